What follows belongs to an exercise in optimizing a design on an open flow for small area; a production flow would make more cautious choices.
Function was checked by simulation only, so behaviour that the tests miss may differ from the original.
Order is by start time. A run may have started before the one above it ended, and the first run may already hold edits.
Not every run is shown, and edits may drop behaviour that the tests do not exercise.

===== flow/config.mk =====
export PLATFORM = sky130hd
export DESIGN_NAME = ArbTop
export DESIGN_NICKNAME = ArbTop
export VERILOG_FILES = /design/flow/design.v
export SDC_FILE = /design/flow/constraint.sdc
export NUM_CORES = 4
export LEC_CHECK = 0
export CAP_MARGIN = 20
export CORE_MARGIN = 2
export CORE_UTILIZATION = 40
export SLEW_MARGIN = 20

===== flow/constraint.sdc =====
create_clock -name core_clock -period 6.0 [get_ports {CLK}]
set_input_delay 1.2000 -clock core_clock [delete_from_list [all_inputs] [get_ports {CLK}]]
set_output_delay 1.2000 -clock core_clock [all_outputs]
set_load 0.01 [all_outputs]

===== flow/design.v =====
module RstGen(
    input           clk,
    input           asrst_n,
    output wire     srst_n
);
reg  asrst_n_d1, asrst_n_d2;
always @(posedge clk or negedge asrst_n) begin
    if (!asrst_n) begin
        asrst_n_d1 <= 1'b0;
        asrst_n_d2 <= 1'b0;
    end
    else begin
        asrst_n_d1 <= asrst_n;
        asrst_n_d2 <= asrst_n_d1;
    end
end
assign srst_n = asrst_n_d2;
endmodule
module RoundRobinArbiter(
    input wire clk,
    input wire asrst,            
    input wire en,
    input wire [2:0] req_vld,
    output reg [2:0] o_grant
);
reg [2:0] last_grant;            
always @(*) begin
    if (en)
        case (last_grant)
            'b001: begin
                if      (req_vld[1]) o_grant = 3'b010;
                else if (req_vld[2]) o_grant = 3'b100;
                else if (req_vld[0]) o_grant = 3'b001;
                else                 o_grant = 3'b000;
            end
            'b010: begin
                if      (req_vld[2]) o_grant = 3'b100;
                else if (req_vld[0]) o_grant = 3'b001;
                else if (req_vld[1]) o_grant = 3'b010;
                else                 o_grant = 3'b000;
            end
            'b100: begin
                if      (req_vld[0]) o_grant = 3'b001;
                else if (req_vld[1]) o_grant = 3'b010;
                else if (req_vld[2]) o_grant = 3'b100;
                else                 o_grant = 3'b000;
            end
            default: o_grant <= 3'b000;
        endcase
    else
        o_grant <= 3'b000;
end
always @(posedge clk or posedge asrst) begin
    if (asrst) last_grant <= 'b100;
    else if (en && (| req_vld)) begin
        last_grant <= o_grant;
    end
end
endmodule
module SyncFIFO #(
    parameter DEPTH = 192,
    parameter WIDTH = 8
)(
    input                           clk,
    input                           asrst,   
    input                           wren,    
    input           [WIDTH-1:0]     wrdata,  
    output   wire                   full,    
    input                           rden,    
    output   reg    [WIDTH-1:0]     rddata,  
    output   wire                   empty    
);
localparam ADDR_WIDTH = $clog2(DEPTH);       
reg  [WIDTH-1:0] mem [0:DEPTH-1];            
reg  [ADDR_WIDTH-1:0] wrptr;                 
reg  [ADDR_WIDTH-1:0] rdptr;
reg  [ADDR_WIDTH:0] cnt;                     
always @(posedge clk or posedge asrst) begin
    if (asrst) begin
        rdptr  <= 'd0;
        rddata <= 'd0;
    end 
    else if (rden && !empty) begin
        rddata <= mem[rdptr];
        if (rdptr < DEPTH - 1) 
            rdptr <= rdptr + 'd1;
        else rdptr <= 'd0;
    end
end
always @(posedge clk or posedge asrst) begin
    if (asrst) begin
        wrptr <= 'd0;
    end 
    else if (wren && !full) begin
        mem[wrptr] <= wrdata;
        if (wrptr < DEPTH - 1) 
            wrptr <= wrptr + 'd1;
        else wrptr <= 'd0;
    end
end
always @(posedge clk or posedge asrst) begin
    if (asrst) 
        cnt <= 'd0;
    else if ((wren && !full) && !(rden && !empty))
        cnt <= cnt + 'd1;
    else if (!(wren && !full) && (rden && !empty))
        cnt <= cnt - 'd1;
end
assign full = (cnt == DEPTH);
assign empty = (cnt == 0);
endmodule
module SyncFIFO_Bypass #(
    parameter   DEPTH = 8,
    parameter   WIDTH = 64
)(
    input                       CLK,
    input                       Reset,       
    input                       i_WrEn,      
    input       [WIDTH-1:0]     i_WrData,    
    output wire                 o_Valid,     
    output wire [WIDTH-1:0]     o_Data,
    input                       i_Grant,
    output wire                 o_Grant
);
wire                    fifo_wren, fifo_rden;
wire                    fifo_empty;
wire  [WIDTH-1:0]       fifo_wrdata, fifo_rddata;
reg   [WIDTH-1:0]       i_WrData_reg;        
reg                     i_Grant_reg;         
reg                     fifo_empty_reg;      
always @(posedge CLK) begin
    i_WrData_reg <= i_WrData;
    i_Grant_reg  <= i_Grant;
    fifo_empty_reg <= fifo_empty;
end
assign o_Valid = i_Grant_reg;
assign fifo_wren = (i_WrEn && i_Grant && fifo_empty) ? 0 : i_WrEn;
assign fifo_wrdata = i_WrData;
assign fifo_rden = i_Grant;
assign o_Grant = fifo_empty ? i_WrEn : 1;
assign o_Data  = (i_Grant_reg && fifo_empty_reg) ? i_WrData_reg : fifo_rddata;
SyncFIFO #(
    .DEPTH      ( DEPTH         ),
    .WIDTH      ( WIDTH         )
)u_SyncFIFO(
    .clk        ( CLK           ),
    .asrst      ( Reset         ),
    .wren       ( fifo_wren     ),
    .wrdata     ( fifo_wrdata   ),
    .full       (               ),
    .rden       ( fifo_rden     ),
    .rddata     ( fifo_rddata   ),
    .empty      ( fifo_empty    )
);
endmodule
module PassC #(
    parameter WIDTH = 8
)(
    input                       CLK,
    input                       Reset,       
    input                       i_WrEn,      
    input       [WIDTH-1:0]     i_WrData,    
    output reg                  o_Valid,     
    output reg  [WIDTH-1:0]     o_Data,
    input                       i_Grant,
    output wire                 o_Grant
);
assign o_Grant = i_WrEn;
always @(posedge CLK or posedge Reset) begin
    if (Reset)
        o_Valid <= 'd0;
    else
        o_Valid <= i_Grant;
end
always @(posedge CLK or posedge Reset) begin
    if (Reset)
        o_Data  <= 'd0;
    else if (i_Grant)
        o_Data  <= i_WrData;
end
endmodule
module ArbTop #(
    parameter   FIFO_DEPTH = 8,
    parameter   WIDTH = 64
)(
    input                       CLK,
    input                       ASynReset_N,
    input                       i_DataValid_A, i_DataValid_B, i_DataValid_C,
    input       [WIDTH-1:0]     i_DataIn_A,    i_DataIn_B,    i_DataIn_C,
    input                       i_DataGrant_D,
    output wire                 o_DataValid_D,
    output wire [WIDTH-1:0]     o_DataOut_D,
    output wire                 o_DataGrant_A, o_DataGrant_B, o_DataGrant_C
);
wire                SynReset_N;
wire  [2:0]         arb_req, arb_grant;
wire                PassA_DataVld, PassB_DataVld, PassC_DataVld;
wire  [WIDTH-1:0]   PassA_Data,    PassB_Data,    PassC_Data;
assign {o_DataGrant_C, o_DataGrant_B, o_DataGrant_A} = arb_grant;
assign o_DataValid_D = (PassA_DataVld || PassB_DataVld || PassC_DataVld);
assign o_DataOut_D = PassA_DataVld ? PassA_Data :
                     PassB_DataVld ? PassB_Data :
                     PassC_DataVld ? PassC_Data :
                     0;
RstGen u_RstGen(
    .clk        ( CLK           ),
    .asrst_n    ( ASynReset_N   ),
    .srst_n     ( SynReset_N    )
);
RoundRobinArbiter u_RoundRobinArbiter(
    .clk        ( CLK           ),
    .asrst      ( ~SynReset_N   ),
    .en         ( i_DataGrant_D ),
    .req_vld    ( arb_req       ),
    .o_grant    ( arb_grant     )
);
SyncFIFO_Bypass #(
    .DEPTH      ( FIFO_DEPTH    ),
    .WIDTH      ( WIDTH         )
) u_PassA (
    .CLK        ( CLK           ),
    .Reset      ( ~SynReset_N   ),
    .i_Grant    ( arb_grant[0]  ),
    .i_WrEn     ( i_DataValid_A ),
    .i_WrData   ( i_DataIn_A    ),
    .o_Grant    ( arb_req[0]    ),
    .o_Valid    ( PassA_DataVld ),
    .o_Data     ( PassA_Data    )
);
SyncFIFO_Bypass #(
    .DEPTH      ( FIFO_DEPTH    ),
    .WIDTH      ( WIDTH         )
) u_PassB (
    .CLK        ( CLK           ),
    .Reset      ( ~SynReset_N   ),
    .i_Grant    ( arb_grant[1]  ),
    .i_WrEn     ( i_DataValid_B ),
    .i_WrData   ( i_DataIn_B    ),
    .o_Grant    ( arb_req[1]    ),
    .o_Valid    ( PassB_DataVld ),
    .o_Data     ( PassB_Data    )
);
PassC #(
    .WIDTH      ( WIDTH         )
)u_PassC (
    .CLK        ( CLK           ),
    .Reset      ( ~SynReset_N   ),
    .i_Grant    ( arb_grant[2]  ),
    .i_WrEn     ( i_DataValid_C ),
    .i_WrData   ( i_DataIn_C    ),
    .o_Grant    ( arb_req[2]    ),
    .o_Valid    ( PassC_DataVld ),
    .o_Data     ( PassC_Data    )
);
endmodule

===== flow/run.sh =====
#!/bin/bash
# synth_recipe.tcl (not shown) runs the flow's synth.tcl, then flattens the netlist and writes it again
# the make line also repeats each setting of config.mk as NAME=value (left out here)
make -C /OpenROAD-flow-scripts/flow DESIGN_CONFIG=/design/flow/config.mk WORK_HOME=/design/flow/orfs CLKGATE_MAP_FILE= SYNTH_SCRIPT=/design/flow/synth_recipe.tcl finish

==> results of run 1 <==
area by class of cell:
class,instances,area share (%)
flip-flops and latches,1374,63.14
inverters,40,0.2439
clock buffers,206,6.609
repair buffers,335,5.514
clock inverters,59,1.061
multi-input cells,1381,19.86
diodes,9,0.03658
well taps,1742,3.540
how the worst max path moves through the flow:
stage | slack, ns | end | start
after floorplan | 0.69 | u_PassA.u_SyncFIFO.mem[3][0] | u_RstGen.asrst_n_d2
after global placement | 1.21 | o_DataGrant_A | i_DataValid_B
after detailed placement | 1.21 | o_DataGrant_A | i_DataValid_B
after CTS | 1.05 | o_DataOut_D[61] | u_PassB.fifo_empty_reg
after global routing | 0.96 | o_DataGrant_B | u_PassA.u_SyncFIFO.cnt[3]
final | 1.10 | o_DataGrant_B | u_PassA.u_SyncFIFO.cnt[3]
logic make-up (layout without fill, tap and decap cells):
family,after synthesis,after routing,synth area share (%)
DFF,1374,1374,74.92
AOI/OAI and AO/OA,680,680,10.48
muxes,451,451,9.814
buffers and inverters,242,640,2.010
and+or+nand+nor,210,210,1.851
adders and majority gates,30,30,0.7529
xor gates and xnor gates,10,10,0.1689
other,0,9,0
cell usage after synthesis, types with 19 or more instances:
| master | count | area share, % |
|---|---|---|
| a221o_1 | 57 | 1.1 |
| mux2_4 | 26 | 0.75 |
| a222oi_1 | 86 | 1.7 |
| mux2i_1 | 70 | 1.4 |
| mux2_2 | 346 | 7.5 |
| edfxtp_1 | 1024 | 59 |
| dfxtp_1 | 132 | 5.1 |
| o211ai_1 | 22 | 0.32 |
| ha_1 | 28 | 0.68 |
| inv_1 | 40 | 0.29 |
| nor2_1 | 74 | 0.54 |
| a221oi_1 | 89 | 1.5 |
| a211o_1 | 19 | 0.32 |
| a21oi_1 | 114 | 1.1 |
| dfrtp_1 | 217 | 10 |
| a22o_1 | 104 | 1.8 |
| clkbuf_1 | 159 | 1.2 |
| a22oi_1 | 103 | 1.5 |
| a31oi_1 | 41 | 0.49 |
| nand2_1 | 72 | 0.52 |
critical path, cell delays in order (launching register included):
cell and delay (ns):
dfrtp_1 0.69, or4_1 0.79, a2111oi_4 0.39, nor2_1 0.12
nor3_1 0.37, clkdlybuf4s50_1 0.62
metal layers:
metal / GRT usage, % / up-vias
li1: - / 12650
met1: 29.86 / 14870
met2: 33.00 / 1061
met3: 4.437 / 203
met4: 6.247 / 12
met5: 0 / -
through the flow:
stage / std cells / util (%) / instance area (um2) / setup WS (ns)
finish: 5146 / 47.67 / 61570 / 1.102
global route: 5145 / 47.67 / 61560 / 0.9629
CTS: 5137 / 47.65 / 61540 / 1.050
detailed placement: 4872 / 43.99 / 56820 / 1.206
global placement: 4871 / 43.98 / 56810 / 1.209
floorplan: 2997 / - / 51970 / 0.6895
placed cells by master, fill, tap and decap left out, types with 26 or more instances in the layout:
cell type	instances
a21oi_1	114
a221o_1	57
a221oi_1	89
a222oi_1	86
a22o_1	104
a22oi_1	103
a31oi_1	41
buf_4	52
clkbuf_1	41
clkbuf_16	146
clkdlybuf4s50_1	265
dfrtp_1	214
dfxtp_1	128
edfxtp_1	1024
inv_1	40
mux2_2	346
mux2_4	26
mux2i_1	70
nand2_1	72
nor2_1	73
==> run notes, run 1 <==
result of the run timing/DRC/antenna clean; register area share after synthesis 74.92%; DRC violations left 0; wire length after detailed routing 142,100 um; mean number of vias per cell 5.596; sum of negative setup slack 0 ns; dominant synthesized flop cell edfxtp_1; number of cell instances on the worst register-to-register path 11; antenna violations before repair 25; CTS tree yes; antenna-violating nets left 0; vias after detailed routing 28,796; first-pass GRT wire length 204,000 um; clk slew on worst S/H paths 0.06 ns; die area 0.1325 mm2; fraction of final layout cells with drive strength greater than 1 20.80%; port bufs 265; average wire length per cell after detail routing 27.62 um; FF-to-FF End u_PassB.u_SyncFIFO.cnt[3]; proportion of synthesized flip-flops having asynchronous set or reset 15.87%; number of instances in the synthesized netlist 2,997; beginning of the worst register-to-register path u_PassA.u_SyncFIFO.cnt[3]; Final Setup Violations 0; netlist area before placement 0.05185 mm2; max-slew violation count 0; Max FO, Critical Path 14; initial standard-cell utilization of the core 40.15%; core outline area 0.1292 mm2; iteration count of the initial detailed-routing pass 9; # fillers 10,962; Period Utilization, post-route 81.64%; number of violations reported at the end of detailed-routing iteration 0 3,176; warnings from Yosys 6; minimum hold slack 0.2518 ns; Worst-Margin Slew 1.135 ns; routed wl met3 10,060 um; sort of element at the start of the critical path register; overall fraction of global-route tracks in use 21.15%; number of enable flip-flop cells after synthesis 1,024; maximum number of pins on one net before global-route repair 118; number of top-level pins 266; vertical die dimension 364.0 um; post-synthesis sequential element count 1,374; distinct cell type count after synthesis 65; Synth-to-Final Area Change 18.73%; Slew Limit Headroom 24.31%; via count of the first global-routing pass 29,185; routed metal-1 wire length 62,920 um; clock tree buffer depth 3; Post-CTS Setup Bufs 0; worst endpoint data arrival time 3.70 ns; Fmax 204.2 MHz; critical path start-end classification reg2out; GR Overflow Total 0; final weighted congestion in routability-driven placement 0.8418; area of combinational cells with multiple inputs 0.01223 mm2; Data required, critical path 4.80 ns; met2 layer wire length in the routed design 65,970 um; Register Area 0.03887 mm2; worst-skew pair later-pin latency 0.75 ns; H-tree levels 4; row count 132; Final Hold Violating Endpoints 0; Post-DP HPWL 84,830 um; setup repair after global routing missed its margin false; CTS hold repair buffers 0; mean cell area of the mapped netlist 17.30 um2; DR top layer met5; horizontal die dimension 364.0 um; total clock sinks 1,374; final net count 3,502; number of max-cap violations 0; setup slack on the worst flop-to-flop path 2.04 ns; Clk Tree Root Cell clkbuf_16; kind of end point of the critical path output port; number of nets in the synthesized netlist 3,225; count of instances resized after the clock tree is built 0; TritonCTS buffer count 142; min Tclk post-route 4.898 ns; worst clock skew on the final layout 0.01971 ns; largest registers in the final layout u_PassA.u_SyncFIFO.mem: 512 flops, u_PassB.u_SyncFIFO.mem: 512 flops; path type of the worst min-delay path reg2async
Power of run 1 is not shown: the default activity estimate is doubtful for this run.
==> inputs of run 2 (changes only) <==
==> flow/design.v (replaced) <==
module RstGen(
    input           clk,
    input           asrst_n,
    output wire     srst_n
);
reg  asrst_n_d1, asrst_n_d2;
always @(posedge clk or negedge asrst_n) begin
    if (!asrst_n) begin
        asrst_n_d1 <= 1'b0;
        asrst_n_d2 <= 1'b0;
    end
    else begin
        asrst_n_d1 <= asrst_n;
        asrst_n_d2 <= asrst_n_d1;
    end
end
assign srst_n = asrst_n_d2;
endmodule
module RoundRobinArbiter(
    input  wire       clk,
    input  wire       asrst,         
    input  wire       en,
    input  wire [2:0] req_vld,
    output reg  [2:0] o_grant,
    output reg        o_valid        
);
reg [1:0] last;
always @(*) begin
    o_grant = 3'b000;
    if (en)
        case (last)
            2'd0:    o_grant = req_vld[1] ? 3'b010 : req_vld[2] ? 3'b100 : req_vld[0] ? 3'b001 : 3'b000;
            2'd1:    o_grant = req_vld[2] ? 3'b100 : req_vld[0] ? 3'b001 : req_vld[1] ? 3'b010 : 3'b000;
            default: o_grant = req_vld[0] ? 3'b001 : req_vld[1] ? 3'b010 : req_vld[2] ? 3'b100 : 3'b000;
        endcase
end
always @(posedge clk or posedge asrst) begin
    if (asrst) begin
        last    <= 2'd2;
        o_valid <= 1'b0;
    end else begin
        o_valid <= |o_grant;
        if (o_grant[0])      last <= 2'd0;
        else if (o_grant[1]) last <= 2'd1;
        else if (o_grant[2]) last <= 2'd2;
    end
end
endmodule
module SyncFIFO_Bypass #(
    parameter   DEPTH = 8,
    parameter   WIDTH = 64
)(
    input                       CLK,
    input                       Reset,       
    input                       i_WrEn,
    input       [WIDTH-1:0]     i_WrData,
    input                       i_Grant,
    output wire                 o_Grant,     
    output wire [WIDTH-1:0]     o_Data       
);
localparam AW = $clog2(DEPTH);
reg  [AW-1:0]   head;
reg  [AW:0]     cnt;
wire            empty = (cnt == 0);
wire            full  = (cnt == DEPTH);
wire            wr    = i_WrEn && !full;
wire [AW-1:0]   tail  = head + cnt[AW-1:0];
assign o_Grant = !empty || i_WrEn;
always @(posedge CLK or posedge Reset) begin
    if (Reset) begin
        head <= 'd0;
        cnt  <= 'd0;
    end else begin
        if (i_Grant)
            head <= head + 1'b1;
        if (wr && !i_Grant)
            cnt <= cnt + 1'b1;
        else if (!wr && i_Grant)
            cnt <= cnt - 1'b1;
    end
end
wire [WIDTH-1:0] slot_out [0:DEPTH-1];
genvar k;
generate
    for (k = 0; k < DEPTH; k = k + 1) begin : g_slot
        reg [WIDTH-1:0] data_q;
        reg             sel_q;
        always @(posedge CLK) begin
            if (wr && tail == k)
                data_q <= i_WrData;
            sel_q <= i_Grant && head == k;
        end
        assign slot_out[k] = data_q & {WIDTH{sel_q}};
    end
endgenerate
integer i;
reg [WIDTH-1:0] rd;
always @(*) begin
    rd = 'd0;
    for (i = 0; i < DEPTH; i = i + 1)
        rd = rd | slot_out[i];
end
assign o_Data = rd;
endmodule
module PassC #(
    parameter WIDTH = 8
)(
    input                       CLK,
    input                       i_WrEn,
    input       [WIDTH-1:0]     i_WrData,
    input                       i_Grant,
    output wire                 o_Grant,
    output wire [WIDTH-1:0]     o_Data
);
assign o_Grant = i_WrEn;
reg [WIDTH-1:0] data_q;
reg             sel_q;       
always @(posedge CLK) begin
    data_q <= i_WrData;
    sel_q  <= i_Grant;
end
assign o_Data = data_q & {WIDTH{sel_q}};
endmodule
module ArbTop #(
    parameter   FIFO_DEPTH = 8,
    parameter   WIDTH = 64
)(
    input                       CLK,
    input                       ASynReset_N,
    input                       i_DataValid_A, i_DataValid_B, i_DataValid_C,
    input       [WIDTH-1:0]     i_DataIn_A,    i_DataIn_B,    i_DataIn_C,
    input                       i_DataGrant_D,
    output wire                 o_DataValid_D,
    output wire [WIDTH-1:0]     o_DataOut_D,
    output wire                 o_DataGrant_A, o_DataGrant_B, o_DataGrant_C
);
wire                SynReset_N;
wire  [2:0]         arb_req, arb_grant;
wire  [WIDTH-1:0]   PassA_Data, PassB_Data, PassC_Data;
assign {o_DataGrant_C, o_DataGrant_B, o_DataGrant_A} = arb_grant;
RstGen u_RstGen(
    .clk        ( CLK           ),
    .asrst_n    ( ASynReset_N   ),
    .srst_n     ( SynReset_N    )
);
RoundRobinArbiter u_RoundRobinArbiter(
    .clk        ( CLK           ),
    .asrst      ( ~SynReset_N   ),
    .en         ( i_DataGrant_D ),
    .req_vld    ( arb_req       ),
    .o_grant    ( arb_grant     ),
    .o_valid    ( o_DataValid_D )
);
SyncFIFO_Bypass #(
    .DEPTH      ( FIFO_DEPTH    ),
    .WIDTH      ( WIDTH         )
) u_PassA (
    .CLK        ( CLK           ),
    .Reset      ( ~SynReset_N   ),
    .i_Grant    ( arb_grant[0]  ),
    .i_WrEn     ( i_DataValid_A ),
    .i_WrData   ( i_DataIn_A    ),
    .o_Grant    ( arb_req[0]    ),
    .o_Data     ( PassA_Data    )
);
SyncFIFO_Bypass #(
    .DEPTH      ( FIFO_DEPTH    ),
    .WIDTH      ( WIDTH         )
) u_PassB (
    .CLK        ( CLK           ),
    .Reset      ( ~SynReset_N   ),
    .i_Grant    ( arb_grant[1]  ),
    .i_WrEn     ( i_DataValid_B ),
    .i_WrData   ( i_DataIn_B    ),
    .o_Grant    ( arb_req[1]    ),
    .o_Data     ( PassB_Data    )
);
PassC #(
    .WIDTH      ( WIDTH         )
) u_PassC (
    .CLK        ( CLK           ),
    .i_Grant    ( arb_grant[2]  ),
    .i_WrEn     ( i_DataValid_C ),
    .i_WrData   ( i_DataIn_C    ),
    .o_Grant    ( arb_req[2]    ),
    .o_Data     ( PassC_Data    )
);
assign o_DataOut_D = PassA_Data | PassB_Data | PassC_Data;
endmodule
==> run 2 against run 1 <==
  * Still clean on timing, DRC and antenna
  * Clock skew rose by 0.028 ns
  * Maximum frequency rose by 4.5%
  * Register-to-register slack improved by 0.59 ns
  * Synthesized cell count fell by 30%
  * Sequential share of layout area rose by 5.7 points
  * Die area fell by 23%
  * Area after synthesis fell by 23%
  * First-iteration DRC count fell by 6.5%
  * Non-clock buffer count fell by 30
  * Design area fell by 22%
==> run notes, run 2 <==
result of the run timing/DRC/antenna clean; port bufs 265; kind of end point of the critical path output port; share of the synthesized area in the top cell type 77.46%; wire length after detailed routing 116,500 um; DRC violations left 0; netlist area before placement 0.03970 mm2; number of enable flip-flop cells after synthesis 1,024; largest registers in the final layout u_PassA.g_slot.data_q: 512 flops, u_PassB.g_slot.data_q: 512 flops, u_PassC.data_q: 64 flops; Layout Cell Area excl Fill 0.04783 mm2; first-pass GRT wire length 165,700 um; initial standard-cell utilization of the core 40.33%; number of violations reported at the end of detailed-routing iteration 0 2,969; Data required, critical path 4.80 ns; TritonCTS buffer count 112; worst-skew pair later-pin latency 0.70 ns; most common cell after layout, fill and taps aside edfxtp_1; proportion of synthesized flip-flops having asynchronous set or reset 1.690%; die area 0.1018 mm2; min Tclk post-route 4.686 ns; max-slew violation count 0; sum of negative setup slack 0 ns; clock tree buffer depth 3; total clock sinks 1,124; core outline area 0.09842 mm2; Final Hold Violating Endpoints 0; Period Utilization, post-route 78.10%; commonest cells after routing, fill and taps aside edfxtp_1, clkdlybuf4s50_1, a22oi_1; fraction of final layout cells with drive strength greater than 1 9.952%; overall fraction of global-route tracks in use 22.43%; Synth-to-Final Area Change 20.48%; horizontal die dimension 319.0 um; worst clock skew on the final layout 0.04725 ns; final net count 2,618; number of nets in the synthesized netlist 2,324; setup repair after global routing missed its margin false; final weighted congestion in routability-driven placement 0.7870; Worst-Margin Slew 1.230 ns; Post-CTS Setup Bufs 0; distinct cell type count after synthesis 50; number of instances in the synthesized netlist 2,102; via count of the first global-routing pass 23,197; clk slew on worst S/H paths 0.06 ns; Final Setup Violations 0; maximum number of pins on one net before global-route repair 65; cells traversed along the worst timing path buf_4 -> a22o_1 -> a221oi_1 -> and3_1 -> nand3_1 -> clkdlybuf4s50_1; ranking of synthesized cells by area edfxtp_1, a22oi_1, dfxtp_1; mean cell area of the mapped netlist 18.89 um2; row count 115; vias after detailed routing 22,882; CTS hold repair buffers 0; sort of element at the start of the critical path register; CTS tree yes; register area share after synthesis 82.75%; most common cell in the netlist edfxtp_1; antenna-violating nets left 0; minimum hold slack 0.2960 ns; mean number of vias per cell 6.049; H-tree levels 3; post-synthesis sequential element count 1,124; placed standard-cell area 0.04409 mm2; biggest cell delay along the critical path 0.80 ns; count of instances resized after the clock tree is built 0; cell with the largest stage delay on the worst path dfxtp_4; Max FO, Critical Path 33; antenna violations before repair 9; Fmax 213.4 MHz; number of top-level pins 266; number of max-cap violations 0; leading area contributor after synthesis edfxtp_1; critical path start-end classification reg2out; dominant synthesized flop cell edfxtp_1; GR Overflow Total 0; Clk Tree Root Cell clkbuf_16; Slew Limit Headroom 18.00%; warnings from Yosys 4; Post-DP HPWL 63,210 um; average wire length per cell after detail routing 30.80 um; iteration count of the initial detailed-routing pass 8; worst endpoint data arrival time 3.49 ns; commonest cells in the netlist edfxtp_1, a22oi_1, a221oi_1; vertical die dimension 319.0 um; path type of the worst min-delay path reg2async
-- run 2: per-stage QoR --
stage | util (%) | instances | worst slack (ns)
6_report | 48.60 | 3783 | 1.314
3_5_place_dp | 44.80 | 3569 | 1.498
3_3_place_gp | 44.78 | 3568 | 1.525
2_1_floorplan | - | 2102 | -2.114
5_1_grt | 48.59 | 3780 | 1.243
4_1_cts | 48.59 | 3779 | 1.320
-- run 2: cell type report --
type                            count  area (um2)
Inverter                           12       45.04
Timing Repair Buffer              305        3123
Clock inverter                     65       754.5
Multi-Input combinational cell    841        6405
Antenna cell                        4       10.01
Sequential cell                  1124       32910
Fill cell                        8137       50590
Tap cell                         1287        1610
Clock buffer                      145        2968
-- run 2: worst paths after layout --
| kind | depth (start not counted) | slack (ns) | start | to |
|---|---|---|---|---|
| min | 0 | 0.30 | u_RstGen.asrst_n_d2 | u_PassA.head[0] |
| max in group asynchronous | 1 | 5.18 | ASynReset_N | u_RstGen.asrst_n_d1 |
| min in group core_clock | 0 | 0.35 | u_RstGen.asrst_n_d1 | u_RstGen.asrst_n_d2 |
| max | 6 | 1.31 | u_PassA.g_slot[2].sel_q | o_DataOut_D[62] |
| min reg2reg | 0 | 0.30 | u_RstGen.asrst_n_d2 | u_PassA.head[0] |
| max reg2reg | 7 | 2.63 | u_PassB.cnt[0] | u_PassB.g_slot[2].data_q[39] |
-- run 2: per-layer routing --
metal	up-vias	share of wire [%]	GRT usage, %
li1	9457	-	-
met1	11931	41	31.11
met2	1323	47	36.05
met3	159	10	5.277
met4	12	1.8	5.168
met5	-	0.066	0
-- run 2: critical path, delay by kind of cell (launching register included) --
family | cells | cell delay (ns)
flip-flops | 1 | 0.80
AO/OA/AOI/OAI | 2 | 0.29
buffers and inverters | 2 | 1.26
AND/OR/NAND/NOR | 2 | 0.40
-- run 2: kinds of logic after synthesis --
| logic type | after synthesis | synth area share, % |
|---|---|---|
| AOI/OAI and AO/OA | 536 | 11.17 |
| and+or+nand+nor | 262 | 3.376 |
| xor gates and xnor gates | 11 | 0.2427 |
| muxes | 8 | 0.2143 |
| DFF | 1124 | 82.75 |
| buffers and inverters | 137 | 1.421 |
| adders and majority gates | 24 | 0.8321 |
Power of run 2 is not shown: the default activity estimate is doubtful for this run.
==> inputs of run 3 (changes only) <==
==> flow/flow/run.sh (new file) <==
#!/bin/bash
# Layout: the standard flow (standard.sh, unchanged synthesis), with
#  - the smallest buffer (buf_1) for the port buffers instead of the default choice,
#  - CTS with clkbuf_8 leaf clusters of at most 16 sinks and no dummy loads.
# make's full output goes to make.log in this folder; ORFS's own per-step logs stay under orfs/logs.
set -euo pipefail
bash standard.sh \
  "BUFFER_PORTS_ARGS=-buffer_cell sky130_fd_sc_hd__buf_1" \
  "CTS_ARGS=-sink_clustering_enable -repair_clock_nets -dont_use_dummy_load -buf_list sky130_fd_sc_hd__clkbuf_8 -sink_clustering_size 16 -sink_clustering_max_diameter 80" \
  finish > make.log 2>&1
==> flow/standard.sh (new file) <==
#!/bin/bash
# synth_recipe.tcl (not shown) runs the flow's synth.tcl, then flattens the netlist and writes it again
# the make line also repeats each setting of config.mk as NAME=value (left out here)
make -C /OpenROAD-flow-scripts/flow DESIGN_CONFIG=/design/flow/config.mk WORK_HOME=/design/flow/orfs CLKGATE_MAP_FILE= SYNTH_SCRIPT=/design/flow/synth_recipe.tcl "${@:-finish}"
removed: flow/run.sh
==> run 3 against run 2 <==
  * Still clean on timing, DRC and antenna
  * Via count down 3.3%
  * Register-to-register slack worse by 0.23 ns
  * Area after synthesis did not move
  * Sequential share of layout area rose by 6.9 points
==> run notes, run 3 <==
Worst-Margin Slew 1.227 ns; clk slew on worst S/H paths 0.10 ns; row count 115; die area 0.1018 mm2; most common cell after layout, fill and taps aside edfxtp_1; max-slew violation count 0; worst clock skew on the final layout 0.08963 ns; count of instances resized after the clock tree is built 0; number of max-cap violations 0; proportion of synthesized flip-flops having asynchronous set or reset 1.690%; fraction of final layout cells with drive strength greater than 1 6.882%; number of enable flip-flop cells after synthesis 1,024; worst endpoint data arrival time 3.01 ns; iteration count of the initial detailed-routing pass 8; most common cell in the netlist edfxtp_1; result of the run timing/DRC/antenna clean; wire length after detailed routing 112,200 um; Post-DP HPWL 60,830 um; min Tclk post-route 4.210 ns; antenna-violating nets left 0; distinct cell type count after synthesis 50; GR Overflow Total 0; mean number of vias per cell 6.064; Worst Setup SP u_PassA.g_slot[2].sel_q; initial standard-cell utilization of the core 40.33%; average wire length per cell after detail routing 30.77 um; maximum number of pins on one net before global-route repair 65; final core utilization 44.18%; final weighted congestion in routability-driven placement 0.8090; FF-to-FF End u_PassA.g_slot[1].data_q[35]; # fillers 8,447; port bufs 265; Final Setup Violations 0; Slew Limit Headroom 18.17%; ranking of synthesized cells by area edfxtp_1, a22oi_1, dfxtp_1; number of nets in the synthesized netlist 2,324; dominant synthesized flop cell edfxtp_1; setup slack on the worst flop-to-flop path 2.40 ns; setup repair after global routing missed its margin false; core outline area 0.09842 mm2; CTS hold repair buffers 0; critical path start-end classification reg2out; H-tree levels 3; commonest cells after routing, fill and taps aside edfxtp_1, buf_1, a22oi_1; kind of end point of the critical path output port; Max FO, Critical Path 35; register area share after synthesis 82.75%; path type of the worst min-delay path reg2async; DRC violations left 0; post-synthesis sequential element count 1,124; antenna violations before repair 20; total clock sinks 1,124; sort of element at the start of the critical path register; sum of negative setup slack 0 ns; mean cell area of the mapped netlist 18.89 um2; clock tree buffer depth 3; end point of the critical path o_DataOut_D[62]; Synth-to-Final Area Change 9.544%; leading area contributor after synthesis edfxtp_1; worst-skew pair later-pin latency 0.74 ns; beginning of the worst register-to-register path u_PassA.cnt[0]; largest registers in the final layout u_PassA.g_slot.data_q: 512 flops, u_PassB.g_slot.data_q: 512 flops, u_PassC.data_q: 64 flops; CTS tree yes; share of the synthesized area in the top cell type 77.46%; via count of the first global-routing pass 22,530; Final Hold Violating Endpoints 0; number of violations reported at the end of detailed-routing iteration 0 3,084; final net count 2,578; vias after detailed routing 22,121; number of cell instances on the worst register-to-register path 7; number of instances in the synthesized netlist 2,102; commonest cells in the netlist edfxtp_1, a22oi_1, a221oi_1; Period Utilization, post-route 70.17%; TritonCTS buffer count 83; overall fraction of global-route tracks in use 21.62%; warnings from Yosys 4; first-pass GRT wire length 159,100 um; number of top-level pins 266; Clk Tree Root Cell clkbuf_8; netlist area before placement 0.03970 mm2; horizontal die dimension 319.0 um; Post-CTS Setup Bufs 0; Fmax 237.5 MHz; vertical die dimension 319.0 um; Data required, critical path 4.80 ns
[run 3: cell count changes in the layout (fill, tap and decap cells not counted), moves of 3 or more]
| cell | before | now |
|---|---|---|
| clkinv_2 | 13 | 0 |
| inv_6 | 3 | 0 |
| clkbuf_16 | 113 | 0 |
| clkinv_1 | 22 | 0 |
| clkbuf_8 | 2 | 83 |
| buf_4 | 27 | 17 |
| buf_1 | 0 | 265 |
| diode_2 | 4 | 7 |
| clkbuf_1 | 30 | 0 |
| clkinvlp_4 | 6 | 0 |
| clkdlybuf4s50_1 | 265 | 0 |
| bufinv_16 | 13 | 0 |
[run 3: stage by stage]
stage / instance area, um2 / cells / setup WS (ns) / hold WS, ns
after floorplan: 39710 / 2102 / -2.114 / 0.2124
after global placement: 42320 / 3558 / 1.670 / 0.3364
after detailed placement: 42330 / 3558 / 1.705 / 0.3365
after CTS: 43470 / 3641 / 1.770 / 0.2865
after global routing: 43480 / 3647 / 1.696 / 0.3039
final: 43490 / 3648 / 1.790 / 0.2582
[run 3: layout make-up]
type                       count  area (um2)  area share [%]
tap                         1287        1610           3.703
sequential                  1124       32910           75.68
antenna                        7       17.52         0.04028
clock buffer                  83        1142           2.627
inverter                      12       45.04          0.1036
timing repair buffer         294        1354           3.113
multi-input combinational    841        6405           14.73
[run 3: kinds of logic after synthesis]
| group | share of synthesized area (%) |
|---|---|
| compound gates | 11.17 |
| xor+xnor | 0.2427 |
| fa+ha+maj | 0.8321 |
| buf+inv | 1.421 |
| flops | 82.75 |
| mux | 0.2143 |
| simple gates | 3.376 |
[run 3: worst min path at each step]
stage	from	to	cells after the start
floorplan	u_RstGen.asrst_n_d2	u_PassA.cnt[0]	0
CTS	ASynReset_N	u_RstGen.asrst_n_d1	1
finish	u_RstGen.asrst_n_d2	u_PassB.cnt[2]	0
global route	ASynReset_N	u_RstGen.asrst_n_d1	1
detailed placement	u_RstGen.asrst_n_d1	u_RstGen.asrst_n_d2	0
global placement	u_RstGen.asrst_n_d2	u_RoundRobinArbiter.o_valid	0
[run 3: routing by layer]
metal	track usage, %	part of all wire (%)
met1	29.07	40
met2	35.00	47
met3	5.588	10
met4	5.587	2.3
met5	0.9456	0.14
[run 3: critical path, stage by stage (launching register included)]
cell      delay (ns)
dfxtp_4         0.84
buf_4           0.59
a22o_1          0.23
a221oi_1        0.05
and3_1          0.20
nand3_1         0.20
buf_1           0.19
Power of run 3 is not shown: the default activity estimate is doubtful for this run.
==> inputs of run 4 (changes only) <==
--- a/flow/design.v
+++ b/flow/design.v
@@ -56,7 +56,8 @@
     input       [WIDTH-1:0]     i_WrData,
     input                       i_Grant,
     output wire                 o_Grant,     
-    output wire [WIDTH-1:0]     o_Data       
+    output wire [DEPTH*WIDTH-1:0] o_Slots,   
+    output wire [DEPTH-1:0]     o_Sel        
 );
 localparam AW = $clog2(DEPTH);
 reg  [AW-1:0]   head;
@@ -79,7 +80,6 @@
             cnt <= cnt - 1'b1;
     end
 end
-wire [WIDTH-1:0] slot_out [0:DEPTH-1];
 genvar k;
 generate
     for (k = 0; k < DEPTH; k = k + 1) begin : g_slot
@@ -90,17 +90,10 @@
                 data_q <= i_WrData;
             sel_q <= i_Grant && head == k;
         end
-        assign slot_out[k] = data_q & {WIDTH{sel_q}};
+        assign o_Slots[k*WIDTH +: WIDTH] = data_q;
+        assign o_Sel[k] = sel_q;
     end
 endgenerate
-integer i;
-reg [WIDTH-1:0] rd;
-always @(*) begin
-    rd = 'd0;
-    for (i = 0; i < DEPTH; i = i + 1)
-        rd = rd | slot_out[i];
-end
-assign o_Data = rd;
 endmodule
 module PassC #(
     parameter WIDTH = 8
@@ -110,7 +103,8 @@
     input       [WIDTH-1:0]     i_WrData,
     input                       i_Grant,
     output wire                 o_Grant,
-    output wire [WIDTH-1:0]     o_Data
+    output wire                 o_Sel,       
+    output wire [WIDTH-1:0]     o_Data       
 );
 assign o_Grant = i_WrEn;
 reg [WIDTH-1:0] data_q;
@@ -119,7 +113,8 @@
     data_q <= i_WrData;
     sel_q  <= i_Grant;
 end
-assign o_Data = data_q & {WIDTH{sel_q}};
+assign o_Sel  = sel_q;
+assign o_Data = data_q;
 endmodule
 module ArbTop #(
     parameter   FIFO_DEPTH = 8,
@@ -136,7 +131,10 @@
 );
 wire                SynReset_N;
 wire  [2:0]         arb_req, arb_grant;
-wire  [WIDTH-1:0]   PassA_Data, PassB_Data, PassC_Data;
+wire  [FIFO_DEPTH*WIDTH-1:0] PassA_Slots, PassB_Slots;
+wire  [FIFO_DEPTH-1:0]       PassA_Sel,   PassB_Sel;
+wire                         PassC_Sel;
+wire  [WIDTH-1:0]            PassC_Data;
 assign {o_DataGrant_C, o_DataGrant_B, o_DataGrant_A} = arb_grant;
 RstGen u_RstGen(
     .clk        ( CLK           ),
@@ -161,7 +159,8 @@
     .i_WrEn     ( i_DataValid_A ),
     .i_WrData   ( i_DataIn_A    ),
     .o_Grant    ( arb_req[0]    ),
-    .o_Data     ( PassA_Data    )
+    .o_Slots    ( PassA_Slots   ),
+    .o_Sel      ( PassA_Sel     )
 );
 SyncFIFO_Bypass #(
     .DEPTH      ( FIFO_DEPTH    ),
@@ -173,7 +172,8 @@
     .i_WrEn     ( i_DataValid_B ),
     .i_WrData   ( i_DataIn_B    ),
     .o_Grant    ( arb_req[1]    ),
-    .o_Data     ( PassB_Data    )
+    .o_Slots    ( PassB_Slots   ),
+    .o_Sel      ( PassB_Sel     )
 );
 PassC #(
     .WIDTH      ( WIDTH         )
@@ -183,7 +183,36 @@
     .i_WrEn     ( i_DataValid_C ),
     .i_WrData   ( i_DataIn_C    ),
     .o_Grant    ( arb_req[2]    ),
+    .o_Sel      ( PassC_Sel     ),
     .o_Data     ( PassC_Data    )
 );
-assign o_DataOut_D = PassA_Data | PassB_Data | PassC_Data;
-endmodule
+genvar i;
+generate
+    for (i = 0; i < WIDTH; i = i + 1) begin : g_out
+        wire [FIFO_DEPTH-1:0] a, b;
+        wire [5:0] x;
+        wire       y;
+        genvar k;
+        for (k = 0; k < FIFO_DEPTH; k = k + 1) begin : g_bit
+            assign a[k] = PassA_Slots[k*WIDTH + i];
+            assign b[k] = PassB_Slots[k*WIDTH + i];
+        end
+        AOI222 u_x0 (.a1(PassA_Sel[0]), .a2(a[0]), .b1(PassA_Sel[1]), .b2(a[1]), .c1(PassA_Sel[2]), .c2(a[2]), .y(x[0]));
+        AOI222 u_x1 (.a1(PassA_Sel[3]), .a2(a[3]), .b1(PassA_Sel[4]), .b2(a[4]), .c1(PassA_Sel[5]), .c2(a[5]), .y(x[1]));
+        AOI222 u_x2 (.a1(PassA_Sel[6]), .a2(a[6]), .b1(PassA_Sel[7]), .b2(a[7]), .c1(PassB_Sel[0]), .c2(b[0]), .y(x[2]));
+        AOI222 u_x3 (.a1(PassB_Sel[1]), .a2(b[1]), .b1(PassB_Sel[2]), .b2(b[2]), .c1(PassB_Sel[3]), .c2(b[3]), .y(x[3]));
+        AOI222 u_x4 (.a1(PassB_Sel[4]), .a2(b[4]), .b1(PassB_Sel[5]), .b2(b[5]), .c1(PassB_Sel[6]), .c2(b[6]), .y(x[4]));
+        AND4   u_y  (.a(x[0]), .b(x[1]), .c(x[2]), .d(x[3]), .y(y));
+        FIN    u_o  (.a(y), .b(x[4]), .p1(PassB_Sel[7]), .p2(b[7]), .q1(PassC_Sel), .q2(PassC_Data[i]), .y(o_DataOut_D[i]));
+    end
+endgenerate
+endmodule
+module AOI222(input a1, a2, b1, b2, c1, c2, output y);
+assign y = ~((a1 & a2) | (b1 & b2) | (c1 & c2));
+endmodule
+module FIN(input a, b, p1, p2, q1, q2, output y);
+assign y = ~(a & b) | (p1 & p2) | (q1 & q2);
+endmodule
+module AND4(input a, b, c, d, output y);
+assign y = a & b & c & d;
+endmodule
--- a/flow/config.mk
+++ b/flow/config.mk
@@ -9,3 +9,5 @@
 export CORE_MARGIN = 2
 export CORE_UTILIZATION = 40
 export SLEW_MARGIN = 20
+export SYNTH_HIERARCHICAL = 1
+export SYNTH_MINIMUM_KEEP_SIZE = 0
==> run 4 against run 3 <==
  * Still clean
  * Synthesized cell count fell by 14%
  * Hold slack got worse by 0.10 ns
  * Non-clock buffer count rose by 14
  * Global-route usage fell by 1.2 points
==> run notes, run 4 <==
Max FO, Critical Path 36; row count 114; number of top-level pins 266; number of nets in the synthesized netlist 2,040; sum of negative setup slack 0 ns; CTS tree yes; final weighted congestion in routability-driven placement 0.7530; number of violations reported at the end of detailed-routing iteration 0 3,308; Final Hold Violating Endpoints 0; total buffers and inverters traversed by the critical path 2; clk slew on worst S/H paths 0.09 ns; total clock sinks 1,124; max-slew violation count 0; initial standard-cell utilization of the core 40.19%; instance count on the critical path 5; setup repair after global routing missed its margin false; count of instances resized after the clock tree is built 0; Synth-to-Final Area Change 10.64%; worst-skew pair later-pin latency 0.72 ns; main combinational cell family by area after synthesis compound AO/OA/AOI/OAI gates; result of the run timing/DRC/antenna clean; multiplexer area fraction after synthesis 0.1875%; beginning of the worst register-to-register path u_PassA.cnt[0]; sort of element at the start of the critical path register; warnings from Yosys 10; mean cell area of the mapped netlist 21.29 um2; clock tree buffer depth 3; ranking of synthesized cells by area edfxtp_1, a222oi_1, dfxtp_1; number of cell instances on the worst register-to-register path 6; dominant synthesized flop cell edfxtp_1; # fillers 8,200; register area share after synthesis 84.88%; Register Area 0.03291 mm2; Data required, critical path 4.80 ns; share of the synthesized netlist area taken by xor and xnor gates 0.2522%; path type of the worst min-delay path reg2async; kind of end point of the critical path output port; share of the synthesized area in the top cell type 79.46%; iteration count of the initial detailed-routing pass 8; post-synthesis sequential element count 1,124; end point of the critical path o_DataOut_D[32]; vertical die dimension 315.0 um; wire length after detailed routing 103,100 um; first-pass GRT wire length 146,200 um; DRC violations left 0; area fraction in compound gates after synthesis 9.949%; commonest cells after routing, fill and taps aside edfxtp_1, a222oi_1, buf_1; critical path start-end classification reg2out; distinct cell type count after synthesis 40; Slew Limit Headroom 26.31%; worst clock skew on the final layout 0.03711 ns; vias after detailed routing 21,029; Period Utilization, post-route 70.47%; commonest cells in the netlist edfxtp_1, a222oi_1, dfxtp_1; biggest cell delay along the critical path 0.75 ns; core outline area 0.09628 mm2; Worst Setup SP u_PassB.g_slot[3].sel_q; largest registers in the final layout u_PassA.g_slot.data_q: 512 flops, u_PassB.g_slot.data_q: 512 flops, u_PassC.data_q: 64 flops; Clk Tree Root Cell clkbuf_8; Post-CTS Setup Bufs 0; worst endpoint data arrival time 3.03 ns; antenna-violating nets left 0; delay-heaviest family, CP buffers and inverters; maximum number of pins on one net before global-route repair 65; cells traversed along the worst timing path buf_4 -> a222oi_1 -> and4_1 -> nand3_1 -> buf_1; most common cell in the netlist edfxtp_1; FF-to-FF End u_PassA.g_slot[1].data_q[33]; most common cell after layout, fill and taps aside edfxtp_1; cell with the largest stage delay on the worst path dfxtp_4; port bufs 265; leading area contributor after synthesis edfxtp_1; min Tclk post-route 4.228 ns; overall fraction of global-route tracks in use 20.45%; number of enable flip-flop cells after synthesis 1,024; GR Overflow Total 0; proportion of synthesized flip-flops having asynchronous set or reset 1.690%; fraction of final layout cells with drive strength greater than 1 7.499%; area of combinational cells with multiple inputs 0.005766 mm2; Final Setup Violations 0; mean number of vias per cell 6.062; H-tree levels 3; die area 0.09925 mm2; netlist area before placement 0.03870 mm2; horizontal die dimension 315.0 um; via count of the first global-routing pass 21,452; Post-DP HPWL 57,580 um; final net count 2,411; synthesized-area fraction occupied by and/or/nand/nor cells 3.346%; TritonCTS buffer count 82; setup slack on the worst flop-to-flop path 2.67 ns; Fmax 236.5 MHz; number of instances in the synthesized netlist 1,818; post-synthesis share of cell area spent on full adders, half adders and majority gates 0.8536%; CTS hold repair buffers 0; average wire length per cell after detail routing 29.72 um; number of max-cap violations 0; Worst-Margin Slew 1.105 ns; antenna violations before repair 27
## run 4: cell count changes in the layout (fill, tap and decap cells not counted), sizes merged, moves of 6 or more
cell,previous run,this run
a222oi,64,320
a22oi,256,64
a221oi,128,0
and3,76,0
and4,0,64
nand2,79,15
a22o,64,1
nor2,15,32
buf,294,308
nor3,13,2
nand3b,0,6
xnor2,10,4
## run 4: tightest hold or removal path: stages, from the launching register on
cell	delay [ns]
dfrtp_1	0.33
inv_1	0.06
inv_1	0.12
## run 4: cell families (layout without fill, tap and decap cells)
family                     after synthesis  count (layout)
DFF                                   1124            1124
AOI/OAI and AO/OA                      408             408
and+or+nand+nor                        210             210
buffers and inverters                   37             406
adders and majority gates               24              24
xor gates and xnor gates                 8               8
muxes                                    7               7
other                                    0               6
## run 4: how the worst min path moves through the flow
stage | to | slack, ns | start
final | u_RoundRobinArbiter.last[0] | 0.16 | u_RstGen.asrst_n_d2
after floorplan | u_RoundRobinArbiter.last[0] | 0.11 | u_RstGen.asrst_n_d2
after global placement | u_RoundRobinArbiter.last[0] | 0.16 | u_RstGen.asrst_n_d2
after CTS | u_RoundRobinArbiter.last[0] | 0.16 | u_RstGen.asrst_n_d2
after detailed placement | u_RoundRobinArbiter.last[0] | 0.16 | u_RstGen.asrst_n_d2
after global routing | u_RoundRobinArbiter.last[0] | 0.20 | u_RstGen.asrst_n_d2
## run 4: routing by layer
metal  routed length, um  vias to the layer above  global-route usage, %
met5                 264                        -                      0
met4                2416                       44                  5.422
met3                8916                      198                  5.065
met2               50340                      944                  34.27
met1               41160                    10938                  26.63
li1                    -                     8905                      -
## run 4: stage by stage
stage | hold WS [ns] | setup WS, ns | instances | instance area, um2 | util [%]
2_1_floorplan | 0.1104 | 1.387 | 1818 | 38700 | -
3_3_place_gp | 0.1609 | 2.153 | 3380 | 41640 | 43.25
3_5_place_dp | 0.1603 | 2.068 | 3380 | 41640 | 43.25
4_1_cts | 0.1626 | 1.735 | 3462 | 42770 | 44.43
5_1_grt | 0.1985 | 1.648 | 3468 | 42810 | 44.47
6_report | 0.1551 | 1.772 | 3469 | 42810 | 44.47
## run 4: cell type report
| cell class | instances | area share (%) |
|---|---|---|
| Antenna cell | 6 | 0.03507 |
| Clock buffer | 82 | 2.636 |
| Inverter | 16 | 0.1403 |
| Multi-Input combinational cell | 657 | 13.47 |
| Sequential cell | 1124 | 76.87 |
| Tap cell | 1276 | 3.729 |
| Timing Repair Buffer | 308 | 3.124 |
## run 4: per-module statistics from Yosys, one instance, submodules excluded, a selection
module             flops+latches  cell area [um2]  cells
AOI222                         0            10.01      1
ArbTop                         0            3.754      1
RoundRobinArbiter              3            202.7     23
RstGen                         2            50.05      2
FIN                            0            12.51      2
AND4                           0            8.758      1
Power of run 4 is not shown: the default activity estimate is doubtful for this run.
==> inputs of run 5 (changes only) <==
--- a/flow/design.v
+++ b/flow/design.v
@@ -21,29 +21,19 @@
     input  wire       asrst,         
     input  wire       en,
     input  wire [2:0] req_vld,
-    output reg  [2:0] o_grant,
-    output reg        o_valid        
-);
-reg [1:0] last;
-always @(*) begin
-    o_grant = 3'b000;
-    if (en)
-        case (last)
-            2'd0:    o_grant = req_vld[1] ? 3'b010 : req_vld[2] ? 3'b100 : req_vld[0] ? 3'b001 : 3'b000;
-            2'd1:    o_grant = req_vld[2] ? 3'b100 : req_vld[0] ? 3'b001 : req_vld[1] ? 3'b010 : 3'b000;
-            default: o_grant = req_vld[0] ? 3'b001 : req_vld[1] ? 3'b010 : req_vld[2] ? 3'b100 : 3'b000;
-        endcase
-end
+    output wire [2:0] o_grant
+);
+reg  [2:0] last_grant;
+wire [2:0] r = req_vld;
+wire [2:0] l = last_grant;
+assign o_grant[0] = en && r[0] && (l[2] || (!r[2] && (l[1] || !r[1])));
+assign o_grant[1] = en && r[1] && (l[0] || (!r[0] && (l[2] || !r[2])));
+assign o_grant[2] = en && r[2] && (l[1] || (!r[1] && (l[0] || !r[0])));
 always @(posedge clk or posedge asrst) begin
-    if (asrst) begin
-        last    <= 2'd2;
-        o_valid <= 1'b0;
-    end else begin
-        o_valid <= |o_grant;
-        if (o_grant[0])      last <= 2'd0;
-        else if (o_grant[1]) last <= 2'd1;
-        else if (o_grant[2]) last <= 2'd2;
-    end
+    if (asrst)
+        last_grant <= 3'b100;
+    else if (|o_grant)
+        last_grant <= o_grant;
 end
 endmodule
 module SyncFIFO_Bypass #(
@@ -56,42 +46,45 @@
     input       [WIDTH-1:0]     i_WrData,
     input                       i_Grant,
     output wire                 o_Grant,     
+    output reg                  o_Valid,     
     output wire [DEPTH*WIDTH-1:0] o_Slots,   
     output wire [DEPTH-1:0]     o_Sel        
 );
 localparam AW = $clog2(DEPTH);
-reg  [AW-1:0]   head;
-reg  [AW:0]     cnt;
-wire            empty = (cnt == 0);
-wire            full  = (cnt == DEPTH);
+reg  [AW-1:0]   head, tail;
+reg             full;
+wire            same  = (head == tail);
+wire            empty = same && !full;
 wire            wr    = i_WrEn && !full;
-wire [AW-1:0]   tail  = head + cnt[AW-1:0];
+wire [AW-1:0]   tail1 = tail + 1'b1;
 assign o_Grant = !empty || i_WrEn;
 always @(posedge CLK or posedge Reset) begin
     if (Reset) begin
         head <= 'd0;
-        cnt  <= 'd0;
+        tail <= 'd0;
+        full <= 1'b0;
     end else begin
         if (i_Grant)
             head <= head + 1'b1;
-        if (wr && !i_Grant)
-            cnt <= cnt + 1'b1;
-        else if (!wr && i_Grant)
-            cnt <= cnt - 1'b1;
-    end
-end
+        if (wr)
+            tail <= tail1;
+        if (i_Grant)
+            full <= 1'b0;
+        else if (wr && tail1 == head)
+            full <= 1'b1;
+    end
+end
+always @(posedge CLK)
+    o_Valid <= i_Grant;
 genvar k;
 generate
     for (k = 0; k < DEPTH; k = k + 1) begin : g_slot
         reg [WIDTH-1:0] data_q;
-        reg             sel_q;
-        always @(posedge CLK) begin
+        always @(posedge CLK)
             if (wr && tail == k)
                 data_q <= i_WrData;
-            sel_q <= i_Grant && head == k;
-        end
         assign o_Slots[k*WIDTH +: WIDTH] = data_q;
-        assign o_Sel[k] = sel_q;
+        assign o_Sel[k] = o_Valid && head == ((k + 1) % DEPTH);
     end
 endgenerate
 endmodule
@@ -103,18 +96,14 @@
     input       [WIDTH-1:0]     i_WrData,
     input                       i_Grant,
     output wire                 o_Grant,
-    output wire                 o_Sel,       
-    output wire [WIDTH-1:0]     o_Data       
+    output reg                  o_Valid,
+    output reg  [WIDTH-1:0]     o_Data       
 );
 assign o_Grant = i_WrEn;
-reg [WIDTH-1:0] data_q;
-reg             sel_q;       
 always @(posedge CLK) begin
-    data_q <= i_WrData;
-    sel_q  <= i_Grant;
-end
-assign o_Sel  = sel_q;
-assign o_Data = data_q;
+    o_Data  <= i_WrData;
+    o_Valid <= i_Grant;
+end
 endmodule
 module ArbTop #(
     parameter   FIFO_DEPTH = 8,
@@ -133,7 +122,7 @@
 wire  [2:0]         arb_req, arb_grant;
 wire  [FIFO_DEPTH*WIDTH-1:0] PassA_Slots, PassB_Slots;
 wire  [FIFO_DEPTH-1:0]       PassA_Sel,   PassB_Sel;
-wire                         PassC_Sel;
+wire                         PassA_Vld,   PassB_Vld,   PassC_Sel;
 wire  [WIDTH-1:0]            PassC_Data;
 assign {o_DataGrant_C, o_DataGrant_B, o_DataGrant_A} = arb_grant;
 RstGen u_RstGen(
@@ -146,8 +135,7 @@
     .asrst      ( ~SynReset_N   ),
     .en         ( i_DataGrant_D ),
     .req_vld    ( arb_req       ),
-    .o_grant    ( arb_grant     ),
-    .o_valid    ( o_DataValid_D )
+    .o_grant    ( arb_grant     )
 );
 SyncFIFO_Bypass #(
     .DEPTH      ( FIFO_DEPTH    ),
@@ -159,6 +147,7 @@
     .i_WrEn     ( i_DataValid_A ),
     .i_WrData   ( i_DataIn_A    ),
     .o_Grant    ( arb_req[0]    ),
+    .o_Valid    ( PassA_Vld     ),
     .o_Slots    ( PassA_Slots   ),
     .o_Sel      ( PassA_Sel     )
 );
@@ -172,6 +161,7 @@
     .i_WrEn     ( i_DataValid_B ),
     .i_WrData   ( i_DataIn_B    ),
     .o_Grant    ( arb_req[1]    ),
+    .o_Valid    ( PassB_Vld     ),
     .o_Slots    ( PassB_Slots   ),
     .o_Sel      ( PassB_Sel     )
 );
@@ -183,9 +173,10 @@
     .i_WrEn     ( i_DataValid_C ),
     .i_WrData   ( i_DataIn_C    ),
     .o_Grant    ( arb_req[2]    ),
-    .o_Sel      ( PassC_Sel     ),
+    .o_Valid    ( PassC_Sel     ),
     .o_Data     ( PassC_Data    )
 );
+assign o_DataValid_D = PassA_Vld | PassB_Vld | PassC_Sel;
 genvar i;
 generate
     for (i = 0; i < WIDTH; i = i + 1) begin : g_out
==> run 5 against run 4 <==
  * First-iteration DRC count decreased by 3.4%
  * Wire length decreased by 2.6%
  * Via count decreased by 1.7%
  * Register-to-register slack improved by 0.54 ns
  * Setup slack got worse by 0.48 ns
  * Die area decreased by 1.2%
  * Critical endpoint is now o_DataOut_D[60]
  * Cell count decreased by 1.6%
==> run notes, run 5 <==
Worst-Margin Slew 1.112 ns; overall fraction of global-route tracks in use 20.09%; placed standard-cell area 0.04119 mm2; min Tclk post-route 4.713 ns; number of violations reported at the end of detailed-routing iteration 0 3,197; via count of the first global-routing pass 20,877; horizontal die dimension 313.1 um; most common cell in the netlist edfxtp_1; H-tree levels 3; FF-to-FF End u_PassB.g_slot[0].data_q[18]; register area share after synthesis 85.22%; cells traversed along the worst timing path and2b_2 -> and2_4 -> buf_4 -> a222oi_1 -> and4_1 -> nand3_1 -> buf_1; number of nets in the synthesized netlist 1,987; dominant synthesized flop cell edfxtp_1; die area 0.09802 mm2; antenna violations before repair 14; clock tree buffer depth 3; distinct cell type count after synthesis 35; setup repair after global routing missed its margin false; Data required, critical path 4.80 ns; worst endpoint data arrival time 3.51 ns; wire length after detailed routing 100,400 um; GR Overflow Total 0; path type of the worst min-delay path reg2async; Fmax 212.2 MHz; biggest cell delay along the critical path 0.75 ns; result of the run timing/DRC/antenna clean; leading area contributor after synthesis edfxtp_1; # fillers 8,058; CTS hold repair buffers 0; number of enable flip-flop cells after synthesis 1,024; count of instances resized after the clock tree is built 0; Final Hold Violating Endpoints 0; maximum number of pins on one net before global-route repair 66; largest registers in the final layout u_PassA.g_slot.data_q: 512 flops, u_PassB.g_slot.data_q: 512 flops, u_PassC.o_Data: 64 flops; ranking of synthesized cells by area edfxtp_1, a222oi_1, dfxtp_1; proportion of synthesized flip-flops having asynchronous set or reset 1.712%; post-synthesis sequential element count 1,110; Synth-to-Final Area Change 10.71%; Post-CTS Setup Bufs 0; cell with the largest stage delay on the worst path and2_4; DRC violations left 0; antenna-violating nets left 0; number of top-level pins 266; critical path start-end classification reg2out; commonest cells after routing, fill and taps aside edfxtp_1, a222oi_1, buf_1; warnings from Yosys 10; Max FO, Critical Path 45; beginning of the worst register-to-register path u_PassB.full; sum of negative setup slack 0 ns; share of the synthesized area in the top cell type 80.47%; most common cell after layout, fill and taps aside edfxtp_1; fraction of final layout cells with drive strength greater than 1 7.376%; sort of element at the start of the critical path register; final core utilization 44.59%; commonest cells in the netlist edfxtp_1, a222oi_1, dfxtp_1; max-slew violation count 0; number of max-cap violations 0; vias after detailed routing 20,675; initial standard-cell utilization of the core 40.28%; row count 113; kind of end point of the critical path output port; core outline area 0.09487 mm2; Post-DP HPWL 54,880 um; setup slack on the worst flop-to-flop path 3.21 ns; port bufs 265; first-pass GRT wire length 143,000 um; final weighted congestion in routability-driven placement 0.7619; Layout Cell Area excl Fill 0.04231 mm2; mean number of vias per cell 6.058; netlist area before placement 0.03821 mm2; worst clock skew on the final layout 0.06379 ns; vertical die dimension 313.1 um; iteration count of the initial detailed-routing pass 9; TritonCTS buffer count 80; Clk Tree Root Cell clkbuf_8; total clock sinks 1,110; CTS tree yes; number of cell instances on the worst register-to-register path 3; Final Setup Violations 0; final net count 2,366; mean cell area of the mapped netlist 21.65 um2; clk slew on worst S/H paths 0.10 ns; Slew Limit Headroom 25.87%; worst-skew pair later-pin latency 0.73 ns; average wire length per cell after detail routing 29.42 um; number of instances in the synthesized netlist 1,765; Period Utilization, post-route 78.55%
==> run 5: cell families (layout without fill, tap and decap cells) <==
kind of cell             count (synthesis)  after routing  share of synthesized area [%]
flip-flops                            1110           1110                          85.22
AO/OA/AOI/OAI                          394            394                          9.917
AND/OR/NAND/NOR                        195            195                          3.356
adder cells (fa/ha/maj)                 24             24                         0.7858
buffers and inverters                   22            399                         0.2325
XOR/XNOR                                14             14                         0.3208
multiplexers                             6              6                         0.1637
other                                    0              6                              0
==> run 5: worst max path at each step <==
| stage | startpoint | end | slack, ns | depth (start not counted) |
|---|---|---|---|---|
| 6_report | u_PassA.head[2] | o_DataOut_D[60] | 1.29 | 7 |
| 5_1_grt | u_PassA.head[1] | o_DataOut_D[18] | 1.13 | 8 |
| 4_1_cts | u_PassA.head[1] | o_DataOut_D[18] | 1.23 | 8 |
| 3_5_place_dp | i_DataValid_B | o_DataGrant_A | 1.90 | 6 |
| 3_3_place_gp | i_DataValid_B | o_DataGrant_A | 1.95 | 6 |
| 2_1_floorplan | i_DataValid_A | u_PassA.g_slot[2].data_q[0] | 1.56 | 2 |
==> run 5: final cells by class <==
cell class | count | area [um2] | share of cell area [%]
sequential | 1110 | 32570 | 76.99
antenna | 6 | 15.01 | 0.03549
inverter | 19 | 71.32 | 0.1686
timing repair buffer | 300 | 1270 | 3.002
multi-input combinational | 633 | 5695 | 13.46
clock buffer | 80 | 1101 | 2.603
tap | 1265 | 1583 | 3.741
==> run 5: metrics by stage <==
step / cells / hold WS [ns] / worst slack, ns
final: 3413 / 0.2066 / 1.287
after global routing: 3410 / 0.1941 / 1.135
after CTS: 3407 / 0.1729 / 1.233
after detailed placement: 3327 / 0.1732 / 1.897
after global placement: 3327 / 0.1672 / 1.953
after floorplan: 1765 / 0.1104 / 1.557
==> run 5: per-module statistics from Yosys (local to each module, per instance), excerpt <==
| module | cell area [um2] | flops+latches |
|---|---|---|
| RoundRobinArbiter | 235.2 | 3 |
| AOI222 | 10.01 | 0 |
| ArbTop | 10.01 | 0 |
| FIN | 12.51 | 0 |
| AND4 | 8.758 | 0 |
| RstGen | 50.05 | 2 |
==> run 5: layer usage <==
layer  GRT usage, %  routed length (um)  vias up
li1               -                   -     8731
met1          28.32               41740    10725
met2          31.87               46690     1076
met3          4.592               10200      123
met4          4.763                1656       20
met5              0                 121        -
==> run 5: worst max-delay path: cells and delay by family (launching register included) <==
| family | cells | cell delay, ns |
|---|---|---|
| buffers and inverters | 2 | 0.69 |
| AO/OA/AOI/OAI | 1 | 0.13 |
| flip-flops | 1 | 0.51 |
| AND/OR/NAND/NOR | 4 | 1.45 |
Power of run 5 is not shown: the default activity estimate is doubtful for this run.
==> inputs of run 6 (changes only) <==
--- a/flow/design.v
+++ b/flow/design.v
@@ -53,24 +53,27 @@
 localparam AW = $clog2(DEPTH);
 reg  [AW-1:0]   head, tail;
 reg             full;
+wire [AW-1:0]   head_n, tail_n;
+wire [DEPTH-1:0] wr_slot;
 wire            same  = (head == tail);
 wire            empty = same && !full;
 wire            wr    = i_WrEn && !full;
-wire [AW-1:0]   tail1 = tail + 1'b1;
 assign o_Grant = !empty || i_WrEn;
+PtrInc #(.AW(AW)) u_head_inc (.q(head), .en(i_Grant), .d(head_n));
+PtrInc #(.AW(AW)) u_tail_inc (.q(tail), .en(wr),      .d(tail_n));
+Decode #(.AW(AW), .N(DEPTH), .ROT(0)) u_wr_dec  (.a(tail), .en(wr),      .y(wr_slot));
+Decode #(.AW(AW), .N(DEPTH), .ROT(1)) u_sel_dec (.a(head), .en(o_Valid), .y(o_Sel));
 always @(posedge CLK or posedge Reset) begin
     if (Reset) begin
         head <= 'd0;
         tail <= 'd0;
         full <= 1'b0;
     end else begin
-        if (i_Grant)
-            head <= head + 1'b1;
-        if (wr)
-            tail <= tail1;
+        head <= head_n;
+        tail <= tail_n;
         if (i_Grant)
             full <= 1'b0;
-        else if (wr && tail1 == head)
+        else if (wr && tail_n == head)
             full <= 1'b1;
     end
 end
@@ -81,10 +84,34 @@
     for (k = 0; k < DEPTH; k = k + 1) begin : g_slot
         reg [WIDTH-1:0] data_q;
         always @(posedge CLK)
-            if (wr && tail == k)
+            if (wr_slot[k])
                 data_q <= i_WrData;
         assign o_Slots[k*WIDTH +: WIDTH] = data_q;
-        assign o_Sel[k] = o_Valid && head == ((k + 1) % DEPTH);
+    end
+endgenerate
+endmodule
+module PtrInc #(
+    parameter AW = 3
+)(
+    input  [AW-1:0] q,
+    input           en,
+    output [AW-1:0] d
+);
+assign d = q + en;
+endmodule
+module Decode #(
+    parameter AW  = 3,
+    parameter N   = 8,
+    parameter ROT = 0
+)(
+    input  [AW-1:0] a,
+    input           en,
+    output [N-1:0]  y
+);
+genvar k;
+generate
+    for (k = 0; k < N; k = k + 1) begin : g_y
+        assign y[k] = en && a == ((k + ROT) % N);
     end
 endgenerate
 endmodule
==> flow/flow/run.sh (replaced) <==
#!/bin/bash
# Layout: the standard flow (standard.sh, unchanged synthesis), with
#  - the smallest buffer (buf_1) for the port buffers instead of the default choice,
#  - CTS with clkbuf_8 leaf clusters of at most 18 sinks and no dummy loads.
# make's full output goes to make.log in this folder; ORFS's own per-step logs stay under orfs/logs.
set -euo pipefail
bash standard.sh \
  "BUFFER_PORTS_ARGS=-buffer_cell sky130_fd_sc_hd__buf_1" \
  "CTS_ARGS=-sink_clustering_enable -repair_clock_nets -dont_use_dummy_load -buf_list sky130_fd_sc_hd__clkbuf_8 -sink_clustering_size 18 -sink_clustering_max_diameter 80" \
  finish > make.log 2>&1
==> flow/config.mk (replaced) <==
export PLATFORM = sky130hd
export DESIGN_NAME = ArbTop
export DESIGN_NICKNAME = ArbTop
export VERILOG_FILES = /design/flow/design.v
export SDC_FILE = /design/flow/constraint.sdc
export NUM_CORES = 4
export LEC_CHECK = 0
export CAP_MARGIN = 0
export CORE_MARGIN = 2
export CORE_UTILIZATION = 65
export PLACE_DENSITY = 0.8
export SLEW_MARGIN = 0
export SYNTH_HIERARCHICAL = 1
export SYNTH_MINIMUM_KEEP_SIZE = 0
==> run 6 against run 5 <==
  * Critical path depth fell by 1
  * Sequential share of layout area is 1.9 points higher
  * Global-route usage increased by 10 points
  * Via count up 1.8%
  * Core utilization increased by 27 points
  * Register-to-register slack got worse by 0.10 ns
  * Area after synthesis down 0.48%
  * Maximum frequency is 0.44% lower
  * Setup slack worse by 0.021 ns
  * Hold slack worse by 0.061 ns
  * Die area down 38%
  * Largest cell class unchanged
==> run notes, run 6 <==
row count 88; max-slew violation count 0; number of enable flip-flop cells after synthesis 1,024; number of max-cap violations 0; fraction of final layout cells with drive strength greater than 1 6.596%; average wire length per cell after detail routing 31.99 um; antenna violations before repair 10; Clk Tree Root Cell clkbuf_8; Synth-to-Final Area Change 8.587%; sort of element at the start of the critical path register; number of top-level pins 266; mean cell area of the mapped netlist 22.15 um2; kind of end point of the critical path output port; worst endpoint data arrival time 3.53 ns; distinct cell type count after synthesis 31; critical path start-end classification reg2out; warnings from Yosys 10; number of nets in the synthesized netlist 1,923; netlist area before placement 0.03803 mm2; H-tree levels 3; dominant synthesized flop cell edfxtp_1; core outline area 0.05781 mm2; Post-DP HPWL 49,290 um; min Tclk post-route 4.734 ns; antenna-violating nets left 0; final weighted congestion in routability-driven placement 0.7950; vias after detailed routing 21,043; worst-skew pair later-pin latency 0.67 ns; leading area contributor after synthesis edfxtp_1; Data required, critical path 4.80 ns; Max FO, Critical Path 40; TritonCTS buffer count 71; largest registers in the final layout u_PassA.g_slot.data_q: 512 flops, u_PassB.g_slot.data_q: 512 flops, u_PassC.o_Data: 64 flops; wire length after detailed routing 91,080 um; count of instances resized after the clock tree is built 0; port bufs 265; number of violations reported at the end of detailed-routing iteration 0 4,386; share of the synthesized area in the top cell type 80.85%; # fillers 3,331; minimum hold slack 0.1459 ns; clock tree buffer depth 3; clk slew on worst S/H paths 0.12 ns; total clock sinks 1,110; initial standard-cell utilization of the core 65.79%; post-route non-filler standard cell count 2,847; horizontal die dimension 245.9 um; Worst-Margin Slew 1.268 ns; post-synthesis sequential element count 1,110; ranking of synthesized cells by area edfxtp_1, a222oi_1, dfxtp_1; Final Hold Violating Endpoints 0; commonest cells in the netlist edfxtp_1, a222oi_1, dfxtp_1; placed cells 2,771; number of instances in the synthesized netlist 1,717; CTS tree yes; most common cell after layout, fill and taps aside edfxtp_1; Fmax 211.2 MHz; maximum number of pins on one net before global-route repair 66; sum of negative setup slack 0 ns; Slew Limit Headroom 15.44%; mean number of vias per cell 7.391; DRC violations left 0; overall fraction of global-route tracks in use 30.32%; result of the run timing/DRC/antenna clean; path type of the worst min-delay path reg2async; die area 0.06046 mm2; commonest cells after routing, fill and taps aside edfxtp_1, a222oi_1, buf_1; Final Setup Violations 0; final net count 2,285; via count of the first global-routing pass 21,150; Post-CTS Setup Bufs 0; most common cell in the netlist edfxtp_1; proportion of synthesized flip-flops having asynchronous set or reset 1.712%; CTS hold repair buffers 0; Period Utilization, post-route 78.90%; register area share after synthesis 85.63%; vertical die dimension 245.9 um; GR Overflow Total 0; first-pass GRT wire length 133,300 um; iteration count of the initial detailed-routing pass 9; worst clock skew on the final layout 0.04079 ns; setup repair after global routing missed its margin false
-- run 6: per-stage QoR --
step	setup WS (ns)	utilization, %	instance area [um2]
6_report	1.266	71.44	41300
3_3_place_gp	2.129	69.73	40310
3_5_place_dp	2.063	69.73	40310
2_1_floorplan	0.4187	-	38030
5_1_grt	1.131	71.43	41290
4_1_cts	1.298	71.42	41280
-- run 6: modules after synthesis, one instance, submodules excluded, a selection --
module             area (um2)  flip-flops and latches
AND4                    8.758                       0
AOI222                  10.01                       0
ArbTop                  10.01                       0
FIN                     12.51                       0
RoundRobinArbiter       235.2                       3
RstGen                  50.05                       2
-- run 6: path summary, 6_finish.rpt --
path	from	endpoint	slack [ns]	cells after the start
max in group asynchronous	u_RstGen.asrst_n_d2	u_PassA.tail[2]	5.51	2
hold / removal	u_RstGen.asrst_n_d2	u_RoundRobinArbiter.last_grant[0]	0.15	2
hold reg to reg	u_RstGen.asrst_n_d2	u_RoundRobinArbiter.last_grant[0]	0.15	2
setup / recovery	u_PassB.head[0]	o_DataOut_D[5]	1.27	6
setup reg to reg	u_PassB.full	u_PassB.g_slot[1].data_q[49]	3.11	3
min in group core_clock	u_RstGen.asrst_n_d1	u_RstGen.asrst_n_d2	0.36	0
-- run 6: logic make-up (layout without fill, tap and decap cells) --
kind of cell,count (synthesis),after routing,share of synthesized area (%)
other,0,5,0
AND/OR/NAND/NOR,183,183,3.708
AO/OA/AOI/OAI,392,392,9.939
XOR/XNOR,16,16,0.3685
flip-flops,1110,1110,85.63
adder cells (fa/ha/maj),8,8,0.2632
buffers and inverters,8,368,0.08885
-- run 6: area by class of cell --
class	instances	area [um2]	area share, %
Sequential cell	1110	32570	78.87
Multi-Input combinational cell	599	5545	13.43
Timing Repair Buffer	290	1207	2.924
Clock buffer	71	977.2	2.366
Tap cell	765	957.2	2.318
Inverter	7	26.28	0.06362
Antenna cell	5	12.51	0.03030
-- run 6: metal layers --
| metal | global-route usage [%] | wire length (um) | vias up |
|---|---|---|---|
| li1 | - | - | 8622 |
| met4 | 9.002 | 2481 | 12 |
| met5 | 0 | 77 | - |
| met2 | 48.32 | 43950 | 1643 |
| met3 | 6.614 | 11970 | 188 |
| met1 | 42.93 | 32590 | 10578 |
-- run 6: worst max-delay path, stage by stage, from the launching register on --
cell      delay, ns
dfrtp_1        0.55
and4bb_4       1.01
buf_4          0.52
a222oi_1       0.16
and4_1         0.32
nand3_1        0.12
buf_1          0.16
Power of run 6 is not shown: the default activity estimate is doubtful for this run.
==> inputs of run 7 (changes only) <==
==> flow/flow/run.sh (replaced) <==
#!/bin/bash
# Layout: the standard flow (standard.sh, unchanged synthesis), with
#  - the smallest buffer (buf_1) for the port buffers instead of the default choice,
#  - CTS with clkbuf_8 leaf clusters of at most 20 sinks within 60 um and no dummy loads.
# make's full output goes to make.log in this folder; ORFS's own per-step logs stay under orfs/logs.
set -euo pipefail
bash standard.sh \
  "BUFFER_PORTS_ARGS=-buffer_cell sky130_fd_sc_hd__buf_1" \
  "CTS_ARGS=-sink_clustering_enable -repair_clock_nets -dont_use_dummy_load -buf_list sky130_fd_sc_hd__clkbuf_8 -sink_clustering_size 20 -sink_clustering_max_diameter 60" \
  finish > make.log 2>&1
==> run 7 against run 6 <==
  * Core utilization hardly changed
  * Via count is 0.96% higher
  * First-iteration DRC count is 4.1% lower
  * Maximum frequency is 0.22% lower
  * Still clean on timing, DRC and antenna
  * Count of clock-buffer cells in the layout is 2 lower
  * Synthesized cell count stayed put
  * Cell count hardly changed
  * Wire length hardly changed
  * Register-to-register slack hardly changed
  * Clock skew is 0.028 ns higher
  * Sequential cell count stayed put
==> run notes, run 7 <==
Post-DP HPWL 49,290 um; clock tree buffer depth 3; Max FO, Critical Path 40; worst endpoint data arrival time 3.54 ns; most common cell in the netlist edfxtp_1; proportion of synthesized flip-flops having asynchronous set or reset 1.712%; Worst-Margin Slew 1.258 ns; number of violations reported at the end of detailed-routing iteration 0 4,204; warnings from Yosys 10; Register Area 0.03257 mm2; path type of the worst min-delay path reg2async; sum of negative setup slack 0 ns; die area 0.06046 mm2; Final Setup Violations 0; mean cell area of the mapped netlist 22.15 um2; Fmax 210.8 MHz; largest registers in the final layout u_PassA.g_slot.data_q: 512 flops, u_PassB.g_slot.data_q: 512 flops, u_PassC.o_Data: 64 flops; Slew Limit Headroom 16.12%; core outline area 0.05781 mm2; final net count 2,283; mean number of vias per cell 7.465; netlist area before placement 0.03803 mm2; count of instances resized after the clock tree is built 0; # fillers 3,349; maximum number of pins on one net before global-route repair 66; number of enable flip-flop cells after synthesis 1,024; initial standard-cell utilization of the core 65.79%; final weighted congestion in routability-driven placement 0.7950; beginning of the worst register-to-register path u_PassB.full; DRC violations left 0; routed metal-1 wire length 32,580 um; DR top layer met5; Data required, critical path 4.80 ns; kind of end point of the critical path output port; commonest cells after routing, fill and taps aside edfxtp_1, a222oi_1, buf_1; horizontal die dimension 245.9 um; CTS tree yes; overall fraction of global-route tracks in use 30.26%; post-synthesis sequential element count 1,110; port bufs 265; worst clock skew on the final layout 0.06836 ns; most common cell after layout, fill and taps aside edfxtp_1; FF-to-FF End u_PassB.g_slot[1].data_q[15]; worst-skew pair later-pin latency 0.68 ns; max-slew violation count 0; first-pass GRT wire length 132,900 um; result of the run timing/DRC/antenna clean; vertical die dimension 245.9 um; total clock sinks 1,110; average wire length per cell after detail routing 32.02 um; TritonCTS buffer count 69; commonest cells in the netlist edfxtp_1, a222oi_1, dfxtp_1; via count of the first global-routing pass 20,991; sort of element at the start of the critical path register; critical path start-end classification reg2out; area of combinational cells with multiple inputs 0.005545 mm2; number of max-cap violations 0; distinct cell type count after synthesis 31; antenna-violating nets left 0; row count 88; antenna violations before repair 10; number of instances in the synthesized netlist 1,717; min Tclk post-route 4.744 ns; GR Overflow Total 0; met2 layer wire length in the routed design 43,850 um; register area share after synthesis 85.63%; number of cell instances on the worst register-to-register path 3; leading area contributor after synthesis edfxtp_1; Post-CTS Setup Bufs 0; number of nets in the synthesized netlist 1,923; Synth-to-Final Area Change 8.521%; minimum hold slack 0.1587 ns; setup repair after global routing missed its margin false; Clk Tree Root Cell clkbuf_8; wire length after detailed routing 91,120 um; clk slew on worst S/H paths 0.08 ns; CTS hold repair buffers 0; share of the synthesized area in the top cell type 80.85%; fraction of final layout cells with drive strength greater than 1 6.506%; number of top-level pins 266; H-tree levels 3; ranking of synthesized cells by area edfxtp_1, a222oi_1, dfxtp_1; setup slack on the worst flop-to-flop path 3.10 ns; dominant synthesized flop cell edfxtp_1; Final Hold Violating Endpoints 0; routed wl met3 12,150 um; vias after detailed routing 21,244; Period Utilization, post-route 79.07%; iteration count of the initial detailed-routing pass 10
[run 7: changes by cell type in the layout (fill, tap and decap cells not counted)]
cell	change
diode_2	+1
clkbuf_8	-2
[run 7: worst max-delay path by stage]
stage	start	endpoint	cells after the start
after floorplan	i_DataValid_A	u_PassA.g_slot[0].data_q[0]	2
after global placement	u_PassB.head[0]	o_DataOut_D[20]	6
after detailed placement	i_DataValid_A	o_DataGrant_A	6
after CTS	u_PassB.head[2]	o_DataOut_D[13]	6
after global routing	u_PassB.head[2]	o_DataOut_D[5]	6
final	u_PassB.head[0]	o_DataOut_D[13]	6
[run 7: Yosys stat by module (local to each module, per instance), excerpt]
module | flip-flops and latches | cell area (um2) | times used
AOI222 | 0 | 10.01 | 320
FIN | 0 | 12.51 | 64
AND4 | 0 | 8.758 | 64
RoundRobinArbiter | 3 | 235.2 | 1
ArbTop | 0 | 10.01 | 1
RstGen | 2 | 50.05 | 1
[run 7: area by class of cell]
cell class	instances	area share [%]
Sequential cell	1110	78.92
Multi-Input combinational cell	599	13.44
Clock buffer	69	2.301
Antenna cell	6	0.03638
Tap cell	765	2.319
Timing Repair Buffer	290	2.925
Inverter	7	0.06366
[run 7: kinds of logic after synthesis]
| group | count (synthesis) | synth area share, % |
|---|---|---|
| compound gates | 392 | 9.939 |
| flops | 1110 | 85.63 |
| xor+xnor | 16 | 0.3685 |
| buf+inv | 8 | 0.08885 |
| simple gates | 183 | 3.708 |
| fa+ha+maj | 8 | 0.2632 |
[run 7: worst max-delay path: stages (launching register included)]
cell	delay (ns)
dfrtp_1	0.54
and4bb_4	1.03
buf_4	0.53
a222oi_1	0.17
and4_1	0.30
nand3_1	0.10
buf_1	0.19
[run 7: per-stage QoR]
step                      util (%)  setup WS (ns)  cells  cell area [um2]
after detailed placement     69.73          2.063   2771            40310
after global placement       69.73          2.129   2771            40310
after CTS                    71.37          1.292   2840            41260
after global routing         71.38          1.173   2842            41260
final                        71.40          1.256   2846            41270
after floorplan                  -         0.4187   1717            38030
[run 7: routing by layer]
layer / up-vias / global-route usage [%]
met2: 1755 / 47.90
li1: 8610 / -
met1: 10682 / 43.14
met4: 12 / 9.430
met3: 185 / 6.352
met5: - / 0
Power of run 7 is not shown: the default activity estimate is doubtful for this run.

-- static timing again, ports no longer ideal --
How much do the figures lean on ideal ports? The routed layouts below were timed once more, with nothing changed but the port constraints.
Step 1 (the two cells are an assumption about what drives the block):
set clk [get_ports {CLK}]
set_driving_cell -lib_cell sky130_fd_sc_hd__clkbuf_16 $clk
set_driving_cell -lib_cell sky130_fd_sc_hd__buf_2 [delete_from_list [all_inputs] $clk]
Step 2 adds t to the input delays and takes it off the output delays; t is the mean of the earliest and latest rising clock arrival at the registers after step 1. Input paths then give back, and output paths get back, about the clock's delay inside the block.
Slacks: ideal ports / drivers / drivers and shift; pairs: ideal ports / drivers.
run | t (ns) | setup WS [ns] | latest minus earliest clock arrival (ns) | worst slew at a driven data input, ns
run 1 | 0.812 | 1.102 / 1.024 / 1.099 | 0.023 / 0.024 | 0.17
run 2 | 0.744 | 1.314 / 1.246 / 1.463 | 0.049 / 0.049 | 0.15
run 3 | 0.761 | 1.790 / 1.724 / 1.691 | 0.090 / 0.090 | 0.17
run 4 | 0.750 | 1.772 / 1.709 / 2.064 | 0.062 / 0.062 | 0.16
run 5 | 0.766 | 1.287 / 1.221 / 1.822 | 0.074 / 0.075 | 0.14
run 6 | 0.721 | 1.266 / 1.206 / 1.927 | 0.058 / 0.058 | 0.11
run 7 | 0.702 | 1.256 / 1.198 / 1.900 | 0.088 / 0.088 | 0.11
After both steps every run listed still meets setup and hold. For run 3, which loses most, drivers alone change the setup slack by -0.066 ns; drivers and shift together by -0.099 ns.
